What follows belongs to an exercise in optimizing a design on an open flow for small area; a production flow would make more cautious choices.
RTL that was checked went through simulation tests only; none was proved equivalent to the original.
Order is by start time. A run may have started before the one above it ended, and the first run may already hold edits.
The series may have gaps, and a smaller design here may also do less where the tests do not look.
For runs 3 and 4, only the layout was checked, not whether the RTL still works.

$ cat config.mk
export PLATFORM = sky130hd
export DESIGN_NAME = pipeline_wrapped
export DESIGN_NICKNAME = pipeline_wrapped
export VERILOG_FILES = /design/flow/design.v
export SDC_FILE = /design/flow/constraint.sdc
export NUM_CORES = 4
export LEC_CHECK = 0
export CAP_MARGIN = 20
export CORE_MARGIN = 2
export CORE_UTILIZATION = 40
export SLEW_MARGIN = 20
$ cat design.v
module arbiter (
    input  wire clk,
    input  wire reset,
    input  wire req_1,
    input  wire req_2,
    output wire grant_1,
    output wire grant_2
);
	reg grant_1_reg;
	reg grant_2_reg;
	assign grant_1 = grant_1_reg;
	assign grant_2 = grant_2_reg;
	reg [3:0] grant_1_cnt;
	always @(posedge clk) begin
		if (reset) grant_1_cnt <= 'd0;
		else if (grant_1_reg) grant_1_cnt <= (grant_1_cnt == 'd5) ? 'd5 : (grant_1_cnt + 'd1);
		else if (grant_2_reg) grant_1_cnt <= 'd0;
	end
	always @(posedge clk) begin	
		if (reset) begin	
			grant_1_reg <= 0;
			grant_2_reg <= 0;
		end
		else begin
			case ({req_2, req_1})
				2'b01: begin
						grant_1_reg <= 1;
						grant_2_reg <= 0;
				end
				2'b10: begin
					grant_1_reg <= 0;
					grant_2_reg <= 1;
				end
				2'b11: begin
					if (grant_1_cnt != 'd5) begin
						grant_1_reg <= 1;
						grant_2_reg <= 0;
					end else begin
						grant_1_reg <= 0;
						grant_2_reg <= 1;
					end
				end
				2'b00: begin
					grant_1_reg <= 0;
					grant_2_reg <= 0;
				end
			endcase
		end
	end
endmodule
module shared_resource (
	input 	wire	clk,
	input 	wire	reset,
	input 	wire [31:0] resource_input,
	output 	wire [31:0] resource_output
);
	reg [31:0] mem_out;
	assign resource_output = mem_out;
	always @(posedge clk) begin
		if (reset) begin
			mem_out <= 'd0;
		end
		else begin	
			case (resource_input)
				'd1  : mem_out <= 'd92;
				'd2  : mem_out <= 'd48;
				'd3  : mem_out <= 'd41;
				'd4  : mem_out <= 'd33;
				'd5  : mem_out <= 'd28;
				'd6  : mem_out <= 'd35;
				'd7  : mem_out <= 'd86;
				'd8  : mem_out <= 'd41;
				'd9  : mem_out <= 'd57;
				'd10 : mem_out <= 'd67;
				'd11 : mem_out <= 'd12;
				'd12 : mem_out <= 'd27;
				'd13 : mem_out <= 'd6;
				'd14 : mem_out <= 'd77;
				'd15 : mem_out <= 'd89;
				'd16 : mem_out <= 'd14;
				'd17 : mem_out <= 'd67;
				'd18 : mem_out <= 'd85;
				'd19 : mem_out <= 'd64;
				'd20 : mem_out <= 'd86;
				'd21 : mem_out <= 'd7;
				'd22 : mem_out <= 'd7;
				'd23 : mem_out <= 'd91;
				'd24 : mem_out <= 'd69;
				'd25 : mem_out <= 'd86;
				'd26 : mem_out <= 'd46;
				'd27 : mem_out <= 'd34;
				'd28 : mem_out <= 'd5;
				'd29 : mem_out <= 'd92;
				'd30 : mem_out <= 'd25;
				'd31 : mem_out <= 'd97;
				'd32 : mem_out <= 'd25;
				'hFFFFFFFF : 	mem_out <= 'hFFFFFFFF;
				default:		mem_out <= 'hFFFFFFFF;
			endcase
		end
	end
endmodule
module pipeline_unit #
(
	parameter TRANS = 'd10
)
(
    input  wire         clk,
    input  wire         reset,
    input  wire [31:0]  inputs,
    input  wire         in_valid,
    input  wire         flush,
    output wire [31:0]  outputs, 
    output wire         out_valid
);
	reg [31:0] 	data 	[2:0];
	reg			valid 	[2:0];
	integer cnt_data;
	integer cnt_valid;
	always @(posedge clk) begin	
		if (reset) begin
			for (cnt_data = 0 ; cnt_data < 3; cnt_data = cnt_data + 1) begin
				data[cnt_data] <= 'hFFFFFFFF;
			end
		end
		else if (flush) begin
			for (cnt_data = 0 ; cnt_data < 3; cnt_data = cnt_data + 1) begin
				data[cnt_data] <= 'hFFFFFFFF;
			end
		end
		else begin
			if (in_valid) begin
				data[0] <= inputs;
			end
			data[1] 	<= data[0] + TRANS;
			data[2]		<= data[1] + ^TRANS;
		end
	end
	always @(posedge clk) begin
		if (reset) begin
			for (cnt_valid = 0; cnt_valid < 3; cnt_valid = cnt_valid + 1) begin
				valid[cnt_valid] <= 0;
			end
		end
		else if (flush) begin
			for (cnt_valid = 0; cnt_valid < 3; cnt_valid = cnt_valid + 1) begin
				valid[cnt_valid] <= 0;
			end
		end
		else begin
			valid[0] <= in_valid;
			valid[2] <= valid[1];
			valid[1] <= valid[0];
		end
	end
	assign outputs = flush ? 'hFFFFFFFF : data[2];
	assign out_valid = flush ? 0 : valid[2];
endmodule
module buffer_slots (
    input  wire        clk,
    input  wire        reset,
    input  wire [31:0] inputs,
    input  wire        stall,
	input  wire		   push,
    output reg [31:0]  outputs,
	output reg		   valid,
    output wire        to_stall_mgmt
);
	reg [31:0] stall_slots [7:0];
	reg stalled;
	assign to_stall_mgmt = stalled;
	always @(posedge clk) begin
		if (reset) begin
			stalled <= 0;
		end else begin
			if (stall) stalled <= 1;
			else stalled <= 0;
		end
	end
	reg [4:0] wr_ptr, rd_ptr;
	reg [4:0] count;
	always @(posedge clk) begin
		if (reset) begin
			count <= 'd0;
			wr_ptr <= 'd0;
			rd_ptr <= 'd0;
			outputs <= 'hFFFFFFFF;
			valid <= 0;
		end
		else begin
			if (push) begin
				if (!stall) begin
					outputs <= inputs;
					valid	<= 1;
				end else begin
					valid <= 0;
					stall_slots[wr_ptr[2:0]] <= inputs;
					wr_ptr 	<= wr_ptr + 'd1;
					count	<= count + 'd1;
				end
			end else begin
				if (count == 'd0) begin
					valid <= 0;
					outputs <= 'hFFFFFFFF;
				end 
				else if (count != 'd0 && !stall) begin
					valid <= 1;
					outputs <= stall_slots[rd_ptr[2:0]];
					rd_ptr	<= rd_ptr + 'd1;
					count	<= count - 'd1;
				end
			end
		end
	end
endmodule
module pipeline_top (
    input  wire         clk,
    input  wire         reset,
    input  wire [31:0]  inputs,
    input  wire         in_valid,
    input  wire         flush,
    output wire [31:0]  outputs,
    output wire         out_valid,
    output wire         arbiter_req,
    input  wire         arbiter_grant,
    output wire [31:0]  resource_input,
    input  wire [31:0]  resource_output
);
    wire [31:0] pipeline_unit_outputs;
    wire stall_signal;
    wire to_stall_mgmt_signal;
    wire _in_valid, _out_valid;
	reg arbiter_req_delayed;
	always @(posedge clk) begin
		if (reset) begin
			arbiter_req_delayed <= 0;
		end else begin
			arbiter_req_delayed <= arbiter_req;
		end
	end
	assign stall_signal = arbiter_req_delayed && ~arbiter_grant;
    assign _in_valid  = in_valid;  
    pipeline_unit pipeline_unit_inst (
        .clk      (clk),
        .reset    (reset),
        .inputs   (inputs),
        .in_valid (_in_valid),
        .flush    (flush),
        .outputs  (pipeline_unit_outputs),
        .out_valid(_out_valid)
    );
    buffer_slots buffer_slots_inst (
        .clk           (clk),
        .reset         (reset),
        .inputs        (pipeline_unit_outputs),
		.push		   (_out_valid),
        .stall         (stall_signal),
        .outputs       (outputs),
		.valid		   (out_valid),
        .to_stall_mgmt (to_stall_mgmt_signal)
    );
    assign arbiter_req    = out_valid;  
    assign resource_input = pipeline_unit_outputs;  
endmodule
module pipeline_wrapped (
    input  wire        clk,
    input  wire        reset,
    input  wire [31:0] pipeline1_inputs,
    input  wire [31:0] pipeline2_inputs,
    input  wire [1:0]  in_valid,
    input  wire        flush_1,
    input  wire        flush_2,
    output wire [31:0] pipeline1_outputs,
    output wire [31:0] pipeline2_outputs,
    output wire [1:0]  out_valid
);
    wire arbiter_req_1;
    wire arbiter_req_2;
    wire arbiter_grant_1;
    wire arbiter_grant_2;
    wire [31:0] resource_input_1;
    wire [31:0] resource_input_2;
    wire [31:0] resource_output;
    arbiter arbiter_inst (
        .clk      (clk),
        .reset    (reset),
        .req_1    (arbiter_req_1),
        .req_2    (arbiter_req_2),
        .grant_1  (arbiter_grant_1),
        .grant_2  (arbiter_grant_2)
    );
    shared_resource shared_resource_inst (
        .clk             (clk),
        .reset           (reset),
        .resource_input  (arbiter_grant_1 ? resource_input_1 : (arbiter_grant_2 ? resource_input_2 : 'hFFFFFFFF)), 
        .resource_output (resource_output)
    );
    wire _in_valid_1, _out_valid_1;
    wire _in_valid_2, _out_valid_2;
    assign _in_valid_1  = in_valid[0]; 
    assign out_valid[0] = _out_valid_1;
    assign _in_valid_2  = in_valid[1];
    assign out_valid[1] = _out_valid_2;
	reg arbiter_grant_1_delayed;
	reg arbiter_grant_2_delayed;
	always @(posedge clk) begin
		arbiter_grant_1_delayed <= arbiter_grant_1;
		arbiter_grant_2_delayed <= arbiter_grant_2;
	end
    pipeline_top pipeline_1 (
        .clk      (clk),
        .reset    (reset),
        .inputs   (pipeline1_inputs),
        .in_valid (_in_valid_1),
        .flush    (flush_1),
        .outputs  (pipeline1_outputs),
        .out_valid(_out_valid_1),
        .arbiter_req      (arbiter_req_1),
        .arbiter_grant    (arbiter_grant_1),
        .resource_input   (resource_input_1),
        .resource_output  (flush_1 ? 'hFFFFFFFF : (arbiter_grant_1_delayed ? resource_output : 'hFFFFFFFF))
    );
    pipeline_top pipeline_2 (
        .clk      (clk),
        .reset    (reset),
        .inputs   (pipeline2_inputs),
        .in_valid (_in_valid_2),
        .flush    (flush_2),
        .outputs  (pipeline2_outputs),
        .out_valid(_out_valid_2),
        .arbiter_req      (arbiter_req_2),
        .arbiter_grant    (arbiter_grant_2),
        .resource_input   (resource_input_2),
        .resource_output  (flush_2 ? 'hFFFFFFFF : (arbiter_grant_2_delayed ? resource_output : 'hFFFFFFFF))
    );
endmodule
$ cat constraint.sdc
create_clock -name core_clock -period 5.0 [get_ports {clk}]
set_input_delay 1.0000 -clock core_clock [delete_from_list [all_inputs] [get_ports {clk}]]
set_output_delay 1.0000 -clock core_clock [all_outputs]
set_load 0.01 [all_outputs]
$ cat run.sh
#!/bin/bash
# synth_recipe.tcl (not shown) runs the flow's synth.tcl, then flattens the netlist and writes it again
# the make line also repeats each setting of config.mk as NAME=value (left out here)
make -C /OpenROAD-flow-scripts/flow DESIGN_CONFIG=/design/flow/config.mk WORK_HOME=/design/flow/orfs CLKGATE_MAP_FILE= SYNTH_SCRIPT=/design/flow/synth_recipe.tcl finish
==> results of run 1 <==
## cell families after synthesis
group / count (synthesis) / synth area share (%)
compound gates: 319 / 7.103
xor+xnor: 58 / 1.635
fa+ha+maj: 16 / 0.6926
buf+inv: 188 / 2.597
flops: 812 / 68.80
mux: 261 / 10.98
simple gates: 485 / 8.186
## synth_stat cells, types with 2 or more instances
cell type	instances	area [um^2]
nand2_1	139	521.8
nor2b_1	28	175.2
o32ai_1	24	210.2
and2_1	12	75.07
nor2_2	2	12.51
inv_1	48	180.2
o21ai_0	45	225.2
a21boi_0	2	15.01
nor3_2	7	70.07
nor4_1	7	43.79
xnor2_1	29	254.0
o31ai_4	2	42.54
and4_1	5	43.79
nand3_1	22	110.1
a211o_1	40	350.3
buf_1	6	22.52
clkbuf_1	88	330.3
edfxtp_1	512	15370
a21o_1	4	30.03
a21oi_1	85	425.4
or2_2	26	162.7
nand4_1	14	87.58
nor3_1	13	65.06
buf_4	16	120.1
fa_1	2	40.04
dfxtp_1	300	6006
mux2i_1	197	1972
nand3b_1	2	15.01
o22ai_1	64	400.4
or3_1	81	506.7
nor2_1	95	356.6
ha_1	14	175.2
nand2b_1	10	62.56
a221o_1	40	400.4
xor2_1	29	254.0
buf_2	25	125.1
mux4_2	64	1441
and3_1	5	31.28
clkbuf_2	2	10.01
nor3b_1	3	22.52
nor4_4	2	42.54
o211ai_1	6	45.04
or4_1	3	22.52
## layout by cell type (no fill, tap or decap), drive strengths merged, types with 3 or more instances in the layout
master,instances
bufinv,11
clkinvlp,3
nor4,10
and2,12
and3,5
or3,82
a211o,40
or4,3
o21ai,45
nand4,15
clkinv,35
xor2,29
mux4,64
o211ai,6
a221o,40
nand3,22
nor2,97
dfxtp,300
nor3b,3
xnor2,29
and4,5
nor3,20
buf,46
a21o,4
clkdlybuf4s50,130
nor2b,29
mux2i,197
inv,54
o22ai,64
edfxtp,512
o32ai,24
nand2b,10
clkbuf,105
ha,14
nand2,139
or2,27
a21oi,86
## layer usage
layer / share of wire [%] / vias up / GRT usage [%]
met2: 49 / 440 / 29.64
met1: 44 / 8991 / 23.13
met3: 5.0 / 98 / 3.022
met4: 1.8 / 2 / 4.626
met5: 0.019 / - / 0
li1: - / 8332 / -
## final timing paths
path	to	start	slack (ps)	cells past startpoint
hold reg to reg	pipeline_2.pipeline_unit_inst.data[2][0]	pipeline_2.pipeline_unit_inst.data[1][0]	400	1
hold / removal	pipeline_2.pipeline_unit_inst.data[2][0]	pipeline_2.pipeline_unit_inst.data[1][0]	400	1
setup / recovery	pipeline_2.buffer_slots_inst.stall_slots[6][5]	pipeline_2.pipeline_unit_inst.valid[2]	1910	6
setup reg to reg	pipeline_2.buffer_slots_inst.stall_slots[6][5]	pipeline_2.pipeline_unit_inst.valid[2]	1910	6
## layout make-up
cell class	instances	area (um^2)	area share, %
sequential	812	21390	58.36
multi-input combinational	1139	9045	24.68
tap	1040	1301	3.551
timing repair buffer	176	1778	4.851
clock buffer	105	2286	6.237
inverter	50	187.7	0.5121
clock inverter	53	663.1	1.809
## through the flow
stage / area, um^2 / instances / utilization (%)
floorplan: 31090 / 2139 / -
global placement: 33500 / 3209 / 43.39
global route: 36650 / 3375 / 47.47
finish: 36650 / 3375 / 47.47
detailed placement: 33500 / 3209 / 43.39
CTS: 36450 / 3367 / 47.21
==> flow_summary.ini, run 1 <==
[timing]
slew_viol_final = 0
worst_slack_ps = 1908
hold_viol = 0
tightest_slew_ps = 1129
period_needed_ps = 3092
setup-tns-final_ps = 0
grt_setup_unrepaired = no
fmaxAchievable_mhz = 323.5
worst_hold_slack_ps = 402.2
setup_violations = 0
min_period_over_period_pct = 61.83
skew_ps = 49.61
slew_headroom_pct = 24.75

[routing]
totalWireLength_um = 69220
drt_iter0_drc = 1260
vias = 17860
drcViolationCount = 0
routed_via_density = 5.293
drtAntennaViolNets = 0
dr.pass1.iters = 6
routedWlPerCell_um = 20.51

[cells_and_area]
diodes = 0
fillers = 6705
drive_above_1_share_pct = 13.23
area_growth_pct = 17.94
fin_nets = 2349

[logic_synthesis]
ys_ff_latch = 812
async_reset_ff_share_pct = 0
ys.flop_type = edfxtp_1
yosysSeqAreaShare_pct = 68.80
synthesis.nets = 2225
synth_edf_count = 512
ys_warn_count = 8
netlist_area_mm2 = 0.03107
synth_cell_types = 62
avgSynthCellArea_um2 = 14.53
netlist_instances = 2139

[cts]
cts_tree = yes
ctsHoldBuffers = 0
post_cts_buffers = 0
cts_made_buffers = 84
cts.repair.resized = 0
cts_sinks = 812
clk-insertion-delay-late_ps = 650
cts_buffer_depth = 3
cts_root_buf = clkbuf_16
cts.clk_slew.worst_paths_ps = 60
htreeDepth = 3

[critical_path]
crit_fanout = 20
path_cells = buf_4, nor2b_2, inv_2, or4_1, nor2_4, buf_4
worstSetupStartpointType = flip-flop
endpoint_kind = flip-flop
worstPathArrival_ps = 3380
crit_buf_inv = 3
worstSetupPathType = reg2reg
worst_path_largest_cell_delay_ps = 680
critPathTopFamily = simple AND/OR/NAND/NOR gates
cp_common_cell = buf_4
worstPathRequired_ps = 5290
crit_slowest_cell = or4_1

[global_route]
grt_usage_pct = 17.44
grt_pass1_vias = 18090
grt_first_pass_wirelength_um = 107000
antenna_found_initial = 1
grt.overflow.total = 0
grt_max_degree = 72

[floorplan]
core_mm2 = 0.07721
io-pin-count = 136
die_w_um = 282.7
die_area_mm2 = 0.07993
die_h_um = 282.7
num_rows = 102
initial_core_util_pct = 40.25

[run]
drv_cap = 0

[placed_design]
routabilityCongestion = 0.8171
dp_slack_ps = 1367
hpwl_um = 43300
io_buffers = 135

[status]
status = complete, no violations

[worst_hold_path]
hold_class = reg2reg
Power of run 1 is not shown: the default activity estimate is doubtful for this run.
==> run 2, diff against run 1 <==
==> design.v (replaced) <==
module arbiter (
    input  wire clk,
    input  wire reset,
    input  wire req_1,
    input  wire req_2,
    output wire stall_1,
    output wire stall_2
);
	reg       grant_1, grant_2;
	reg       req_1_d, req_2_d;
	reg [2:0] cnt;
	wire      sat = (cnt == 3'd5);
	always @(posedge clk) begin
		if (reset) begin
			grant_1 <= 1'b0;
			grant_2 <= 1'b0;
			req_1_d <= 1'b0;
			req_2_d <= 1'b0;
			cnt     <= 3'd0;
		end else begin
			grant_1 <= req_1 & (~req_2 | ~sat);
			grant_2 <= req_2 & (~req_1 | sat);
			req_1_d <= req_1;
			req_2_d <= req_2;
			if (grant_1)      cnt <= sat ? cnt : cnt + 3'd1;
			else if (grant_2) cnt <= 3'd0;
		end
	end
	assign stall_1 = req_1_d & ~grant_1;
	assign stall_2 = req_2_d & ~grant_2;
endmodule
module shared_resource (
	input 	wire	clk,
	input 	wire	reset,
	input 	wire [31:0] resource_input,
	output 	wire [31:0] resource_output
);
	reg [31:0] mem_out;
	assign resource_output = mem_out;
	always @(posedge clk) begin
		if (reset) begin
			mem_out <= 'd0;
		end
		else begin	
			case (resource_input)
				'd1  : mem_out <= 'd92;
				'd2  : mem_out <= 'd48;
				'd3  : mem_out <= 'd41;
				'd4  : mem_out <= 'd33;
				'd5  : mem_out <= 'd28;
				'd6  : mem_out <= 'd35;
				'd7  : mem_out <= 'd86;
				'd8  : mem_out <= 'd41;
				'd9  : mem_out <= 'd57;
				'd10 : mem_out <= 'd67;
				'd11 : mem_out <= 'd12;
				'd12 : mem_out <= 'd27;
				'd13 : mem_out <= 'd6;
				'd14 : mem_out <= 'd77;
				'd15 : mem_out <= 'd89;
				'd16 : mem_out <= 'd14;
				'd17 : mem_out <= 'd67;
				'd18 : mem_out <= 'd85;
				'd19 : mem_out <= 'd64;
				'd20 : mem_out <= 'd86;
				'd21 : mem_out <= 'd7;
				'd22 : mem_out <= 'd7;
				'd23 : mem_out <= 'd91;
				'd24 : mem_out <= 'd69;
				'd25 : mem_out <= 'd86;
				'd26 : mem_out <= 'd46;
				'd27 : mem_out <= 'd34;
				'd28 : mem_out <= 'd5;
				'd29 : mem_out <= 'd92;
				'd30 : mem_out <= 'd25;
				'd31 : mem_out <= 'd97;
				'd32 : mem_out <= 'd25;
				'hFFFFFFFF : 	mem_out <= 'hFFFFFFFF;
				default:		mem_out <= 'hFFFFFFFF;
			endcase
		end
	end
endmodule
module pipeline_unit (
    input  wire         clk,
    input  wire         reset,
    input  wire [31:0]  inputs,
    input  wire         in_valid,
    input  wire         flush,
    output wire [31:0]  outputs,
    output wire         push
);
	reg [31:0] d0, d1, d2;
	reg        v0, v1, v2;
	always @(posedge clk) begin
		d0 <= inputs;
		d1 <= d0 + 32'd10;
		d2 <= d1;
	end
	always @(posedge clk) begin
		if (reset | flush) begin
			v0 <= 1'b0;
			v1 <= 1'b0;
			v2 <= 1'b0;
		end else begin
			v0 <= in_valid;
			v1 <= v0;
			v2 <= v1;
		end
	end
	assign outputs = d2;
	assign push    = v2 & ~flush;
endmodule
module buffer_slots (
    input  wire        clk,
    input  wire        reset,
    input  wire [31:0] inputs,
    input  wire        stall,
    input  wire        push,
    output reg  [31:0] outputs,
    output reg         valid
);
	reg [31:0] slot [7:0];
	reg [4:0]  count;
	wire empty = (count == 5'd0);
	wire write = push & stall;
	wire pop   = ~push & ~empty & ~stall;
	integer i;
	always @(posedge clk) begin
		if (write) begin
			slot[0] <= inputs;
			for (i = 1; i < 8; i = i + 1) slot[i] <= slot[i-1];
		end
	end
	wire [2:0] rd = count[2:0] - 3'd1;
	always @(posedge clk) begin
		if (reset)      count <= 5'd0;
		else if (write) count <= count + 5'd1;
		else if (pop)   count <= count - 5'd1;
	end
	always @(posedge clk) begin
		if (reset)      valid <= 1'b0;
		else if (push)  valid <= ~stall;
		else if (empty) valid <= 1'b0;
		else if (~stall) valid <= 1'b1;
	end
	always @(posedge clk) begin
		if (push)        outputs <= inputs;
		else if (~stall) outputs <= slot[rd];
	end
endmodule
module pipeline_top (
    input  wire         clk,
    input  wire         reset,
    input  wire [31:0]  inputs,
    input  wire         in_valid,
    input  wire         flush,
    input  wire         stall,
    output wire [31:0]  outputs,
    output wire         out_valid
);
	wire [31:0] word;
	wire        push;
	pipeline_unit pipeline_unit_inst (
		.clk      (clk),
		.reset    (reset),
		.inputs   (inputs),
		.in_valid (in_valid),
		.flush    (flush),
		.outputs  (word),
		.push     (push)
	);
	buffer_slots buffer_slots_inst (
		.clk     (clk),
		.reset   (reset),
		.inputs  (word),
		.stall   (stall),
		.push    (push),
		.outputs (outputs),
		.valid   (out_valid)
	);
endmodule
module pipeline_wrapped (
    input  wire        clk,
    input  wire        reset,
    input  wire [31:0] pipeline1_inputs,
    input  wire [31:0] pipeline2_inputs,
    input  wire [1:0]  in_valid,
    input  wire        flush_1,
    input  wire        flush_2,
    output wire [31:0] pipeline1_outputs,
    output wire [31:0] pipeline2_outputs,
    output wire [1:0]  out_valid
);
	wire stall_1, stall_2;
	arbiter arbiter_inst (
		.clk     (clk),
		.reset   (reset),
		.req_1   (out_valid[0]),
		.req_2   (out_valid[1]),
		.stall_1 (stall_1),
		.stall_2 (stall_2)
	);
	pipeline_top pipeline_1 (
		.clk       (clk),
		.reset     (reset),
		.inputs    (pipeline1_inputs),
		.in_valid  (in_valid[0]),
		.flush     (flush_1),
		.stall     (stall_1),
		.outputs   (pipeline1_outputs),
		.out_valid (out_valid[0])
	);
	pipeline_top pipeline_2 (
		.clk       (clk),
		.reset     (reset),
		.inputs    (pipeline2_inputs),
		.in_valid  (in_valid[1]),
		.flush     (flush_2),
		.stall     (stall_2),
		.outputs   (pipeline2_outputs),
		.out_valid (out_valid[1])
	);
endmodule
==> run 2 against run 1 <==
Utilization is 0.16 points higher. Sequential share of layout area is 6.7 points higher. Design area is 9.2% lower. Wire length is 16% lower. First-iteration DRC count is 16% higher. Cell count is 12% lower. Synthesized cell count is 16% lower. Sequential cell count is 19 lower. Setup slack better by 380 ps. Non-clock buffer count is 15 lower. Count of clock-buffer cells in the layout is 4 higher. Register-to-register slack better by 380 ps. Critical path type unchanged. Largest cell class unchanged. Highest routed layer is now met4.
==> flow_summary.ini, run 2 <==
[status]
status = complete, no violations

[placed_design]
hpwl_um = 34910
dp_slack_ps = 1747
dp.cells = 2817
postPlaceCellArea_mm2 = 0.03059
io_buffers = 135
routabilityCongestion = 0.7685

[logic_synthesis]
avgSynthCellArea_um2 = 15.64
netlist.area_leader.share_pct = 61.35
ys.flop_type = edfxtp_1
synthXorXnorAreaFrac_pct = 2.019
synth_simple_gate_area_share_pct = 6.094
synthesis.nets = 1885
synth_edf_count = 576
synth_cell_types = 65
muxShareOfSynthArea_pct = 5.388
synth_fa_ha_area_share_pct = 0.5858
synthTopCellsByArea = edfxtp_1 (61%), dfxtp_1 (15%), mux2i_1 (2.9%), o21ai_0 (1.8%), nand2_1 (1.7%)
ys_ff_latch = 793
yosysSeqAreaShare_pct = 76.76
synth_compound_area_share_pct = 7.514
async_reset_ff_share_pct = 0
yosysMostFrequentCell = edfxtp_1
ys_warn_count = 4
synth_top_area_cell = edfxtp_1
synth_top_family_by_area = compound AO/OA/AOI/OAI gates
netlist_instances = 1803
synth_common_cells = edfxtp_1 (576), dfxtp_1 (217), nand2_1 (125)
netlist_area_mm2 = 0.02819

[critical_path]
r2r_setup_slack_ps = 2290
crit_end = pipeline_2.buffer_slots_inst.outputs[17]
worst_path_largest_cell_delay_ps = 680
crit_slowest_cell = buf_4
r2r-start = pipeline_2.buffer_slots_inst.count[2]
endpoint_kind = flip-flop
rr_worst_depth = 5
path_cells = buf_4, and3_1, a22o_1, a211oi_1, o21ai_1
r2r_end = pipeline_2.buffer_slots_inst.outputs[17]
worstPathRequired_ps = 5410
crit_path_start = pipeline_2.buffer_slots_inst.count[2]
worstSetupPathType = reg2reg
worstSetupStartpointType = flip-flop
crit_fanout = 54
worstPathArrival_ps = 3120

[cts]
cts_made_buffers = 81
cts_sinks = 793
cts.repair.resized = 0
post_cts_buffers = 0
cts_root_buf = clkbuf_16
ctsHoldBuffers = 0
cts_tree = yes
htreeDepth = 3
cts_buffer_depth = 3
clk-insertion-delay-late_ps = 630
cts.clk_slew.worst_paths_ps = 60

[routing]
wl_met2_um = 26590
drtAntennaViolNets = 0
routedWlPerCell_um = 19.48
totalWireLength_um = 57850
dr.pass1.iters = 5
dr.max_layer_used = met4
met1_length_um = 26290
wl_met3_um = 3595
drcViolationCount = 0
routed_via_density = 5.137
drt_iter0_drc = 1460
vias = 15250

[floorplan]
initial_core_util_pct = 40.33
die_h_um = 269.5
io-pin-count = 136
die_w_um = 269.5
num_rows = 97
die_area_mm2 = 0.07262
core_mm2 = 0.06991

[cells_and_area]
drive_above_1_share_pct = 11.24
finalInstanceArea_mm2 = 0.03329
area_growth_pct = 18.10
fin_nets = 2042
fillers = 5998
stdcell_count = 2969
final_common_cell = edfxtp_1
diodes = 0
final_cell_mix = edfxtp_1 (576), dfxtp_1 (211), clkdlybuf4s50_1 (135)

[worst_hold_path]
hold_class = reg2reg

[timing]
slew_headroom_pct = 29.76
grt_setup_unrepaired = no
min_period_over_period_pct = 54.16
worst_slack_ps = 2292
tightest_slew_ps = 1054
slew_viol_final = 0
skew_ps = 29.03
setup_violations = 0
fmaxAchievable_mhz = 369.3
period_needed_ps = 2708
hold_viol = 0

[run]
drv_cap = 0

[global_route]
antenna_found_initial = 0
grt_usage_pct = 15.75
grt_first_pass_wirelength_um = 89800
grt_max_degree = 155
grt.overflow.total = 0
grt_pass1_vias = 15220
run 2: through the flow:
step	hold WS, ps	util (%)	setup TNS (ps)
finish	312.4	47.63	0
global placement	310.4	43.76	0
floorplan	309.6	-	-223660
detailed placement	312.1	43.76	0
CTS	315.0	47.63	0
global route	315.5	47.63	0
run 2: how the worst min path moves through the flow:
stage | start | end | slack, ps | cells after the start
5_1_grt | pipeline_1.pipeline_unit_inst.d1[18] | pipeline_1.pipeline_unit_inst.d2[18] | 320 | 0
4_1_cts | pipeline_1.pipeline_unit_inst.d1[18] | pipeline_1.pipeline_unit_inst.d2[18] | 310 | 0
6_report | pipeline_1.pipeline_unit_inst.d1[18] | pipeline_1.pipeline_unit_inst.d2[18] | 310 | 0
2_1_floorplan | pipeline_1.pipeline_unit_inst.d0[0] | pipeline_1.pipeline_unit_inst.d1[0] | 310 | 0
3_3_place_gp | pipeline_1.pipeline_unit_inst.d0[0] | pipeline_1.pipeline_unit_inst.d1[0] | 310 | 0
3_5_place_dp | pipeline_2.pipeline_unit_inst.d1[4] | pipeline_2.pipeline_unit_inst.d2[4] | 310 | 0
run 2: kinds of logic after synthesis:
group / count (synthesis)
buffers and inverters: 99
muxes: 126
adders and majority gates: 12
DFF: 793
xor gates and xnor gates: 65
and+or+nand+nor: 355
AOI/OAI and AO/OA: 353
run 2: critical path: cells and delay by family, from the launching register on:
kind,cells,cell delay [ps]
and+or+nand+nor,1,600
buffers and inverters,1,680
DFF,1,650
AOI/OAI and AO/OA,3,560
run 2: layout make-up:
| type | instances | area (um^2) | area share [%] |
|---|---|---|---|
| clock buffers | 109 | 2280 | 6.847 |
| flip-flops and latches | 793 | 21650 | 65.04 |
| multi-input cells | 911 | 6125 | 18.40 |
| well taps | 940 | 1176 | 3.533 |
| repair buffers | 161 | 1584 | 4.758 |
| inverters | 12 | 52.55 | 0.1578 |
| clock inverters | 43 | 424.2 | 1.274 |
run 2: layer usage:
metal	GRT usage, %	vias up
li1	-	7135
met1	22.31	7540
met2	24.33	473
met3	3.251	103
met4	5.175	0
met5	0	-
Power of run 2 is not shown: the default activity estimate is doubtful for this run.
==> run 3, diff against run 2 <==
--- a/design.v
+++ b/design.v
@@ -91,11 +91,36 @@
     output wire         push
 );
 	reg [31:0] d0, d1, d2;
+	reg        c1;
 	reg        v0, v1, v2;
+	wire [16:0] cl;
+	wire [15:0] sl;
+	assign sl[0] = d0[0];
+	assign sl[1] = ~d0[1];
+	assign sl[2] = d0[2] ^ d0[1];
+	assign sl[3] = ~(d0[3] ^ (d0[2] & d0[1]));
+	assign cl[4] = d0[3] | (d0[2] & d0[1]);
+	genvar i;
+	generate
+		for (i = 4; i < 16; i = i + 1) begin : g_lo
+			assign sl[i]   = d0[i] ^ cl[i];
+			assign cl[i+1] = d0[i] & cl[i];
+		end
+	endgenerate
+	wire [32:16] ch;
+	wire [31:16] sh;
+	assign ch[16] = c1;
+	generate
+		for (i = 16; i < 32; i = i + 1) begin : g_hi
+			assign sh[i]   = d1[i] ^ ch[i];
+			assign ch[i+1] = d1[i] & ch[i];
+		end
+	endgenerate
 	always @(posedge clk) begin
 		d0 <= inputs;
-		d1 <= d0 + 32'd10;
-		d2 <= d1;
+		d1 <= {d0[31:16], sl};
+		c1 <= cl[16];
+		d2 <= {sh, d1[15:0]};
 	end
 	always @(posedge clk) begin
 		if (reset | flush) begin
@@ -132,7 +157,12 @@
 			for (i = 1; i < 8; i = i + 1) slot[i] <= slot[i-1];
 		end
 	end
-	wire [2:0] rd = count[2:0] - 3'd1;
+	reg [7:0] rd_oh;
+	always @(posedge clk) begin
+		if (reset)      rd_oh <= 8'b1000_0000;
+		else if (write) rd_oh <= {rd_oh[6:0], rd_oh[7]};
+		else if (pop)   rd_oh <= {rd_oh[0], rd_oh[7:1]};
+	end
 	always @(posedge clk) begin
 		if (reset)      count <= 5'd0;
 		else if (write) count <= count + 5'd1;
@@ -144,10 +174,21 @@
 		else if (empty) valid <= 1'b0;
 		else if (~stall) valid <= 1'b1;
 	end
-	always @(posedge clk) begin
-		if (push)        outputs <= inputs;
-		else if (~stall) outputs <= slot[rd];
-	end
+	wire       hold = ~push & stall;
+	wire [7:0] sel;
+	genvar k;
+	generate
+		for (k = 0; k < 8; k = k + 1) begin : g_sel
+			assign sel[k] = ~push & ~stall & rd_oh[k];
+		end
+	endgenerate
+	reg [31:0] next_out;
+	always @(*) begin
+		next_out = ({32{push}} & inputs) | ({32{hold}} & outputs);
+		for (i = 0; i < 8; i = i + 1)
+			next_out = next_out | ({32{sel[i]}} & slot[i]);
+	end
+	always @(posedge clk) outputs <= next_out;
 endmodule
 module pipeline_top (
     input  wire         clk,
--- a/config.mk
+++ b/config.mk
@@ -7,5 +7,7 @@
 export LEC_CHECK = 0
 export CAP_MARGIN = 20
 export CORE_MARGIN = 2
-export CORE_UTILIZATION = 40
+export CORE_UTILIZATION = 70
+export CTS_BUF_LIST = sky130_fd_sc_hd__clkbuf_8
+export CTS_CLUSTER_SIZE = 30
 export SLEW_MARGIN = 20
==> run 3 against run 2 <==
Count of clock-buffer cells in the layout is 30 higher. Wire length is 5.2% higher. Global-route usage is 14 points higher. Utilization is 34 points higher. Critical path type unchanged. Register-to-register slack worse by 820 ps. Still clean. Critical endpoint is now pipeline_1.pipeline_unit_inst.d2[31].
==> flow_summary.ini, run 3 <==
[timing]
setup_violations = 0
min_period_over_period_pct = 70.54
worst_hold_slack_ps = 300.6
grt_setup_unrepaired = no
slew_headroom_pct = 31.45
fmaxAchievable_mhz = 283.5
skew_ps = 34.58
period_needed_ps = 3527
slew_viol_final = 0
hold_viol = 0
tightest_slew_ps = 1028
setup-tns-final_ps = 0

[floorplan]
io-pin-count = 136
die_area_mm2 = 0.04097
die_h_um = 202.4
die_w_um = 202.4
initial_core_util_pct = 71.14
core_mm2 = 0.03874
num_rows = 72

[global_route]
grt_first_pass_wirelength_um = 93650
grt_usage_pct = 29.87
antenna_found_initial = 0
grt_pass1_vias = 17040
grt.overflow.total = 0
grt_max_degree = 95

[placed_design]
routabilityCongestion = 0.8385
postPlaceCellArea_mm2 = 0.02943
io_buffers = 135
hpwl_um = 34600

[cts]
post_cts_buffers = 0
cts_root_buf = clkbuf_8
cts_made_buffers = 117
htreeDepth = 3
cts_sinks = 811
cts.repair.resized = 0
cts.clk_slew.worst_paths_ps = 60
ctsHoldBuffers = 0
clk-insertion-delay-late_ps = 690
cts_buffer_depth = 3
cts_tree = yes

[logic_synthesis]
yosysMostFrequentCell = edfxtp_1
ys_ff_latch = 811
yosysSeqAreaShare_pct = 77.51
synth_cell_types = 56
ys_warn_count = 4
synthTopCellsByArea = edfxtp_1 (56%), dfxtp_1 (22%), ha_1 (3.0%), a22oi_1 (2.8%), nand2_1 (1.6%)
synth_compound_area_share_pct = 9.730
avgSynthCellArea_um2 = 15.51
netlist_instances = 1777
netlist.area_leader.share_pct = 55.79
synth_top_area_cell = edfxtp_1
synth_fa_ha_area_share_pct = 3.142
ys.flop_type = edfxtp_1
synthXorXnorAreaFrac_pct = 0.2543
async_reset_ff_share_pct = 0
synth_simple_gate_area_share_pct = 7.224
muxShareOfSynthArea_pct = 0.03632
synth_common_cells = edfxtp_1 (512), dfxtp_1 (299), nand2_1 (117)
netlist_area_mm2 = 0.02756
synth_edf_count = 512
synth_top_family_by_area = compound AO/OA/AOI/OAI gates
synthesis.nets = 1915

[critical_path]
worstPathArrival_ps = 4080
worstSetupStartpointType = flip-flop
worstSetupPathType = reg2reg
rr_worst_depth = 16
cp_common_cell = ha_1
worst_path_largest_cell_delay_ps = 300
crit_fanout = 1
endpoint_kind = flip-flop
crit_slowest_cell = dfxtp_1
r2r_setup_slack_ps = 1470
path_cells = ha_1, ha_1, ha_1, ha_1, ha_1, ha_1, ha_1, ha_1, ha_1, ha_1, ha_1, ha_1, ha_1, ha_1, ha_1, xor2_1
worstPathRequired_ps = 5560

[run]
drv_cap = 0

[cells_and_area]
final_common_cell = edfxtp_1
fillers = 2004
drive_above_1_share_pct = 10.40
area_growth_pct = 15.30
diodes = 0
finalInstanceArea_mm2 = 0.03177
final_cell_mix = edfxtp_1 (512), dfxtp_1 (299), clkbuf_8 (139)
fin_nets = 2090

[routing]
dr.pass1.iters = 6
drtAntennaViolNets = 0
totalWireLength_um = 60850
drcViolationCount = 0
vias = 16600
routedWlPerCell_um = 23.63
drt_iter0_drc = 1976
routed_via_density = 6.448

[worst_hold_path]
hold_class = reg2reg
hold_depth = 0

[status]
status = complete, no violations
run 3: layer usage:
metal / vias to the layer above / global-route usage, % / share of wire (%)
met5: - / 0 / 0
met2: 1041 / 48.39 / 48
met4: 0 / 14.23 / 3.8
li1: 7259 / - / -
met3: 165 / 6.498 / 9.5
met1: 8139 / 39.00 / 38
run 3: cell type report:
cell class | count | area [um^2] | area share, %
clock buffers | 139 | 1913 | 6.021
inverters | 14 | 67.56 | 0.2126
multi-input cells | 835 | 5644 | 17.76
repair buffers | 173 | 1712 | 5.387
flip-flops and latches | 811 | 21360 | 67.23
clock inverters | 85 | 429.2 | 1.351
well taps | 518 | 648.1 | 2.040
run 3: cell families after synthesis:
logic type | count (synthesis)
flip-flops | 811
XOR/XNOR | 8
AND/OR/NAND/NOR | 414
AO/OA/AOI/OAI | 344
buffers and inverters | 131
multiplexers | 1
adder cells (fa/ha/maj) | 68
run 3: final timing paths:
path / from / to
min: pipeline_2.pipeline_unit_inst.d1[3] / pipeline_2.pipeline_unit_inst.d2[3]
max: pipeline_1.pipeline_unit_inst.d1[16] / pipeline_1.pipeline_unit_inst.d2[31]
max reg2reg: pipeline_1.pipeline_unit_inst.d1[16] / pipeline_1.pipeline_unit_inst.d2[31]
min reg2reg: pipeline_2.pipeline_unit_inst.d1[3] / pipeline_2.pipeline_unit_inst.d2[3]
run 3: per-stage QoR:
| step | utilization [%] | std cells | worst slack (ps) |
|---|---|---|---|
| floorplan | - | 1777 | 17.35 |
| global placement | 75.98 | 2351 | 1222 |
| detailed placement | 75.98 | 2351 | 1119 |
| CTS | 82.02 | 2575 | 1395 |
| global route | 82.03 | 2575 | 1293 |
| finish | 82.03 | 2575 | 1473 |
run 3: critical path, delay by kind of cell (launching register included):
kind | cells | cell delay, ps
adder cells (fa/ha/maj) | 15 | 2970
flip-flops | 1 | 300
XOR/XNOR | 1 | 160
Power of run 3 is not shown: the default activity estimate is doubtful for this run.
==> run 4, diff against run 3 <==
--- a/config.mk
+++ b/config.mk
@@ -8,6 +8,5 @@
 export CAP_MARGIN = 20
 export CORE_MARGIN = 2
 export CORE_UTILIZATION = 70
-export CTS_BUF_LIST = sky130_fd_sc_hd__clkbuf_8
-export CTS_CLUSTER_SIZE = 30
+export CTS_BUF_LIST = sky130_fd_sc_hd__clkbuf_4
 export SLEW_MARGIN = 20
==> run 4 against run 3 <==
Sequential share of layout area shrank 0.84 points. Critical endpoint unchanged. Register-to-register slack gained 80 ps. Design area grew 1.3%.
==> flow_summary.ini, run 4 <==
[cts]
cts_sinks = 811
cts.repair.resized = 0
ctsHoldBuffers = 0
cts_buffer_depth = 3
htreeDepth = 4
cts.clk_slew.worst_paths_ps = 70
cts_tree = yes
cts_made_buffers = 191
clk-insertion-delay-late_ps = 920
post_cts_buffers = 0
cts_root_buf = clkbuf_4

[routing]
dr.pass1.iters = 7
routedWlPerCell_um = 22.86
drcViolationCount = 0
drt_iter0_drc = 2046
wl_met2_um = 30120
wl_met3_um = 6208
vias = 17170
routed_via_density = 6.325
drtAntennaViolNets = 0
totalWireLength_um = 62050
met1_length_um = 23690
dr.max_layer_used = met4

[logic_synthesis]
netlist.area_leader.share_pct = 55.79
netlist_instances = 1777
avgSynthCellArea_um2 = 15.51
yosysMostFrequentCell = edfxtp_1
ys_warn_count = 4
synthTopCellsByArea = edfxtp_1 (56%), dfxtp_1 (22%), ha_1 (3.0%), a22oi_1 (2.8%), nand2_1 (1.6%)
yosysSeqAreaShare_pct = 77.51
synth_edf_count = 512
synthesis.nets = 1915
synth_cell_types = 56
ys_ff_latch = 811
ys.flop_type = edfxtp_1
synth_top_area_cell = edfxtp_1
netlist_area_mm2 = 0.02756
async_reset_ff_share_pct = 0
synth_common_cells = edfxtp_1 (512), dfxtp_1 (299), nand2_1 (117)

[timing]
fmaxAchievable_mhz = 290.3
skew_ps = 43.05
setup-tns-final_ps = 0
grt_setup_unrepaired = no
setup_violations = 0
slew_headroom_pct = 29.92
hold_viol = 0
min_period_over_period_pct = 68.90
period_needed_ps = 3445
slew_viol_final = 0
tightest_slew_ps = 1051

[floorplan]
io-pin-count = 136
die_w_um = 202.4
num_rows = 72
core_mm2 = 0.03874
die_area_mm2 = 0.04097
die_h_um = 202.4
initial_core_util_pct = 71.14

[critical_path]
endpoint_kind = flip-flop
worst_path_largest_cell_delay_ps = 310
crit_path_start = pipeline_1.pipeline_unit_inst.c1
worstSetupStartpointType = flip-flop
worstPathArrival_ps = 4220
worstPathRequired_ps = 5780
crit_slowest_cell = dfxtp_1
worstSetupPathType = reg2reg
r2r-start = pipeline_1.pipeline_unit_inst.c1
crit_fanout = 1
path_cells = ha_1, ha_1, ha_1, ha_1, ha_1, ha_1, ha_1, ha_1, ha_1, ha_1, ha_1, ha_1, ha_1, ha_1, ha_1, xor2_1
cp_common_cell = ha_1

[global_route]
grt_usage_pct = 30.62
grt.overflow.total = 0
antenna_found_initial = 2
grt_max_degree = 95
grt_first_pass_wirelength_um = 95750
grt_pass1_vias = 17770

[cells_and_area]
fillers = 2059
fin_nets = 2164
area_growth_pct = 16.77
final_util_pct = 83.07
regArea_mm2 = 0.02136
final_cell_mix = edfxtp_1 (512), clkbuf_4 (308), dfxtp_1 (299)
finalInstanceArea_mm2 = 0.03218
final_common_cell = edfxtp_1
multiInputGateArea_mm2 = 0.005644
drive_above_1_share_pct = 17.28

[worst_hold_path]
hold_class = reg2reg
hold_start = pipeline_1.pipeline_unit_inst.d1[2]

[placed_design]
routabilityCongestion = 0.8385
io_buffers = 135
postPlaceCellArea_mm2 = 0.02943
hpwl_um = 34600

[status]
status = complete, no violations

[run]
drv_cap = 0
run 4: cell counts after synthesis:
No cell type changed its count.
run 4: cell type report:
class / count / area share (%)
Timing Repair Buffer: 173 / 5.319
Inverter: 14 / 0.2100
Clock inverter: 52 / 1.326
Tap cell: 518 / 2.014
Multi-Input combinational cell: 835 / 17.54
Antenna cell: 3 / 0.02333
Clock buffer: 308 / 7.186
Sequential cell: 811 / 66.38
run 4: kinds of logic after synthesis:
kind of cell	after synthesis	share of synthesized area [%]
and+or+nand+nor	414	7.224
xor gates and xnor gates	8	0.2542
buffers and inverters	131	2.102
DFF	811	77.51
AOI/OAI and AO/OA	344	9.730
muxes	1	0.03632
adders and majority gates	68	3.142
run 4: worst paths after layout:
| check | end | slack, ps | depth (start not counted) |
|---|---|---|---|
| setup / recovery | pipeline_1.pipeline_unit_inst.d2[31] | 1550 | 16 |
| hold / removal | pipeline_1.pipeline_unit_inst.d2[2] | 310 | 0 |
| setup reg to reg | pipeline_1.pipeline_unit_inst.d2[31] | 1550 | 16 |
| hold reg to reg | pipeline_1.pipeline_unit_inst.d2[2] | 310 | 0 |
run 4: stage by stage:
step	setup WS (ps)	cells	hold WS (ps)
global placement	1222	2351	309.7
global route	1351	2714	316.9
floorplan	17.35	1777	309.6
finish	1555	2714	313.3
CTS	1496	2711	309.0
detailed placement	1119	2351	312.1
run 4: worst max-delay path: cells and delay by family (launching register included):
| family | cells | cell delay, ps |
|---|---|---|
| fa+ha+maj | 15 | 2860 |
| xor+xnor | 1 | 160 |
| flops | 1 | 310 |
run 4: metal layers:
| metal | up-vias | global-route usage, % |
|---|---|---|
| li1 | 7548 | - |
| met1 | 8344 | 39.07 |
| met3 | 156 | 8.143 |
| met5 | - | 0 |
| met2 | 1117 | 49.63 |
| met4 | 0 | 14.13 |
Power of run 4 is not shown: the default activity estimate is doubtful for this run.
==> run 5, diff against run 4 <==
--- a/design.v
+++ b/design.v
@@ -157,12 +157,6 @@
 			for (i = 1; i < 8; i = i + 1) slot[i] <= slot[i-1];
 		end
 	end
-	reg [7:0] rd_oh;
-	always @(posedge clk) begin
-		if (reset)      rd_oh <= 8'b1000_0000;
-		else if (write) rd_oh <= {rd_oh[6:0], rd_oh[7]};
-		else if (pop)   rd_oh <= {rd_oh[0], rd_oh[7:1]};
-	end
 	always @(posedge clk) begin
 		if (reset)      count <= 5'd0;
 		else if (write) count <= count + 5'd1;
@@ -175,20 +169,64 @@
 		else if (~stall) valid <= 1'b1;
 	end
 	wire       hold = ~push & stall;
+	wire       take = ~push & ~stall;
 	wire [7:0] sel;
 	genvar k;
 	generate
 		for (k = 0; k < 8; k = k + 1) begin : g_sel
-			assign sel[k] = ~push & ~stall & rd_oh[k];
+			assign sel[k] = take & (count[2:0] == k);
 		end
 	endgenerate
-	reg [31:0] next_out;
-	always @(*) begin
-		next_out = ({32{push}} & inputs) | ({32{hold}} & outputs);
-		for (i = 0; i < 8; i = i + 1)
-			next_out = next_out | ({32{sel[i]}} & slot[i]);
-	end
+	wire [31:0] next_out;
+	generate
+		for (k = 0; k < 32; k = k + 1) begin : g_bit
+			out_bit u_bit (
+				.push (push),
+				.word (inputs[k]),
+				.hold (hold),
+				.q    (outputs[k]),
+				.sel  (sel),
+				.e    ({slot[6][k], slot[5][k], slot[4][k], slot[3][k],
+				        slot[2][k], slot[1][k], slot[0][k], slot[7][k]}),
+				.y    (next_out[k])
+			);
+		end
+	endgenerate
 	always @(posedge clk) outputs <= next_out;
+endmodule
+module out_bit (
+    input  wire       push,
+    input  wire       word,
+    input  wire       hold,
+    input  wire       q,
+    input  wire [7:0] sel,
+    input  wire [7:0] e,
+    output wire       y
+);
+	wire y1, y2, y3, y4;
+	gate_aoi222 u1 (.a1(push),   .a2(word), .b1(hold),   .b2(q),    .c1(sel[0]), .c2(e[0]), .y(y1));
+	gate_aoi222 u2 (.a1(sel[1]), .a2(e[1]), .b1(sel[2]), .b2(e[2]), .c1(sel[3]), .c2(e[3]), .y(y2));
+	gate_aoi222 u3 (.a1(sel[4]), .a2(e[4]), .b1(sel[5]), .b2(e[5]), .c1(sel[6]), .c2(e[6]), .y(y3));
+	gate_nand2  u4 (.a(sel[7]), .b(e[7]), .y(y4));
+	gate_nand4  u5 (.a(y1), .b(y2), .c(y3), .d(y4), .y(y));
+endmodule
+module gate_aoi222 (
+    input  wire a1, a2, b1, b2, c1, c2,
+    output wire y
+);
+	assign y = ~((a1 & a2) | (b1 & b2) | (c1 & c2));
+endmodule
+module gate_nand2 (
+    input  wire a, b,
+    output wire y
+);
+	assign y = ~(a & b);
+endmodule
+module gate_nand4 (
+    input  wire a, b, c, d,
+    output wire y
+);
+	assign y = ~(a & b & c & d);
 endmodule
 module pipeline_top (
     input  wire         clk,
--- a/config.mk
+++ b/config.mk
@@ -7,6 +7,9 @@
 export LEC_CHECK = 0
 export CAP_MARGIN = 20
 export CORE_MARGIN = 2
-export CORE_UTILIZATION = 70
-export CTS_BUF_LIST = sky130_fd_sc_hd__clkbuf_4
+export CORE_UTILIZATION = 55
+export CTS_BUF_LIST = sky130_fd_sc_hd__clkbuf_8
+export CTS_CLUSTER_SIZE = 30
 export SLEW_MARGIN = 20
+export SYNTH_HIERARCHICAL = 1
+export SYNTH_MINIMUM_KEEP_SIZE = 0
==> run 5 against run 4 <==
Still clean. Via count decreased by 18%. Largest cell class unchanged. Synthesized cell count shrank 25%. Design area is 6.3% lower. First-iteration DRC count up 11%. Cell count fell by 15%. Non-clock buffer count is 16 lower. Maximum frequency decreased by 3.6%. Sequential cell count is 16 lower. Clock skew fell by 21 ps. Sequential share of layout area increased by 3.4 points. Synthesized area shrank 7.7%. Wire length shrank 15%.
==> flow_summary.ini, run 5 <==
[status]
status = complete, no violations

[global_route]
grt_max_degree = 106
grt_pass1_vias = 13830
antenna_found_initial = 0
grt_usage_pct = 22.04
grt.overflow.total = 0
grt_first_pass_wirelength_um = 80460

[logic_synthesis]
netlist_instances = 1332
muxShareOfSynthArea_pct = 0.07871
netlist.area_leader.share_pct = 60.45
synthTopCellsByArea = edfxtp_1 (60%), dfxtp_1 (22%), a222oi_1 (7.6%), ha_1 (3.3%), nand4_1 (1.6%)
ys_warn_count = 10
synth_simple_gate_area_share_pct = 4.398
synth_fa_ha_area_share_pct = 3.503
avgSynthCellArea_um2 = 19.09
ys_ff_latch = 795
synth_common_cells = edfxtp_1 (512), dfxtp_1 (283), a222oi_1 (192)
synthXorXnorAreaFrac_pct = 0.2066
ys.flop_type = edfxtp_1
netlist_area_mm2 = 0.02543
async_reset_ff_share_pct = 0
synth_cell_types = 40
yosysMostFrequentCell = edfxtp_1
synth_edf_count = 512
synthesis.nets = 1472
synth_top_area_cell = edfxtp_1
synth_top_family_by_area = compound AO/OA/AOI/OAI gates
yosysSeqAreaShare_pct = 82.73
synth_compound_area_share_pct = 8.693

[timing]
setup_violations = 0
slew_viol_final = 0
fmaxAchievable_mhz = 279.8
period_needed_ps = 3575
grt_setup_unrepaired = no
tightest_slew_ps = 1139
skew_ps = 22.33
slew_headroom_pct = 23.90
min_period_over_period_pct = 71.49
hold_viol = 0
worst_hold_slack_ps = 324.4
setup-tns-final_ps = 0

[cts]
htreeDepth = 3
post_cts_buffers = 0
cts.clk_slew.worst_paths_ps = 60
ctsHoldBuffers = 0
cts_buffer_depth = 3
cts_sinks = 795
cts_made_buffers = 117
cts_root_buf = clkbuf_8
cts.repair.resized = 0
clk-insertion-delay-late_ps = 700
cts_tree = yes

[floorplan]
initial_core_util_pct = 55.92
core_mm2 = 0.04548
die_h_um = 219.0
num_rows = 78
io-pin-count = 136
die_w_um = 219.0
die_area_mm2 = 0.04798

[critical_path]
worstPathArrival_ps = 4150
rr_worst_depth = 16
r2r_end = pipeline_2.pipeline_unit_inst.d2[31]
worstPathRequired_ps = 5580
worstSetupStartpointType = flip-flop
crit_fanout = 1
endpoint_kind = flip-flop
r2r_setup_slack_ps = 1430
r2r-start = pipeline_2.pipeline_unit_inst.c1
worstSetupPathType = reg2reg

[cells_and_area]
area_growth_pct = 18.51
final_cell_mix = edfxtp_1 (512), dfxtp_1 (283), a222oi_1 (192)
drive_above_1_share_pct = 12.34
final_util_pct = 66.27
diodes = 0
final_common_cell = edfxtp_1
fin_nets = 1746
fillers = 3181
stdcell_count = 2310

[routing]
vias = 14050
drt_iter0_drc = 2262
totalWireLength_um = 52990
routed_via_density = 6.083
drtAntennaViolNets = 0
drcViolationCount = 0
routedWlPerCell_um = 22.94
dr.pass1.iters = 6

[worst_hold_path]
hold_class = reg2reg
hold_start = pipeline_2.pipeline_unit_inst.d0[19]
holdPathEnd = pipeline_2.pipeline_unit_inst.d1[19]
hold_depth = 0

[placed_design]
hpwl_um = 28600
routabilityCongestion = 0.7522
dp.cells = 2086
io_buffers = 135

[run]
drv_cap = 0
## run 5: cell count changes in the layout (fill, tap and decap cells not counted), moves of 64 or more
cell,delta
inv_1,+64
a22oi_1,-104
clkbuf_8,+141
nor2_1,-68
clkbuf_4,-308
a222oi_1,+150
## run 5: how the worst max path moves through the flow
stage / startpoint / cells after the start / slack, ps / end
4_1_cts: pipeline_2.pipeline_unit_inst.c1 / 16 / 1380 / pipeline_2.pipeline_unit_inst.d2[31]
2_1_floorplan: flush_1 / 8 / 480 / pipeline_1.buffer_slots_inst.count[4]
3_3_place_gp: flush_2 / 6 / 1310 / pipeline_2.buffer_slots_inst.outputs[0]
6_report: pipeline_2.pipeline_unit_inst.c1 / 16 / 1430 / pipeline_2.pipeline_unit_inst.d2[31]
3_5_place_dp: flush_2 / 6 / 1160 / pipeline_2.buffer_slots_inst.outputs[31]
5_1_grt: pipeline_2.pipeline_unit_inst.c1 / 16 / 1260 / pipeline_2.pipeline_unit_inst.d2[31]
## run 5: cells by family (layout without fill, tap and decap cells)
family | Yosys count | count (layout)
fa+ha+maj | 70 | 70
compound gates | 223 | 223
simple gates | 216 | 216
flops | 795 | 795
mux | 2 | 2
buf+inv | 20 | 398
xor+xnor | 6 | 6
## run 5: through the flow
stage | setup WS [ps] | instance area [um^2]
after floorplan | 480.6 | 25450
after global placement | 1309 | 27840
after detailed placement | 1164 | 27840
after CTS | 1378 | 30110
after global routing | 1264 | 30140
final | 1425 | 30140
## run 5: worst max-delay path, stage by stage (launching register included)
cell	delay (ps)
dfxtp_1	310
ha_1	200
ha_1	210
ha_1	190
ha_1	180
ha_1	180
ha_1	190
ha_1	180
ha_1	210
ha_1	200
ha_1	220
ha_1	230
ha_1	190
ha_1	200
ha_1	200
ha_1	190
xor2_1	160
## run 5: per-module statistics from Yosys (local to each module, per instance), excerpt
module,times used,area (um^2),cells inside,flip-flops and latches
gate_aoi222,192,10.01,1,0
pipeline_unit,2,2421,139,100
arbiter,1,301.5,30,7
gate_nand2,64,3.754,1,0
buffer_slots,2,8864,352,294
gate_nand4,64,6.256,1,0
## run 5: layer usage
metal  GRT usage, %  up-vias  share of wire [%]
met5              0        -                  0
met1          34.22     7017                 46
met4          7.432        0                2.1
met3          4.685       99                8.9
li1               -     6230                  -
met2          31.01      705                 43
## run 5: final cells by class
type / instances / area, um^2 / share of cell area, %
sequential: 795 / 21040 / 69.81
multi-input combinational: 517 / 4395 / 14.58
clock buffer: 141 / 1941 / 6.439
timing repair buffer: 157 / 1587 / 5.264
tap: 600 / 750.7 / 2.491
clock inverter: 82 / 334.1 / 1.108
inverter: 18 / 92.59 / 0.3072
Power of run 5 is not shown: the default activity estimate is doubtful for this run.
==> run 6, diff against run 5 <==
==> flow/run.sh (new file) <==
#!/bin/bash
# Standard layout (standard.sh, standard synthesis unchanged) with two
# changes: ports are buffered with buf_1 instead of the default buffer cell, and
# clock tree synthesis inserts no dummy loads and uses clkbuf_8 buffers.
set -euo pipefail
cat >> config.mk <<'EOF'
export BUFFER_PORTS_ARGS = -buffer_cell sky130_fd_sc_hd__buf_1
export CTS_ARGS = -sink_clustering_enable -repair_clock_nets -dont_use_dummy_load -buf_list sky130_fd_sc_hd__clkbuf_8
EOF
bash standard.sh > standard.log 2>&1
==> standard.sh (new file) <==
#!/bin/bash
# synth_recipe.tcl (not shown) runs the flow's synth.tcl, then flattens the netlist and writes it again
# the make line also repeats each setting of config.mk as NAME=value (left out here)
make -C /OpenROAD-flow-scripts/flow DESIGN_CONFIG=/design/flow/config.mk WORK_HOME=/design/flow/orfs CLKGATE_MAP_FILE= SYNTH_SCRIPT=/design/flow/synth_recipe.tcl "${@:-finish}"
--- a/config.mk
+++ b/config.mk
@@ -8,8 +8,8 @@
 export CAP_MARGIN = 20
 export CORE_MARGIN = 2
 export CORE_UTILIZATION = 55
-export CTS_BUF_LIST = sky130_fd_sc_hd__clkbuf_8
-export CTS_CLUSTER_SIZE = 30
 export SLEW_MARGIN = 20
 export SYNTH_HIERARCHICAL = 1
 export SYNTH_MINIMUM_KEEP_SIZE = 0
+export BUFFER_PORTS_ARGS = -buffer_cell sky130_fd_sc_hd__buf_1
+export CTS_ARGS = -sink_clustering_enable -repair_clock_nets -dont_use_dummy_load -buf_list sky130_fd_sc_hd__clkbuf_8
removed: run.sh
==> run 6 against run 5 <==
Global-route usage down 0.24 points. Setup slack better by 140 ps. Non-clock buffer count up 3. Via count down 1.3%. Critical path depth unchanged. Synthesized cell count unchanged. Register-to-register slack better by 140 ps. Die area unchanged.
==> flow_summary.ini, run 6 <==
[logic_synthesis]
synth_common_cells = edfxtp_1 (512), dfxtp_1 (283), a222oi_1 (192)
netlist_area_mm2 = 0.02543
synth_fa_ha_area_share_pct = 3.503
synthesis.nets = 1472
synth_compound_area_share_pct = 8.693
netlist.area_leader.share_pct = 60.45
ys.flop_type = edfxtp_1
yosysSeqAreaShare_pct = 82.73
synth_cell_types = 40
muxShareOfSynthArea_pct = 0.07871
synthXorXnorAreaFrac_pct = 0.2066
synth_top_family_by_area = compound AO/OA/AOI/OAI gates
async_reset_ff_share_pct = 0
yosysMostFrequentCell = edfxtp_1
synthTopCellsByArea = edfxtp_1 (60%), dfxtp_1 (22%), a222oi_1 (7.6%), ha_1 (3.3%), nand4_1 (1.6%)
synth_edf_count = 512
ys_ff_latch = 795
synth_top_area_cell = edfxtp_1
ys_warn_count = 10
netlist_instances = 1332
avgSynthCellArea_um2 = 19.09
synth_simple_gate_area_share_pct = 4.398

[critical_path]
worstSetupStartpointType = flip-flop
worstSetupPathType = reg2reg
endpoint_kind = flip-flop
worstPathArrival_ps = 3980
worstPathRequired_ps = 5550
r2r_setup_slack_ps = 1570
r2r-start = pipeline_2.pipeline_unit_inst.c1
r2r_end = pipeline_2.pipeline_unit_inst.d2[31]
crit_end = pipeline_2.pipeline_unit_inst.d2[31]
rr_worst_depth = 16
crit_path_start = pipeline_2.pipeline_unit_inst.c1
crit_fanout = 1

[run]
drv_cap = 0

[floorplan]
num_rows = 78
die_area_mm2 = 0.04798
die_h_um = 219.0
initial_core_util_pct = 55.92
core_mm2 = 0.04548
die_w_um = 219.0
io-pin-count = 136

[cts]
cts.repair.resized = 0
cts_sinks = 795
cts_tree = yes
cts_made_buffers = 119
ctsHoldBuffers = 0
post_cts_buffers = 0
cts.clk_slew.worst_paths_ps = 60
cts_buffer_depth = 3
clk-insertion-delay-late_ps = 690
cts_root_buf = clkbuf_8
htreeDepth = 3

[global_route]
grt_usage_pct = 21.80
grt_first_pass_wirelength_um = 79310
grt_max_degree = 113
grt.overflow.total = 0
antenna_found_initial = 1
grt_pass1_vias = 13660

[routing]
dr.pass1.iters = 9
vias = 13860
routed_via_density = 6.276
drt_iter0_drc = 2390
drtAntennaViolNets = 0
drcViolationCount = 0
routedWlPerCell_um = 23.72
totalWireLength_um = 52390

[worst_hold_path]
hold_class = reg2reg

[cells_and_area]
diodes = 0
final_cell_mix = edfxtp_1 (512), dfxtp_1 (283), a222oi_1 (192)
final_common_cell = edfxtp_1
fillers = 3294
drive_above_1_share_pct = 11.25
area_growth_pct = 12.76
fin_nets = 1751
final_util_pct = 63.06

[timing]
slew_headroom_pct = 22.49
grt_setup_unrepaired = no
period_needed_ps = 3435
hold_viol = 0
fmaxAchievable_mhz = 291.1
slew_viol_final = 0
setup_violations = 0
tightest_slew_ps = 1160
setup-tns-final_ps = 0
min_period_over_period_pct = 68.70
skew_ps = 49.08

[placed_design]
routabilityCongestion = 0.7625
hpwl_um = 28230
io_buffers = 135

[status]
status = complete, no violations
run 6: cell counts after synthesis:
Identical to the previous run, type by type.
run 6: how the worst min path moves through the flow:
stage / start / endpoint / cells past startpoint / slack (ps)
floorplan: pipeline_1.pipeline_unit_inst.d0[0] / pipeline_1.pipeline_unit_inst.d1[0] / 0 / 310
global placement: pipeline_1.pipeline_unit_inst.d0[25] / pipeline_1.pipeline_unit_inst.d1[25] / 0 / 310
detailed placement: pipeline_1.pipeline_unit_inst.d0[16] / pipeline_1.pipeline_unit_inst.d1[16] / 0 / 310
CTS: pipeline_1.pipeline_unit_inst.d1[4] / pipeline_1.pipeline_unit_inst.d2[4] / 0 / 320
global route: pipeline_2.pipeline_unit_inst.d1[0] / pipeline_2.pipeline_unit_inst.d2[0] / 0 / 320
finish: pipeline_2.pipeline_unit_inst.d1[6] / pipeline_2.pipeline_unit_inst.d2[6] / 0 / 320
run 6: final cells by class:
cell class	count	area, um^2	share of cell area, %
Sequential cell	795	21040	73.36
Multi-Input combinational cell	517	4385	15.29
Clock buffer	119	1638	5.711
Timing Repair Buffer	160	772.0	2.692
Tap cell	600	750.7	2.618
Inverter	18	92.59	0.3228
run 6: cells by family after synthesis:
logic type      Yosys count
fa+ha+maj                70
flops                   795
compound gates          223
buf+inv                  20
xor+xnor                  6
mux                       2
simple gates            216
run 6: worst max-delay path, stage by stage, from the launching register on:
cell	delay [ps]
dfxtp_1	310
ha_1	190
ha_1	180
ha_1	180
ha_1	200
ha_1	190
ha_1	180
ha_1	180
ha_1	190
ha_1	190
ha_1	210
ha_1	200
ha_1	190
ha_1	190
ha_1	180
ha_1	190
xor2_1	150
run 6: layer usage:
layer  track usage, %  vias up  share of wire, %
met2            31.47      683                44
met3            5.405       85               9.6
met1            33.21     6960                44
li1                 -     6134                 -
met4            5.901        2               1.8
met5                0        -             0.025
run 6: modules after synthesis (local to each module, per instance), excerpt:
module	cells	times used
pipeline_unit	139	2
arbiter	30	1
gate_nand2	1	64
buffer_slots	352	2
gate_aoi222	1	192
gate_nand4	1	64
run 6: metrics by stage:
| step | setup WS, ps | cell area, um^2 | hold slack, ps | instances |
|---|---|---|---|---|
| floorplan | 480.6 | 25450 | 309.6 | 1332 |
| global placement | 1581 | 26990 | 309.7 | 2088 |
| detailed placement | 1521 | 26990 | 312.1 | 2088 |
| CTS | 1548 | 28620 | 316.7 | 2207 |
| global route | 1432 | 28680 | 322.6 | 2209 |
| finish | 1565 | 28680 | 315.6 | 2209 |
Power of run 6 is not shown: the default activity estimate is doubtful for this run.
==> run 7, diff against run 6 <==
==> flow/run.sh (replaced) <==
#!/bin/bash
# Standard layout (standard.sh, standard synthesis unchanged) with two
# changes: ports are buffered with buf_1 instead of the default buffer cell, and
# clock tree synthesis inserts no dummy loads and uses clkbuf_8 buffers driving
# clusters of up to 16 flip-flops within 50 um.
set -euo pipefail
cat >> config.mk <<'EOF'
export BUFFER_PORTS_ARGS = -buffer_cell sky130_fd_sc_hd__buf_1
export CTS_ARGS = -sink_clustering_enable -repair_clock_nets -dont_use_dummy_load -buf_list sky130_fd_sc_hd__clkbuf_8 -sink_clustering_size 16 -sink_clustering_max_diameter 50
EOF
bash standard.sh > standard.log 2>&1
--- a/config.mk
+++ b/config.mk
@@ -12,4 +12,4 @@
 export SYNTH_HIERARCHICAL = 1
 export SYNTH_MINIMUM_KEEP_SIZE = 0
 export BUFFER_PORTS_ARGS = -buffer_cell sky130_fd_sc_hd__buf_1
-export CTS_ARGS = -sink_clustering_enable -repair_clock_nets -dont_use_dummy_load -buf_list sky130_fd_sc_hd__clkbuf_8
+export CTS_ARGS = -sink_clustering_enable -repair_clock_nets -dont_use_dummy_load -buf_list sky130_fd_sc_hd__clkbuf_8 -sink_clustering_size 16 -sink_clustering_max_diameter 50
==> run 7 against run 6 <==
Die area did not move. Count of clock-buffer cells in the layout is 60 lower. Design area decreased by 2.9%. Synthesized area stayed put. Register-to-register slack improved by 20 ps.
==> flow_summary.ini, run 7 <==
[worst_hold_path]
hold_depth = 0
hold_start = pipeline_1.pipeline_unit_inst.d0[0]
hold_class = reg2reg
holdPathEnd = pipeline_1.pipeline_unit_inst.d1[0]

[timing]
grt_setup_unrepaired = no
slew_headroom_pct = 21.73
hold_viol = 0
setup_violations = 0
period_needed_ps = 3419
worst_slack_ps = 1581
skew_ps = 42.37
min_period_over_period_pct = 68.38
fmaxAchievable_mhz = 292.5
tightest_slew_ps = 1171
setup-tns-final_ps = 0
slew_viol_final = 0

[placed_design]
routabilityCongestion = 0.7625
dp_slack_ps = 1521
hpwl_um = 28230
io_buffers = 135

[cts]
cts_tree = yes
cts_buffer_depth = 3
cts.repair.resized = 0
cts.clk_slew.worst_paths_ps = 100
cts_sinks = 795
post_cts_buffers = 0
htreeDepth = 2
ctsHoldBuffers = 0
clk-insertion-delay-late_ps = 680
cts_root_buf = clkbuf_8
cts_made_buffers = 59

[logic_synthesis]
netlist_instances = 1332
synth_common_cells = edfxtp_1 (512), dfxtp_1 (283), a222oi_1 (192)
synth_top_area_cell = edfxtp_1
ys_warn_count = 10
synthTopCellsByArea = edfxtp_1 (60%), dfxtp_1 (22%), a222oi_1 (7.6%), ha_1 (3.3%), nand4_1 (1.6%)
ys_ff_latch = 795
synth_cell_types = 40
avgSynthCellArea_um2 = 19.09
yosysMostFrequentCell = edfxtp_1
netlist_area_mm2 = 0.02543
synth_edf_count = 512
ys.flop_type = edfxtp_1
async_reset_ff_share_pct = 0
yosysSeqAreaShare_pct = 82.73
netlist.area_leader.share_pct = 60.45
synthesis.nets = 1472

[floorplan]
io-pin-count = 136
num_rows = 78
die_h_um = 219.0
die_w_um = 219.0
core_mm2 = 0.04548
initial_core_util_pct = 55.92
die_area_mm2 = 0.04798

[run]
drv_cap = 0

[routing]
routedWlPerCell_um = 23.95
drtAntennaViolNets = 0
drcViolationCount = 0
totalWireLength_um = 51470
vias = 13600
drt_iter0_drc = 2350
dr.pass1.iters = 8
routed_via_density = 6.330

[global_route]
grt_usage_pct = 21.27
grt_max_degree = 113
grt_pass1_vias = 13120
grt_first_pass_wirelength_um = 77570
antenna_found_initial = 1
grt.overflow.total = 0

[cells_and_area]
final_common_cell = edfxtp_1
area_growth_pct = 9.515
drive_above_1_share_pct = 7.811
fin_nets = 1691
diodes = 0
final_cell_mix = edfxtp_1 (512), dfxtp_1 (283), a222oi_1 (192)

[critical_path]
crit_buf_inv = 0
worstSetupStartpointType = flip-flop
rr_worst_depth = 16
endpoint_kind = flip-flop
r2r_setup_slack_ps = 1580
r2r-start = pipeline_2.pipeline_unit_inst.c1
critPathTopFamily = adder cells
r2r_end = pipeline_2.pipeline_unit_inst.d2[31]
crit_slowest_cell = dfxtp_1
worstPathArrival_ps = 3970
cp_common_cell = ha_1
path_cells = ha_1, ha_1, ha_1, ha_1, ha_1, ha_1, ha_1, ha_1, ha_1, ha_1, ha_1, ha_1, ha_1, ha_1, ha_1, xor2_1
worstPathRequired_ps = 5550
worstSetupPathType = reg2reg
worst_path_largest_cell_delay_ps = 320
crit_fanout = 1

[status]
status = complete, no violations
[run 7: cell counts after synthesis]
Identical to the previous run, type by type.
[run 7: routing by layer]
layer,vias to the layer above,track usage (%),routed length (um)
li1,6007,-,-
met1,6870,33.07,22640
met2,649,31.03,22870
met3,75,3.950,5013
met4,2,5.676,945
met5,-,0,13
[run 7: worst max path at each step]
| stage | from | to | slack (ps) | cells past startpoint |
|---|---|---|---|---|
| after floorplan | flush_1 | pipeline_1.buffer_slots_inst.count[4] | 480 | 8 |
| after global placement | flush_2 | pipeline_2.buffer_slots_inst.slot[4][20] | 1580 | 5 |
| after detailed placement | flush_2 | pipeline_2.buffer_slots_inst.slot[4][20] | 1520 | 5 |
| after CTS | pipeline_2.pipeline_unit_inst.c1 | pipeline_2.pipeline_unit_inst.d2[31] | 1560 | 16 |
| after global routing | pipeline_2.pipeline_unit_inst.c1 | pipeline_2.pipeline_unit_inst.d2[31] | 1440 | 16 |
| final | pipeline_2.pipeline_unit_inst.c1 | pipeline_2.pipeline_unit_inst.d2[31] | 1580 | 16 |
[run 7: worst register-to-register path, delay by kind of cell, from the launching register on]
family     cells  cell delay [ps]
fa+ha+maj     15             2840
flops          1              320
xor+xnor       1              150
[run 7: through the flow]
stage / utilization, % / hold slack, ps / cell area, um^2 / cells
finish: 61.24 / 308.5 / 27850 / 2149
floorplan: - / 309.6 / 25450 / 1332
global placement: 59.34 / 309.7 / 26990 / 2088
detailed placement: 59.34 / 312.1 / 26990 / 2088
CTS: 61.12 / 311.9 / 27800 / 2147
global route: 61.24 / 316.2 / 27850 / 2149
[run 7: cell type report]
class,count,area [um^2]
Sequential cell,795,21040
Fill cell,3360,17630
Multi-Input combinational cell,517,4385
Clock buffer,59,812.0
Timing Repair Buffer,160,772.0
Tap cell,600,750.7
Inverter,18,92.59
[run 7: cell families after synthesis]
logic type / after synthesis / synth area share (%)
XOR/XNOR: 6 / 0.2066
AND/OR/NAND/NOR: 216 / 4.398
buffers and inverters: 20 / 0.3936
adder cells (fa/ha/maj): 70 / 3.503
AO/OA/AOI/OAI: 223 / 8.693
multiplexers: 2 / 0.07872
flip-flops: 795 / 82.73
[run 7: per-module statistics from Yosys, one instance, submodules excluded, a selection]
module,cells inside,area (um^2)
gate_nand4,1,6.256
gate_aoi222,1,10.01
pipeline_unit,139,2421
arbiter,30,301.5
gate_nand2,1,3.754
buffer_slots,352,8864
Power of run 7 is not shown: the default activity estimate is doubtful for this run.
==> run 8, diff against run 7 <==
==> flow/run.sh (replaced) <==
#!/bin/bash
# Standard layout (standard.sh, standard synthesis unchanged) with two
# changes: ports are buffered with buf_1 instead of the default buffer cell, and
# clock tree synthesis inserts no dummy loads and uses clkbuf_8 buffers driving
# clusters of up to 18 flip-flops within 50 um.
set -euo pipefail
cat >> config.mk <<'EOF'
export BUFFER_PORTS_ARGS = -buffer_cell sky130_fd_sc_hd__buf_1
export CTS_ARGS = -sink_clustering_enable -repair_clock_nets -dont_use_dummy_load -buf_list sky130_fd_sc_hd__clkbuf_8 -sink_clustering_size 18 -sink_clustering_max_diameter 50
EOF
bash standard.sh > standard.log 2>&1
--- a/config.mk
+++ b/config.mk
@@ -12,4 +12,4 @@
 export SYNTH_HIERARCHICAL = 1
 export SYNTH_MINIMUM_KEEP_SIZE = 0
 export BUFFER_PORTS_ARGS = -buffer_cell sky130_fd_sc_hd__buf_1
-export CTS_ARGS = -sink_clustering_enable -repair_clock_nets -dont_use_dummy_load -buf_list sky130_fd_sc_hd__clkbuf_8 -sink_clustering_size 16 -sink_clustering_max_diameter 50
+export CTS_ARGS = -sink_clustering_enable -repair_clock_nets -dont_use_dummy_load -buf_list sky130_fd_sc_hd__clkbuf_8 -sink_clustering_size 18 -sink_clustering_max_diameter 50
==> run 8 against run 7 <==
Critical path depth did not move. Utilization fell by 0.12 points. Critical path type unchanged. Setup slack got worse by 40 ps. Still clean.
==> flow_summary.ini, run 8 <==
[timing]
min_period_over_period_pct = 69.18
tightest_slew_ps = 1161
skew_ps = 50.57
setup_violations = 0
slew_viol_final = 0
hold_viol = 0
setup-tns-final_ps = 0
grt_setup_unrepaired = no
slew_headroom_pct = 22.43
period_needed_ps = 3459
fmaxAchievable_mhz = 289.1

[cells_and_area]
drive_above_1_share_pct = 7.573
final_cell_mix = edfxtp_1 (512), dfxtp_1 (283), a222oi_1 (192)
final_util_pct = 61.12
final_common_cell = edfxtp_1
area_growth_pct = 9.298
diodes = 0
fin_nets = 1687

[routing]
totalWireLength_um = 51290
drtAntennaViolNets = 0
drcViolationCount = 0
vias = 13510
routed_via_density = 6.296
dr.pass1.iters = 9
drt_iter0_drc = 2364
routedWlPerCell_um = 23.91

[critical_path]
worstSetupStartpointType = flip-flop
worst_path_largest_cell_delay_ps = 320
worstSetupPathType = reg2reg
worstPathRequired_ps = 5520
endpoint_kind = flip-flop
worstPathArrival_ps = 3980
cp_common_cell = ha_1
crit_path_start = pipeline_2.pipeline_unit_inst.c1
crit_slowest_cell = dfxtp_1
r2r-start = pipeline_2.pipeline_unit_inst.c1
crit_fanout = 1
path_cells = ha_1, ha_1, ha_1, ha_1, ha_1, ha_1, ha_1, ha_1, ha_1, ha_1, ha_1, ha_1, ha_1, ha_1, ha_1, xor2_1

[placed_design]
hpwl_um = 28230
routabilityCongestion = 0.7625
io_buffers = 135

[logic_synthesis]
yosysSeqAreaShare_pct = 82.73
ys_ff_latch = 795
synth_common_cells = edfxtp_1 (512), dfxtp_1 (283), a222oi_1 (192)
avgSynthCellArea_um2 = 19.09
netlist_area_mm2 = 0.02543
synth_cell_types = 40
async_reset_ff_share_pct = 0
netlist_instances = 1332
synthesis.nets = 1472
yosysMostFrequentCell = edfxtp_1
netlist.area_leader.share_pct = 60.45
ys.flop_type = edfxtp_1
synth_edf_count = 512
ys_warn_count = 10
synthTopCellsByArea = edfxtp_1 (60%), dfxtp_1 (22%), a222oi_1 (7.6%), ha_1 (3.3%), nand4_1 (1.6%)
synth_top_area_cell = edfxtp_1

[floorplan]
die_w_um = 219.0
num_rows = 78
initial_core_util_pct = 55.92
die_h_um = 219.0
die_area_mm2 = 0.04798
core_mm2 = 0.04548
io-pin-count = 136

[status]
status = complete, no violations

[worst_hold_path]
hold_class = reg2reg
hold_start = pipeline_1.pipeline_unit_inst.d0[0]

[global_route]
grt_max_degree = 113
grt.overflow.total = 0
grt_first_pass_wirelength_um = 77420
antenna_found_initial = 1
grt_usage_pct = 21.23
grt_pass1_vias = 13070

[cts]
cts.clk_slew.worst_paths_ps = 100
cts_sinks = 795
cts_buffer_depth = 3
ctsHoldBuffers = 0
htreeDepth = 2
clk-insertion-delay-late_ps = 680
post_cts_buffers = 0
cts_root_buf = clkbuf_8
cts_made_buffers = 55
cts_tree = yes
cts.repair.resized = 0

[run]
drv_cap = 0
[run 8: final timing paths]
| path | to | slack, ps | depth (start not counted) |
|---|---|---|---|
| setup / recovery | pipeline_2.pipeline_unit_inst.d2[31] | 1540 | 16 |
| setup reg to reg | pipeline_2.pipeline_unit_inst.d2[31] | 1540 | 16 |
| hold / removal | pipeline_1.pipeline_unit_inst.d1[0] | 300 | 0 |
| hold reg to reg | pipeline_1.pipeline_unit_inst.d1[0] | 300 | 0 |
[run 8: worst max-delay path, delay by kind of cell (launching register included)]
kind                     cells  cell delay [ps]
XOR/XNOR                     1              150
adder cells (fa/ha/maj)     15             2840
flip-flops                   1              320
[run 8: logic make-up (layout without fill, tap and decap cells)]
| logic type | after synthesis | in the layout | share of synthesized area (%) |
|---|---|---|---|
| XOR/XNOR | 6 | 6 | 0.2066 |
| AO/OA/AOI/OAI | 223 | 223 | 8.693 |
| multiplexers | 2 | 2 | 0.07872 |
| AND/OR/NAND/NOR | 216 | 216 | 4.398 |
| flip-flops | 795 | 795 | 82.73 |
| adder cells (fa/ha/maj) | 70 | 70 | 3.503 |
| buffers and inverters | 20 | 233 | 0.3936 |
[run 8: layout make-up]
class / count / area, um^2
multi-input cells: 517 / 4385
clock buffers: 55 / 757.0
flip-flops and latches: 795 / 21040
inverters: 18 / 92.59
repair buffers: 160 / 772.0
fillers: 3350 / 17680
well taps: 600 / 750.7
[run 8: stage by stage]
step	hold WS (ps)	setup WS, ps	cells	cell area [um^2]
after floorplan	309.6	480.6	1332	25450
after global placement	309.7	1581	2088	26990
after detailed placement	312.1	1521	2088	26990
after CTS	303.7	1527	2143	27740
after global routing	298.6	1403	2145	27800
final	302.4	1541	2145	27800
[run 8: modules after synthesis (local to each module, per instance), excerpt]
module	copies in the design	cell area [um^2]
arbiter	1	301.5
buffer_slots	2	8864
gate_aoi222	192	10.01
gate_nand2	64	3.754
gate_nand4	64	6.256
pipeline_unit	2	2421
[run 8: per-layer routing]
metal | track usage [%] | vias up | part of all wire, %
li1 | - | 5993 | -
met1 | 32.99 | 6843 | 45
met2 | 30.97 | 598 | 45
met3 | 3.964 | 69 | 8.7
met4 | 5.721 | 2 | 1.9
met5 | 0 | - | 0.025
Power of run 8 is not shown: the default activity estimate is doubtful for this run.
==> run 9, diff against run 8 <==
==> flow/run.sh (replaced) <==
#!/bin/bash
# Standard layout (standard.sh, standard synthesis unchanged) with two
# changes: ports are buffered with buf_1 instead of the default buffer cell, and
# clock tree synthesis inserts no dummy loads and uses clkbuf_8 buffers driving
# clusters of up to 16 flip-flops within 50 um.
set -euo pipefail
cat >> config.mk <<'EOF'
export BUFFER_PORTS_ARGS = -buffer_cell sky130_fd_sc_hd__buf_1
export CTS_ARGS = -sink_clustering_enable -repair_clock_nets -dont_use_dummy_load -buf_list sky130_fd_sc_hd__clkbuf_8 -sink_clustering_size 16 -sink_clustering_max_diameter 50
EOF
bash standard.sh > standard.log 2>&1
==> config.mk (replaced) <==
export PLATFORM = sky130hd
export DESIGN_NAME = pipeline_wrapped
export DESIGN_NICKNAME = pipeline_wrapped
export VERILOG_FILES = /design/flow/design.v
export SDC_FILE = /design/flow/constraint.sdc
export NUM_CORES = 4
export LEC_CHECK = 0
export CAP_MARGIN = 20
export CORE_MARGIN = 2
export CORE_UTILIZATION = 70
export SLEW_MARGIN = 20
export SYNTH_HIERARCHICAL = 1
export SYNTH_MINIMUM_KEEP_SIZE = 0
export BUFFER_PORTS_ARGS = -buffer_cell sky130_fd_sc_hd__buf_1
export CTS_ARGS = -sink_clustering_enable -repair_clock_nets -dont_use_dummy_load -buf_list sky130_fd_sc_hd__clkbuf_8 -sink_clustering_size 16 -sink_clustering_max_diameter 50
==> run 9 against run 8 <==
Still clean on timing, DRC and antenna. Count of clock-buffer cells in the layout rose by 2. Maximum frequency is 0.67% higher. Clock skew up 18 ps. Cell count decreased by 6.4%. Via count rose by 1.5%. Wire length decreased by 2.9%. Critical path depth unchanged. Critical path type unchanged. Critical endpoint unchanged.
==> flow_summary.ini, run 9 <==
[routing]
wl_met2_um = 22700
dr.pass1.iters = 10
met1_length_um = 21060
totalWireLength_um = 49820
dr.max_layer_used = met4
drcViolationCount = 0
routedWlPerCell_um = 24.81
drt_iter0_drc = 2245
drtAntennaViolNets = 0
vias = 13710
routed_via_density = 6.829
wl_met3_um = 5252

[global_route]
grt_first_pass_wirelength_um = 76550
grt_pass1_vias = 13510
grt_max_degree = 145
grt.overflow.total = 0
antenna_found_initial = 0
grt_usage_pct = 26.29

[cts]
post_cts_buffers = 0
cts.repair.resized = 0
clk-insertion-delay-late_ps = 690
cts_root_buf = clkbuf_8
cts.clk_slew.worst_paths_ps = 90
cts_tree = yes
cts_buffer_depth = 3
cts_made_buffers = 57
ctsHoldBuffers = 0
htreeDepth = 2
cts_sinks = 795

[logic_synthesis]
yosysMostFrequentCell = edfxtp_1
async_reset_ff_share_pct = 0
synth_cell_types = 40
netlist_instances = 1332
synth_common_cells = edfxtp_1 (512), dfxtp_1 (283), a222oi_1 (192)
yosysSeqAreaShare_pct = 82.73
ys_ff_latch = 795
ys.flop_type = edfxtp_1
netlist.area_leader.share_pct = 60.45
synthesis.nets = 1472
synth_edf_count = 512
ys_warn_count = 10
synth_top_area_cell = edfxtp_1
synthTopCellsByArea = edfxtp_1 (60%), dfxtp_1 (22%), a222oi_1 (7.6%), ha_1 (3.3%), nand4_1 (1.6%)
avgSynthCellArea_um2 = 19.09
netlist_area_mm2 = 0.02543

[floorplan]
initial_core_util_pct = 71.33
die_area_mm2 = 0.03787
io-pin-count = 136
core_mm2 = 0.03566
die_w_um = 194.6
num_rows = 69
die_h_um = 194.6

[cells_and_area]
area_growth_pct = 8.363
final_common_cell = edfxtp_1
fin_nets = 1689
diodes = 0
regArea_mm2 = 0.02104
fillers = 2027
final_cell_mix = edfxtp_1 (512), dfxtp_1 (283), a222oi_1 (192)
multiInputGateArea_mm2 = 0.004359
drive_above_1_share_pct = 7.628

[placed_design]
io_buffers = 135
hpwl_um = 27840
routabilityCongestion = 0.8137

[timing]
period_needed_ps = 3436
grt_setup_unrepaired = no
min_period_over_period_pct = 68.72
tightest_slew_ps = 958.0
skew_ps = 68.70
setup_violations = 0
hold_viol = 0
slew_headroom_pct = 36.14
slew_viol_final = 0
fmaxAchievable_mhz = 291.0
setup-tns-final_ps = 0

[worst_hold_path]
hold_start = pipeline_2.pipeline_unit_inst.d0[28]
hold_class = reg2reg
hold_depth = 0
holdPathEnd = pipeline_2.pipeline_unit_inst.d1[28]

[status]
status = complete, no violations

[critical_path]
r2r_end = pipeline_2.pipeline_unit_inst.d2[31]
r2r-start = pipeline_2.pipeline_unit_inst.c1
worstSetupStartpointType = flip-flop
endpoint_kind = flip-flop
rr_worst_depth = 16
worstPathArrival_ps = 3970
worstPathRequired_ps = 5540
crit_fanout = 1
r2r_setup_slack_ps = 1560
worstSetupPathType = reg2reg

[run]
drv_cap = 0
[run 9: cell counts after synthesis]
No cell type changed its count.
[run 9: critical path, stage by stage (launching register included)]
cell and delay, ps:
dfxtp_1 310, ha_1 190, ha_1 190, ha_1 180, ha_1 180, ha_1 180
ha_1 180, ha_1 200, ha_1 190, ha_1 180, ha_1 190, ha_1 190
ha_1 210, ha_1 190, ha_1 180, ha_1 180, xor2_1 150
[run 9: worst max-delay path by stage]
stage               slack, ps  depth (start not counted)                             start                                    end
floorplan                 480                          8                           flush_1  pipeline_1.buffer_slots_inst.count[4]
global placement         1540                          9                           flush_1  pipeline_1.buffer_slots_inst.count[4]
detailed placement       1440                          9                           flush_1  pipeline_1.buffer_slots_inst.count[4]
CTS                      1520                         16  pipeline_2.pipeline_unit_inst.c1   pipeline_2.pipeline_unit_inst.d2[31]
global route             1440                         16  pipeline_2.pipeline_unit_inst.c1   pipeline_2.pipeline_unit_inst.d2[31]
finish                   1560                         16  pipeline_2.pipeline_unit_inst.c1   pipeline_2.pipeline_unit_inst.d2[31]
[run 9: per-stage QoR]
step / std cells / hold WS (ps) / cell area, um^2 / utilization [%] / setup WS (ps)
floorplan: 1332 / 309.6 / 25450 / - / 480.6
global placement: 1951 / 309.5 / 26780 / 75.10 / 1542
detailed placement: 1951 / 312.1 / 26780 / 75.10 / 1442
CTS: 2008 / 286.6 / 27560 / 77.30 / 1524
global route: 2008 / 306.8 / 27560 / 77.30 / 1439
finish: 2008 / 279.7 / 27560 / 77.30 / 1564
[run 9: modules after synthesis, one instance, submodules excluded, excerpt]
module         copies in the design  area, um^2  flops+latches
buffer_slots                      2        8864            294
gate_nand4                       64       6.256              0
gate_aoi222                     192       10.01              0
arbiter                           1       301.5              7
gate_nand2                       64       3.754              0
pipeline_unit                     2        2421            100
[run 9: cells by family after synthesis]
| family | after synthesis | synth area share [%] |
|---|---|---|
| muxes | 2 | 0.07872 |
| buffers and inverters | 20 | 0.3936 |
| and+or+nand+nor | 216 | 4.398 |
| xor gates and xnor gates | 6 | 0.2066 |
| AOI/OAI and AO/OA | 223 | 8.693 |
| adders and majority gates | 70 | 3.503 |
| DFF | 795 | 82.73 |
[run 9: area by class of cell]
class | count | share of cell area, %
multi-input cells | 517 | 15.82
repair buffers | 160 | 2.565
flip-flops and latches | 795 | 76.34
clock buffers | 57 | 2.847
inverters | 18 | 0.3360
well taps | 461 | 2.093
[run 9: metal layers]
layer	GRT usage, %	up-vias
met4	7.123	0
met5	0	-
met3	4.980	70
li1	-	5994
met1	41.11	6862
met2	38.75	786
Power of run 9 is not shown: the default activity estimate is doubtful for this run.
==> run 10, diff against run 9 <==
--- a/design.v
+++ b/design.v
@@ -157,10 +157,19 @@
 			for (i = 1; i < 8; i = i + 1) slot[i] <= slot[i-1];
 		end
 	end
+	wire [4:0] up_t, dn_t;
+	assign up_t[0] = write;
+	assign dn_t[0] = pop;
+	genvar j;
+	generate
+		for (j = 1; j < 5; j = j + 1) begin : g_cnt
+			assign up_t[j] = up_t[j-1] &  count[j-1];
+			assign dn_t[j] = dn_t[j-1] & ~count[j-1];
+		end
+	endgenerate
 	always @(posedge clk) begin
-		if (reset)      count <= 5'd0;
-		else if (write) count <= count + 5'd1;
-		else if (pop)   count <= count - 5'd1;
+		if (reset) count <= 5'd0;
+		else       count <= count ^ (up_t | dn_t);
 	end
 	always @(posedge clk) begin
 		if (reset)      valid <= 1'b0;
==> run 10 against run 9 <==
Design area fell by 0.41%. Sequential share of layout area rose by 0.31 points. Die area fell by 0.61%. Synthesized cell count fell by 1.2%. Non-clock buffer count rose by 4. Wire length fell by 2.6%. Global-route usage fell by 0.73 points. Hold slack improved by 52 ps. Register-to-register slack barely moved. Count of clock-buffer cells in the layout fell by 1. Critical endpoint unchanged.
==> flow_summary.ini, run 10 <==
[routing]
drt_iter0_drc = 2244
totalWireLength_um = 48500
drtAntennaViolNets = 0
dr.pass1.iters = 8
routed_via_density = 6.838
routedWlPerCell_um = 24.41
vias = 13590
drcViolationCount = 0

[logic_synthesis]
yosysSeqAreaShare_pct = 83.24
netlist_instances = 1316
ys.flop_type = edfxtp_1
yosysMostFrequentCell = edfxtp_1
synth_common_cells = edfxtp_1 (512), dfxtp_1 (283), a222oi_1 (192)
avgSynthCellArea_um2 = 19.21
synth_top_area_cell = edfxtp_1
netlist_area_mm2 = 0.02528
netlist.area_leader.share_pct = 60.83
ys_ff_latch = 795
async_reset_ff_share_pct = 0
synthTopCellsByArea = edfxtp_1 (61%), dfxtp_1 (22%), a222oi_1 (7.6%), ha_1 (3.0%), nand4_1 (1.6%)
synth_edf_count = 512
synthesis.nets = 1446
ys_warn_count = 10
synth_cell_types = 41

[placed_design]
hpwl_um = 27330
routabilityCongestion = 0.8260
io_buffers = 135

[cells_and_area]
drive_above_1_share_pct = 7.602
diodes = 0
area_growth_pct = 8.594
final_common_cell = edfxtp_1
fin_nets = 1658
final_cell_mix = edfxtp_1 (512), dfxtp_1 (283), a222oi_1 (192)

[global_route]
grt_max_degree = 92
antenna_found_initial = 0
grt.overflow.total = 0
grt_first_pass_wirelength_um = 74710
grt_usage_pct = 25.56
grt_pass1_vias = 13030

[timing]
skew_ps = 21.54
setup_violations = 0
slew_viol_final = 0
hold_viol = 0
tightest_slew_ps = 1059
grt_setup_unrepaired = no
slew_headroom_pct = 29.23
setup-tns-final_ps = 0
fmaxAchievable_mhz = 291.6
period_needed_ps = 3429
min_period_over_period_pct = 68.58

[critical_path]
worstPathArrival_ps = 3970
endpoint_kind = flip-flop
rr_worst_depth = 16
worstSetupStartpointType = flip-flop
worstPathRequired_ps = 5550
crit_fanout = 1
worstSetupPathType = reg2reg

[worst_hold_path]
hold_depth = 0
hold_class = reg2reg

[floorplan]
die_w_um = 194.0
num_rows = 69
die_h_um = 194.0
io-pin-count = 136
initial_core_util_pct = 71.06
core_mm2 = 0.03557
die_area_mm2 = 0.03764

[status]
status = complete, no violations

[cts]
cts_sinks = 795
cts_made_buffers = 56
post_cts_buffers = 0
cts.clk_slew.worst_paths_ps = 90
clk-insertion-delay-late_ps = 650
htreeDepth = 2
cts.repair.resized = 0
cts_buffer_depth = 3
cts_root_buf = clkbuf_8
ctsHoldBuffers = 0
cts_tree = yes

[run]
drv_cap = 0
-- run 10: cell count changes after synthesis, sizes merged, moves of 4 or more --
cell and change:
a211oi -6, ha -8, or3 +4, nor2 -10, nand2 -14, nor4 +6, nand2b +4, buf +4
clkbuf +4
-- run 10: cell type report --
type	instances	area (um^2)
multi-input cells	497	4208
clock buffers	56	770.7
repair buffers	164	799.5
flip-flops and latches	795	21040
well taps	461	576.8
fillers	2043	8122
inverters	14	52.55
-- run 10: metrics by stage --
stage / cells / hold WS [ps] / instance area [um^2] / worst slack [ps] / utilization [%]
after floorplan: 1316 / 309.6 / 25280 / 158.8 / -
after global placement: 1931 / 309.9 / 26680 / 1560 / 75.00
after detailed placement: 1931 / 312.1 / 26680 / 1437 / 75.00
after CTS: 1987 / 333.7 / 27450 / 1530 / 77.17
after global routing: 1987 / 338.9 / 27450 / 1418 / 77.17
final: 1987 / 331.5 / 27450 / 1571 / 77.17
-- run 10: worst max-delay path: stages (launching register included) --
cell and delay [ps]:
dfxtp_1 310, ha_1 190, ha_1 180, ha_1 190
ha_1 180, ha_1 180, ha_1 190, ha_1 200
ha_1 180, ha_1 180, ha_1 220, ha_1 210
ha_1 200, ha_1 190, ha_1 180, ha_1 180
xor2_1 150
-- run 10: final timing paths --
check / startpoint / slack, ps / to
worst min register to register: pipeline_1.pipeline_unit_inst.d0[21] / 330 / pipeline_1.pipeline_unit_inst.d1[21]
worst min-delay path: pipeline_1.pipeline_unit_inst.d0[21] / 330 / pipeline_1.pipeline_unit_inst.d1[21]
worst max register to register: pipeline_2.pipeline_unit_inst.c1 / 1570 / pipeline_2.pipeline_unit_inst.d2[31]
worst max-delay path: pipeline_2.pipeline_unit_inst.c1 / 1570 / pipeline_2.pipeline_unit_inst.d2[31]
-- run 10: metal layers --
metal	wire length, um	global-route usage, %	share of wire [%]
met3	5023	3.949	10
met5	0	0	0
met2	22000	38.07	45
met4	838	7.464	1.7
met1	20640	40.08	43
-- run 10: Yosys stat by module (local to each module, per instance), a selection --
module,cells,copies in the design,flops+latches
arbiter,30,1,7
gate_nand4,1,64,0
gate_aoi222,1,192,0
pipeline_unit,139,2,100
gate_nand2,1,64,0
buffer_slots,344,2,294
-- run 10: logic make-up (layout without fill, tap and decap cells) --
group / count (synthesis) / in the layout / share of synthesized area [%]
fa+ha+maj: 60 / 60 / 2.970
flops: 795 / 795 / 83.24
xor+xnor: 4 / 4 / 0.1386
simple gates: 212 / 212 / 4.693
buf+inv: 24 / 234 / 0.4851
mux: 2 / 2 / 0.08910
compound gates: 219 / 219 / 8.381
Power of run 10 is not shown: the default activity estimate is doubtful for this run.
==> run 11, diff against run 10 <==
--- a/design.v
+++ b/design.v
@@ -9,7 +9,7 @@
 	reg       grant_1, grant_2;
 	reg       req_1_d, req_2_d;
 	reg [2:0] cnt;
-	wire      sat = (cnt == 3'd5);
+	wire      sat = cnt[2] & ~cnt[1];
 	always @(posedge clk) begin
 		if (reset) begin
 			grant_1 <= 1'b0;
@@ -22,7 +22,7 @@
 			grant_2 <= req_2 & (~req_1 | sat);
 			req_1_d <= req_1;
 			req_2_d <= req_2;
-			if (grant_1)      cnt <= sat ? cnt : cnt + 3'd1;
+			if (grant_1)      cnt <= sat ? cnt : {cnt[1:0], ~cnt[2]};
 			else if (grant_2) cnt <= 3'd0;
 		end
 	end
==> run 11 against run 10 <==
Sequential share of layout area rose by 0.17 points. Maximum frequency fell by 6.2%. Synthesized cell count fell by 0.30%. Cell count fell by 0.10%. Hold slack got worse by 3.6 ps. Critical endpoint is now pipeline_1.pipeline_unit_inst.d2[31].
==> flow_summary.ini, run 11 <==
[critical_path]
worstSetupPathType = reg2reg
r2r_setup_slack_ps = 1340
worstPathRequired_ps = 5530
endpoint_kind = flip-flop
crit_fanout = 1
worstPathArrival_ps = 4190
rr_worst_depth = 16
r2r-start = pipeline_1.pipeline_unit_inst.c1
r2r_end = pipeline_1.pipeline_unit_inst.d2[31]
worstSetupStartpointType = flip-flop

[routing]
drt_iter0_drc = 2423
vias = 13500
drtAntennaViolNets = 0
totalWireLength_um = 49540
drcViolationCount = 0
routedWlPerCell_um = 24.96
dr.pass1.iters = 9
routed_via_density = 6.802

[placed_design]
routabilityCongestion = 0.7546
postPlaceCellArea_mm2 = 0.02659
io_buffers = 135
hpwl_um = 27910

[timing]
min_period_over_period_pct = 73.11
period_needed_ps = 3655
hold_viol = 0
worst_hold_slack_ps = 327.9
slew_headroom_pct = 40.60
setup-tns-final_ps = 0
tightest_slew_ps = 891.0
skew_ps = 59.66
slew_viol_final = 0
setup_violations = 0
grt_setup_unrepaired = no
fmaxAchievable_mhz = 273.6

[status]
status = complete, no violations

[floorplan]
io-pin-count = 136
initial_core_util_pct = 70.91
die_area_mm2 = 0.03757
die_w_um = 193.8
core_mm2 = 0.03557
num_rows = 69
die_h_um = 193.8

[global_route]
grt_pass1_vias = 13290
grtUsageMet1_pct = 40.06
grt_use_met2_pct = 40.36
grt_usage_pct = 26.31
grtUsageMet3_pct = 4.714
grt_max_degree = 109
antenna_found_initial = 0
grt.overflow.total = 0
grt-busiest-layer = met2
grt_first_pass_wirelength_um = 76620

[cts]
cts.clk_slew.worst_paths_ps = 100
cts_tree = yes
cts_sinks = 795
htreeDepth = 2
cts_made_buffers = 58
cts_buffer_depth = 3
post_cts_buffers = 0
clk-insertion-delay-late_ps = 670
cts_root_buf = clkbuf_8
cts.repair.resized = 0
ctsHoldBuffers = 0

[worst_hold_path]
hold_class = reg2reg
holdPathEnd = pipeline_2.pipeline_unit_inst.d1[22]
hold_depth = 0
hold_start = pipeline_2.pipeline_unit_inst.d0[22]

[logic_synthesis]
synth_cell_types = 41
yosysMostFrequentCell = edfxtp_1
synth_top_area_cell = edfxtp_1
synthTopCellsByArea = edfxtp_1 (61%), dfxtp_1 (22%), a222oi_1 (7.6%), ha_1 (2.9%), nand4_1 (1.6%)
synth_common_cells = edfxtp_1 (512), dfxtp_1 (283), a222oi_1 (192)
netlist_area_mm2 = 0.02522
synthesis.nets = 1440
netlist_instances = 1312
synth_edf_count = 512
avgSynthCellArea_um2 = 19.22
async_reset_ff_share_pct = 0
ys_ff_latch = 795
ys_warn_count = 10
netlist.area_leader.share_pct = 60.96
ys.flop_type = edfxtp_1
yosysSeqAreaShare_pct = 83.42

[cells_and_area]
final_common_cell = edfxtp_1
multiInputGateArea_mm2 = 0.004145
fin_nets = 1654
diodes = 0
area_growth_pct = 8.587
regArea_mm2 = 0.02104
drive_above_1_share_pct = 7.612
final_util_pct = 77.00
finalInstanceArea_mm2 = 0.02739
fillers = 2042
final_cell_mix = edfxtp_1 (512), dfxtp_1 (283), a222oi_1 (192)

[run]
drv_cap = 0
-- run 11: layout make-up --
type	instances	share of cell area [%]
Inverter	14	0.1919
Timing Repair Buffer	164	2.828
Clock buffer	58	2.915
Tap cell	461	2.106
Multi-Input combinational cell	493	15.14
Sequential cell	795	76.82
-- run 11: critical path, stage by stage (launching register included) --
cell and delay, ps:
dfxtp_1 320, ha_1 190, ha_1 190, ha_1 200
ha_1 200, ha_1 200, ha_1 200, ha_1 230
ha_1 210, ha_1 230, ha_1 200, ha_1 200
ha_1 200, ha_1 190, ha_1 190, ha_1 210
xor2_1 160
-- run 11: worst max path at each step --
stage,endpoint,start,slack (ps),cells past startpoint
6_report,pipeline_1.pipeline_unit_inst.d2[31],pipeline_1.pipeline_unit_inst.c1,1340,16
5_1_grt,pipeline_2.pipeline_unit_inst.d2[31],pipeline_2.pipeline_unit_inst.c1,1190,16
4_1_cts,pipeline_1.pipeline_unit_inst.d2[31],pipeline_1.pipeline_unit_inst.c1,1340,16
3_5_place_dp,pipeline_1.pipeline_unit_inst.d2[31],pipeline_1.pipeline_unit_inst.c1,1370,16
3_3_place_gp,pipeline_1.pipeline_unit_inst.d2[31],pipeline_1.pipeline_unit_inst.c1,1460,16
2_1_floorplan,pipeline_1.buffer_slots_inst.slot[0][0],flush_1,160,3
-- run 11: stage by stage --
step	worst slack [ps]	std cells
final	1345	1985
after global routing	1185	1985
after CTS	1335	1985
after detailed placement	1374	1927
after global placement	1462	1927
after floorplan	158.8	1312
-- run 11: kinds of logic (layout without fill, tap and decap cells) --
group	after synthesis	in the layout	share of synthesized area, %
simple gates	210	210	4.599
xor+xnor	4	4	0.1389
fa+ha+maj	58	58	2.877
buf+inv	24	236	0.4861
flops	795	795	83.42
compound gates	218	218	8.349
mux	3	3	0.1290
-- run 11: Yosys stat by module, one instance, submodules excluded, excerpt --
module	copies in the design	flops+latches	area, um^2
gate_nand4	64	0	6.256
gate_nand2	64	0	3.754
arbiter	1	7	247.7
pipeline_unit	2	100	2421
buffer_slots	2	294	8785
gate_aoi222	192	0	10.01
-- run 11: routing by layer --
layer  share of wire [%]  vias up
li1                    -     5938
met1                  42     6769
met5                   0        -
met4                 1.7        0
met3                  10       71
met2                  47      723
Power of run 11 is not shown: the default activity estimate is doubtful for this run.
==> run 12, diff against run 11 <==
==> flow/run.sh (replaced) <==
#!/bin/bash
# Standard layout (standard.sh, standard synthesis unchanged) with two
# changes: ports are buffered with buf_1 instead of the default buffer cell, and
# clock tree synthesis inserts no dummy loads and uses clkbuf_4 buffers driving
# clusters of up to 10 flip-flops within 45 um.
set -euo pipefail
cat >> config.mk <<'EOF'
export BUFFER_PORTS_ARGS = -buffer_cell sky130_fd_sc_hd__buf_1
export CTS_ARGS = -sink_clustering_enable -repair_clock_nets -dont_use_dummy_load -buf_list sky130_fd_sc_hd__clkbuf_4 -sink_clustering_size 10 -sink_clustering_max_diameter 45
EOF
bash standard.sh > standard.log 2>&1
--- a/config.mk
+++ b/config.mk
@@ -12,4 +12,4 @@
 export SYNTH_HIERARCHICAL = 1
 export SYNTH_MINIMUM_KEEP_SIZE = 0
 export BUFFER_PORTS_ARGS = -buffer_cell sky130_fd_sc_hd__buf_1
-export CTS_ARGS = -sink_clustering_enable -repair_clock_nets -dont_use_dummy_load -buf_list sky130_fd_sc_hd__clkbuf_8 -sink_clustering_size 16 -sink_clustering_max_diameter 50
+export CTS_ARGS = -sink_clustering_enable -repair_clock_nets -dont_use_dummy_load -buf_list sky130_fd_sc_hd__clkbuf_4 -sink_clustering_size 10 -sink_clustering_max_diameter 45
==> run 12 against run 11 <==
Still clean on timing, DRC and antenna. Clock skew fell by 7.9 ps. Critical path depth did not move. Wire length rose by 1.2%. Via count rose by 1.7%. Design area fell by 0.45%. Setup slack got worse by 7.6 ps. Die area did not move. Critical path type unchanged.
==> flow_summary.ini, run 12 <==
[logic_synthesis]
netlist.area_leader.share_pct = 60.96
synthTopCellsByArea = edfxtp_1 (61%), dfxtp_1 (22%), a222oi_1 (7.6%), ha_1 (2.9%), nand4_1 (1.6%)
synth_top_area_cell = edfxtp_1
ys.flop_type = edfxtp_1
ys_warn_count = 10
yosysMostFrequentCell = edfxtp_1
synthesis.nets = 1440
ys_ff_latch = 795
synth_edf_count = 512
avgSynthCellArea_um2 = 19.22
yosysSeqAreaShare_pct = 83.42
async_reset_ff_share_pct = 0
synth_cell_types = 41
synth_common_cells = edfxtp_1 (512), dfxtp_1 (283), a222oi_1 (192)
netlist_area_mm2 = 0.02522
netlist_instances = 1312

[timing]
hold_viol = 0
min_period_over_period_pct = 73.26
tightest_slew_ps = 900.6
period_needed_ps = 3663
slew_headroom_pct = 39.96
setup_violations = 0
fmaxAchievable_mhz = 273.0
setup-tns-final_ps = 0
grt_setup_unrepaired = no
skew_ps = 51.80
slew_viol_final = 0

[cells_and_area]
final_util_pct = 76.65
area_growth_pct = 8.101
final_common_cell = edfxtp_1
drive_above_1_share_pct = 9.453
final_cell_mix = edfxtp_1 (512), dfxtp_1 (283), a222oi_1 (192)
fin_nets = 1685
fillers = 2116

[routing]
drcViolationCount = 0
totalWireLength_um = 50120
routedWlPerCell_um = 24.82
vias = 13730
drt_iter0_drc = 2410
routed_via_density = 6.802
drtAntennaViolNets = 0
dr.pass1.iters = 8

[floorplan]
die_area_mm2 = 0.03757
num_rows = 69
core_mm2 = 0.03557
io-pin-count = 136
die_w_um = 193.8
die_h_um = 193.8
initial_core_util_pct = 70.91

[placed_design]
routabilityCongestion = 0.7546
io_buffers = 135
hpwl_um = 27910

[global_route]
grt_pass1_vias = 13580
grt_first_pass_wirelength_um = 77650
grt_max_degree = 109
grt_usage_pct = 26.70
antenna_found_initial = 2
grt.overflow.total = 0

[status]
status = complete, no violations

[critical_path]
worstPathRequired_ps = 5660
worstPathArrival_ps = 4320
worstSetupStartpointType = flip-flop
endpoint_kind = flip-flop
worstSetupPathType = reg2reg
crit_fanout = 1

[cts]
cts.repair.resized = 0
cts_sinks = 795
cts.clk_slew.worst_paths_ps = 110
htreeDepth = 3
cts_root_buf = clkbuf_4
post_cts_buffers = 0
cts_buffer_depth = 3
clk-insertion-delay-late_ps = 810
ctsHoldBuffers = 0
cts_made_buffers = 89
cts_tree = yes

[worst_hold_path]
hold_class = in2reg

[run]
drv_cap = 0
[run 12: cell counts after synthesis]
No cell type changed its count.
[run 12: area by class of cell]
cell class	count	area (um^2)	share of cell area (%)
well taps	461	576.8	2.116
clock buffers	89	668.1	2.451
repair buffers	164	774.5	2.841
diodes	3	7.507	0.02753
multi-input cells	493	4145	15.20
flip-flops and latches	795	21040	77.17
inverters	14	52.55	0.1927
[run 12: logic make-up after synthesis]
| group | after synthesis | share of synthesized area (%) |
|---|---|---|
| flip-flops | 795 | 83.42 |
| AO/OA/AOI/OAI | 218 | 8.349 |
| AND/OR/NAND/NOR | 210 | 4.599 |
| adder cells (fa/ha/maj) | 58 | 2.877 |
| buffers and inverters | 24 | 0.4861 |
| XOR/XNOR | 4 | 0.1389 |
| multiplexers | 3 | 0.1290 |
[run 12: stage by stage]
stage	std cells	setup slack [ps]	hold slack, ps	instance area (um^2)
3_5_place_dp	1927	1374	312.1	26590
5_1_grt	2019	1164	197.6	27260
6_report	2019	1337	271.7	27260
3_3_place_gp	1927	1462	310.0	26590
4_1_cts	2016	1320	210.8	27260
2_1_floorplan	1312	158.8	309.6	25230
[run 12: worst paths after layout]
kind | start | endpoint | slack, ps | cells past startpoint
worst max-delay path | pipeline_1.pipeline_unit_inst.c1 | pipeline_1.pipeline_unit_inst.d2[31] | 1340 | 16
worst min-delay path | pipeline2_inputs[18] | pipeline_2.pipeline_unit_inst.d0[18] | 270 | 1
worst max register to register | pipeline_1.pipeline_unit_inst.c1 | pipeline_1.pipeline_unit_inst.d2[31] | 1340 | 16
worst min register to register | pipeline_2.pipeline_unit_inst.d0[0] | pipeline_2.pipeline_unit_inst.d1[0] | 330 | 0
[run 12: Yosys stat by module, one instance, submodules excluded, excerpt]
module / cells / flip-flops and latches / area, um^2
buffer_slots: 344 / 294 / 8785
gate_aoi222: 1 / 0 / 10.01
gate_nand2: 1 / 0 / 3.754
gate_nand4: 1 / 0 / 6.256
arbiter: 26 / 7 / 247.7
pipeline_unit: 139 / 100 / 2421
[run 12: layer usage]
metal	up-vias	track usage [%]	wire (um)
met5	-	0	0
met4	0	7.688	1117
met3	90	5.949	5375
met2	831	40.28	23140
met1	6778	40.12	20480
li1	6034	-	-
[run 12: worst max-delay path, cell delays in order, from the launching register on]
cell and delay, ps:
dfxtp_1 320, ha_1 190, ha_1 200, ha_1 200, ha_1 190, ha_1 200, ha_1 200, ha_1 230
ha_1 210, ha_1 230, ha_1 200, ha_1 200, ha_1 200, ha_1 200, ha_1 200, ha_1 210
xor2_1 160
Power of run 12 is not shown: the default activity estimate is doubtful for this run.

[re-timing with driven ports]
The flow's constraints put no driver on any port. The routed layouts listed below were extracted and timed again, unchanged, in two steps.
Step 1 (the two cells are an assumption about what drives the block):
set clk [get_ports {clk}]
set_driving_cell -lib_cell sky130_fd_sc_hd__clkbuf_16 $clk
set_driving_cell -lib_cell sky130_fd_sc_hd__buf_2 [delete_from_list [all_inputs] $clk]
Step 2 adds t to the input delays and takes it off the output delays; t is the mean of the earliest and latest rising clock arrival at the registers after step 1. Input paths then give back, and output paths get back, about the clock's delay inside the block.
a / b / c = ideal ports / drivers / drivers and shift; a / b = the first two.
| run | shift t [ns] | slack for setup (ns) | worst setup path after step 2 | cell pins on the clock port's net |
|---|---|---|---|---|
| run 1 | 0.689 | 1.908 / 1.908 / 1.436 | input to register | 1 |
| run 2 | 0.678 | 2.292 / 2.270 / 1.798 | input to register | 1 |
| run 3 | 0.724 | 1.473 / 1.473 / 1.080 | input to register | 1 |
| run 4 | 0.953 | 1.555 / 1.555 / 1.106 | input to register | 1 |
| run 5 | 0.743 | 1.425 / 1.425 / 1.125 | input to register | 1 |
| run 6 | 0.718 | 1.565 / 1.565 / 1.539 | input to register | 1 |
| run 7 | 0.708 | 1.581 / 1.581 / 1.540 | input to register | 1 |
| run 8 | 0.709 | 1.541 / 1.541 / 1.525 | input to register | 1 |
| run 9 | 0.703 | 1.564 / 1.564 / 1.418 | input to register | 1 |
| run 10 | 0.692 | 1.571 / 1.571 / 1.459 | input to register | 1 |
| run 11 | 0.696 | 1.345 / 1.345 / 1.345 | register to register | 1 |
| run 12 | 0.836 | 1.337 / 1.337 / 1.337 | register to register | 1 |
After both steps every run listed still meets setup and hold. For run 2, which loses most, drivers alone change the setup slack by -0.022 ns; drivers and shift together by -0.494 ns.
